Source: an optimization exercise on an open RTL-to-GDS flow (aim: small area). Production flows keep margins and buffers that such runs may drop. The RTL was checked by simulation tests, not by an equivalence proof against the original design. The runs stand in the order in which they began. Some may have run side by side, so a run need not build on the results above it, and the first need not be the original design. The series may have gaps, and a smaller design here may also do less where the tests do not look. The clock port is modelled as an ideal driver; clocking choices that lean on that would not hold on a real chip.

==> design.v <==
module conv_buffer_5x5 (
    input clk,
    input reset,
    input [7:0] pixel_in,
    input valid_in,
    output reg [199:0] window, 
    output reg window_valid
);
reg [7:0] LB0 [31:0]; 
reg [7:0] LB1 [31:0]; 
reg [7:0] LB2 [31:0]; 
reg [7:0] LB3 [31:0]; 
reg [7:0] curr_row [31:0]; 
reg [5:0] col_count;
reg [5:0] row_count;
reg [7:0] sr0_0, sr0_1, sr0_2, sr0_3, sr0_4; 
reg [7:0] sr1_0, sr1_1, sr1_2, sr1_3, sr1_4; 
reg [7:0] sr2_0, sr2_1, sr2_2, sr2_3, sr2_4; 
reg [7:0] sr3_0, sr3_1, sr3_2, sr3_3, sr3_4; 
reg [7:0] sr4_0, sr4_1, sr4_2, sr4_3, sr4_4; 
integer i;
always @(posedge clk) begin
    if (reset) begin
        col_count <= 0;
        row_count <= 0;
        window_valid <= 0;
        for(i=0; i<32; i=i+1) begin
            LB0[i] <= 0;
            LB1[i] <= 0;
            LB2[i] <= 0; 
            LB3[i] <= 0;
            curr_row[i] <= 0;
        end
        {sr0_0,sr0_1,sr0_2,sr0_3,sr0_4} <= 0;
        {sr1_0,sr1_1,sr1_2,sr1_3,sr1_4} <= 0;
        {sr2_0,sr2_1,sr2_2,sr2_3,sr2_4} <= 0;
        {sr3_0,sr3_1,sr3_2,sr3_3,sr3_4} <= 0;
        {sr4_0,sr4_1,sr4_2,sr4_3,sr4_4} <= 0;
    end
    else if (valid_in) begin
        curr_row[col_count] <= pixel_in;
        if(row_count >= 4) begin
            sr0_0 <= sr0_1;
             sr0_1 <= sr0_2;
            sr0_2 <= sr0_3;
             sr0_3 <= sr0_4;
            sr0_4 <= LB0[col_count];
        end
        if(row_count >= 3) begin
            sr1_0 <= sr1_1; 
            sr1_1 <= sr1_2;
            sr1_2 <= sr1_3; 
            sr1_3 <= sr1_4;
            sr1_4 <= LB1[col_count];
        end
        if(row_count >= 2) begin
            sr2_0 <= sr2_1;
             sr2_1 <= sr2_2;
            sr2_2 <= sr2_3; 
            sr2_3 <= sr2_4;
            sr2_4 <= LB2[col_count];
        end
        if(row_count >= 1) begin
            sr3_0 <= sr3_1; 
            sr3_1 <= sr3_2;
            sr3_2 <= sr3_3; 
            sr3_3 <= sr3_4;
            sr3_4 <= LB3[col_count];
        end
        if(col_count == 0) begin
            {sr4_0, sr4_1, sr4_2, sr4_3, sr4_4} <= {32'b0, pixel_in};
        end else begin
            sr4_0 <= sr4_1;
            sr4_1 <= sr4_2;
            sr4_2 <= sr4_3;
            sr4_3 <= sr4_4;
            sr4_4 <= pixel_in;
        end
        if(col_count == 31) begin
            col_count <= 0;
            row_count <= (row_count == 31) ? 0 : row_count + 1;
            for(i=0; i<32; i=i+1) begin
                LB0[i] <= LB1[i];
                LB1[i] <= LB2[i];
                LB2[i] <= LB3[i];
                LB3[i] <= curr_row[i];
            end
            LB3[31] <= pixel_in;
        end
        else begin
            col_count <= col_count + 1;
        end
        window_valid <= (row_count >= 4) && (col_count >= 4);
    end
end
always @(*) begin
    window = {sr0_0,sr0_1,sr0_2,sr0_3,sr0_4,
             sr1_0,sr1_1,sr1_2,sr1_3,sr1_4,
             sr2_0,sr2_1,sr2_2,sr2_3,sr2_4,
             sr3_0,sr3_1,sr3_2,sr3_3,sr3_4,
             sr4_0,sr4_1,sr4_2,sr4_3,sr4_4};
end
endmodule
==> run.sh <==
#!/bin/bash
# synth_recipe.tcl (not shown) runs the flow's synth.tcl, then flattens the netlist and writes it again
# the make line also repeats each setting of config.mk as NAME=value (left out here)
make -C /OpenROAD-flow-scripts/flow DESIGN_CONFIG=/design/flow/config.mk WORK_HOME=/design/flow/orfs CLKGATE_MAP_FILE= SYNTH_SCRIPT=/design/flow/synth_recipe.tcl finish
==> config.mk <==
export PLATFORM = sky130hd
export DESIGN_NAME = conv_buffer_5x5
export DESIGN_NICKNAME = conv_buffer_5x5
export VERILOG_FILES = /design/flow/design.v
export SDC_FILE = /design/flow/constraint.sdc
export NUM_CORES = 4
export LEC_CHECK = 0
export CAP_MARGIN = 20
export CORE_MARGIN = 2
export CORE_UTILIZATION = 40
export SLEW_MARGIN = 20
==> constraint.sdc <==
create_clock -name core_clock -period 6.0 [get_ports {clk}]
set_input_delay 1.2000 -clock core_clock [delete_from_list [all_inputs] [get_ports {clk}]]
set_output_delay 1.2000 -clock core_clock [all_outputs]
set_load 0.01 [all_outputs]
==> results.json, run 1 <==
{
  "core_sq_mm": 0.148,
  "area_delta_synth_final_pct": 15.3,
  "grt_antenna_before_repair": 12,
  "cts.clk_slew.worst_paths_ps": 60,
  "num_vias": 54500,
  "dpl_worst_slack_ps": 1550,
  "hold_path.class": "reg2reg",
  "use_met1_pct": 46.2,
  "synth-simple-area-share_pct": 20.5,
  "yosysSeqAreaShare_pct": 54.0,
  "cts_tree": "yes",
  "setup_tns_ps": 0,
  "fin_crit_ps": 4610,
  "arrival_ps": 5290,
  "yosysUniqueCellTypes": 88,
  "initial_utilization_pct": 40.3,
  "viasPerCell": 6.02,
  "synth_area_sq_mm": 0.0597,
  "ioPinCount": 212,
  "synthMuxAreaShare_pct": 3.02,
  "synth_top_family_by_area": "simple AND/OR/NAND/NOR gates",
  "final_util_pct": 46.5,
  "synth-async-reset-ratio_pct": 0,
  "worst-path-max-fanout": 88,
  "path_buf_inv": 2,
  "critPathLaunchType": "flip-flop",
  "syn_inst": 7056,
  "wire_per_inst_um": 29.5,
  "cp_top_family": "simple AND/OR/NAND/NOR gates",
  "worstSetupPathType": "reg2reg",
  "clock_sinks": 1485,
  "worstSetupEndpointType": "flip-flop",
  "die_width_um": 390,
  "totalWireLength_um": 267000,
  "drcViolationCount": 0,
  "synth_ff_type": "dfxtp_1",
  "grt_pass1_wl_um": 371000,
  "tightestPinTransition_ps": 1280,
  "post-route-period-util_pct": 76.8,
  "synth_adder_area_share_pct": 0.210,
  "overflow": 0,
  "cts-buffers-inserted": 164,
  "place_inst": 8751,
  "core.rowCount": 141,
  "portBuffers": 211,
  "hold_path_depth": 2,
  "synth_nets": 7077,
  "die-area_sq_mm": 0.152,
  "max_stage_delay_ps": 880,
  "synthTopCellsByCount": "nand2_1 (2416), dfxtp_1 (1237), a21oi_1 (1188), clkbuf_1 (446), edfxtp_1 (248)",
  "cts_max_level": 4,
  "final_hold_viol_count": 0,
  "rsz0062_at_grt": "no",
  "rr_worst_depth": 8,
  "drive_gt1_share_pct": 7.39,
  "final.setup.worst_slack_ps": 1390,
  "synth-edff-count": 248,
  "finClkSkew_ps": 41.1,
  "synth_top_area_share_pct": 41.5,
  "dr.pass1.iters": 11,
  "synth_top_area_cell": "dfxtp_1",
  "clockBufferDepth": 3,
  "grtUsageMet3_pct": 10.8,
  "dr.first_iter.drc_count": 8637,
  "critPathSlowestCell": "dfxtp_4",
  "syn_avg_cell_area_sq_um": 8.46,
  "synth_area_leaders": "dfxtp_1 (41%), nand2_1 (15%), edfxtp_1 (12%), a21oi_1 (10%), clkbuf_1 (2.8%)",
  "globalplace.congestion": 1.01,
  "r2r_end": "sr0_4[2]$_SDFFE_PP0P_",
  "fin_nets": 7009,
  "grt.total_usage_pct": 33.9,
  "busiest_layer": "met2",
  "reg2reg_slack_ps": 1390,
  "slew_headroom_pct": 14.4,
  "route.antenna.remaining_nets": 0,
  "maxClockFrequency_ghz": 0.217,
  "synth_xor_area_share_pct": 0.0880,
  "cp_data_required_time_ps": 6690,
  "ctsHoldBuffers": 0,
  "synth_seq_cells": 1485,
  "grt_start_max_net_pins": 252,
  "fp.dieH_um": 390,
  "use_met2_pct": 47.8,
  "setup_violations": 0,
  "crit_chain": "buf_12 > nand2b_1 > a21oi_1 > or3_1 > nor2_4 > buf_4 > a21oi_1 > a32oi_1",
  "holdPathEnd": "LB2[17][6]$_SDFFE_PP0P_",
  "cts-root-buf": "clkbuf_16",
  "path_common_cell": "a21oi_1",
  "grt_pass1_vias": 49300,
  "finalMaxSlewViolations": 0,
  "outcome": "finished clean",
  "layout.cells.non_filler": 9055,
  "r2r-start": "col_count[2]$_SDFFE_PP0P_",
  "yosysMostFrequentCell": "nand2_1",
  "hold_path_startpoint": "LB3[17][6]$_SDFFE_PP0P_",
  "synth_compound_area_share_pct": 17.8,
  "clk_latency_ps": 840,
  "post-dp-hpwl_um": 178000,
  "drv_cap": 0,
  "yosys_warnings": 5,
  "post_cts_resized": 0,
  "post_cts_buffers": 0
}
## registers in the layout (all words and copies together) (netlist names), 248 cells and up
| name | flops |
|---|---|
| LB1 | 256 |
| LB3 | 256 |
| LB0 | 256 |
| curr_row | 248 |
| LB2 | 256 |
## per-layer routing
layer,up-vias,share of wire [%]
met2,3502,41
met4,12,5.8
li1,24000,-
met5,-,0.030
met1,26300,40
met3,702,13
## cell usage in the layout, fill, tap and decap left out, types with 15 or more instances in the layout
cell type        synthesis  layout
buf_4                   21     134
clkinv_2                 0      33
nand2_1               2416    2415
dfxtp_1               1237    1234
a31oi_1                 16      16
and2_1                 151     152
o22ai_1                 49      49
nor2_1                 122     113
nand4_1                 18      18
and3_1                 114     114
edfxtp_1               248     248
clkbuf_16                0     168
nand3_1                 30      29
a221oi_1                37      37
nor3_1                  31      31
o21ai_0                 91      90
a32oi_1                 15      15
mux2_2                  22      22
a22o_1                  34      34
clkdlybuf4s50_1          0     205
a21oi_1               1188    1187
buf_12                   0      20
clkbuf_1               446      35
mux2i_1                142     142
clkbuf_8                 0      27
a22oi_1                205     205
a222oi_1                20      20
## cell type report
cell class                 instances  area, sq um
antenna                            4         10.0
fill                           14600        79200
timing repair buffer             367         3530
clock inverter                    69          773
clock buffer                     230         4710
tap                             1930         2410
inverter                          14         52.6
sequential                      1485        32200
multi-input combinational       4956        25100
## worst reg2reg max path, delay by kind of cell (launching register included)
family	cells	cell delay (ps)
compound gates	3	650
buf+inv	2	1210
flops	1	880
simple gates	3	1730
## how the worst max path moves through the flow
stage | cells after the start | to | start
after CTS | 8 | sr0_4[2]$_SDFFE_PP0P_ | col_count[2]$_SDFFE_PP0P_
after global placement | 9 | sr2_4[3]$_SDFFE_PP0P_ | col_count[0]$_SDFFE_PP0P_
after floorplan | 6 | curr_row[11][0]$_SDFFCE_PN0P_ | valid_in
after global routing | 8 | sr0_4[2]$_SDFFE_PP0P_ | col_count[2]$_SDFFE_PP0P_
final | 8 | sr0_4[2]$_SDFFE_PP0P_ | col_count[2]$_SDFFE_PP0P_
after detailed placement | 8 | sr0_4[2]$_SDFFE_PP0P_ | col_count[2]$_SDFFE_PP0P_
## stage by stage
step                hold WS, ps  area (sq um)
finish                      447         68800
global route                466         68800
CTS                         451         68800
detailed placement          444         63300
global placement            438         63300
floorplan                   432         59700
## cells by family (layout without fill, tap and decap cells)
logic type,Yosys count,in the layout
other cells,0,4
buf+inv,615,680
compound gates,1805,1805
fa+ha+maj,10,10
simple gates,2965,2965
mux,170,170
xor+xnor,6,6
flops,1485,1485
Power of run 1 is not shown: the default activity estimate is doubtful for this run.
==> inputs of run 2 (changes only) <==
==> design.v (replaced) <==
module conv_buffer_5x5 (
    input clk,
    input reset,
    input [7:0] pixel_in,
    input valid_in,
    output [199:0] window,
    output reg window_valid
);
localparam N = 4 * 32 + 5;
reg [8*N-1:0] sr;       
reg [9:0] pos;          
always @(posedge clk) begin
    if (valid_in)
        sr <= {sr[8*N-9:0], pixel_in};
end
always @(posedge clk) begin
    if (reset) begin
        pos <= 10'd0;
        window_valid <= 1'b0;
    end else if (valid_in) begin
        pos <= pos + 10'd1;
        window_valid <= (pos[9:7] != 3'd0) && (pos[4:2] != 3'd0);
    end
end
genvar k, j;
generate
    for (k = 0; k < 5; k = k + 1) begin : g_row
        for (j = 0; j < 5; j = j + 1) begin : g_col
            assign window[199 - 8*(5*k + j) -: 8] = sr[8*(32*(4-k) + (4-j)) +: 8];
        end
    end
endgenerate
endmodule
==> run 2 against run 1 <==
  * Die area fell by 43%
  * Synthesized cell count fell by 81%
  * Cell area fell by 42%
  * Largest cell class unchanged
==> results.json, run 2 <==
{
  "core.rowCount": 106,
  "post_cts_buffers": 0,
  "holdPathEnd": "sr[636]$_DFFE_PP_",
  "drcViolationCount": 0,
  "critPathLaunchType": "flip-flop",
  "grt_pass1_vias": 11700,
  "post-route-period-util_pct": 49.1,
  "syn_inst": 1317,
  "grt.total_usage_pct": 9.47,
  "cts_tree": "yes",
  "r2r_end": "pos[9]$_SDFFE_PP0P_",
  "grt_antenna_before_repair": 1,
  "cp_data_required_time_ps": 4800,
  "syn_avg_cell_area_sq_um": 25.8,
  "setup_tns_ps": 0,
  "synth_area_leaders": "edfxtp_1 (94%), buf_4 (4.4%), dfxtp_1 (0.65%), a21oi_1 (0.088%), o31ai_1 (0.088%)",
  "dr.pass1.iters": 4,
  "largest_registers": "sr (1064), pos (10), window_valid (1)",
  "fp.dieH_um": 295,
  "synth-async-reset-ratio_pct": 0,
  "rr_worst_depth": 3,
  "area_delta_synth_final_pct": 16.8,
  "final_cell_mix": "edfxtp_1 (1064), clkdlybuf4s50_1 (210), clkbuf_16 (108), clkinv_1 (32), clkbuf_1 (23)",
  "synth_area_sq_mm": 0.0339,
  "synth_nets": 1329,
  "ctsHoldBuffers": 0,
  "synth-edff-count": 1064,
  "tightestPinTransition_ps": 770,
  "diodes": 0,
  "portBuffers": 211,
  "hold_path_startpoint": "sr[628]$_DFFE_PP_",
  "synth_ff_type": "edfxtp_1",
  "worst-path-stages": 1,
  "fin_crit_ps": 2940,
  "grt_pass1_wl_um": 65600,
  "wire_per_inst_um": 15.8,
  "yosysSeqAreaShare_pct": 94.8,
  "max_stage_delay_ps": 590,
  "synth_top_area_cell": "edfxtp_1",
  "path_buf_inv": 1,
  "clock_sinks": 1075,
  "worstSetupEndpointType": "output pin",
  "synthTopCellsByCount": "edfxtp_1 (1064), buf_4 (200), dfxtp_1 (11), a21oi_1 (6), nor2_1 (5)",
  "dr.first_iter.drc_count": 1104,
  "r2r-start": "pos[2]$_SDFFE_PP0P_",
  "viasPerCell": 4.35,
  "overflow": 0,
  "yosysUniqueCellTypes": 22,
  "arrival_ps": 1740,
  "grt_start_max_net_pins": 149,
  "cp_top_family": "buffers and inverters",
  "drv_cap": 0,
  "largest_register_ff_count": 1064,
  "cts-root-buf": "clkbuf_16",
  "setup_violations": 0,
  "die-area_sq_mm": 0.0872,
  "clockBufferDepth": 3,
  "critPathSlowestCell": "clkdlybuf4s50_1",
  "top_register": "sr",
  "outcome": "finished clean",
  "core_sq_mm": 0.0838,
  "worst-path-max-fanout": 2,
  "fin_nets": 1461,
  "post-dp-hpwl_um": 19200,
  "reg2reg_slack_ps": 4560,
  "die_width_um": 295,
  "ioPinCount": 212,
  "crit_chain": "clkdlybuf4s50_1",
  "hold_path.class": "reg2reg",
  "hold_path_depth": 0,
  "worstSetupPathType": "reg2out",
  "synth_top_area_share_pct": 94.1,
  "drive_gt1_share_pct": 10.6,
  "finalMaxSlewViolations": 0,
  "totalWireLength_um": 42100,
  "rsz0062_at_grt": "no",
  "synth_seq_cells": 1075,
  "globalplace.congestion": 0.684,
  "yosysMostFrequentCell": "edfxtp_1",
  "final_hold_viol_count": 0,
  "yosys_warnings": 1,
  "initial_utilization_pct": 40.5,
  "route.antenna.remaining_nets": 0,
  "cts_max_level": 3,
  "slew_headroom_pct": 48.7,
  "post_cts_resized": 0,
  "cts.clk_slew.worst_paths_ps": 60,
  "cts-buffers-inserted": 108,
  "clk_latency_ps": 670,
  "maxClockFrequency_ghz": 0.340,
  "finClkSkew_ps": 22.2,
  "final_common_cell": "edfxtp_1",
  "num_vias": 11600
}
run 2: logic make-up (layout without fill, tap and decap cells):
logic type,count (synthesis),after routing,share of synthesized area (%)
AOI/OAI and AO/OA,12,12,0.217
xor gates and xnor gates,4,4,0.103
adders and majority gates,1,1,0.0369
buffers and inverters,204,427,4.47
DFF,1075,1075,94.8
muxes,1,1,0.0295
and+or+nand+nor,20,20,0.372
run 2: cell type report:
| type | instances | area, sq um |
|---|---|---|
| Fill cell | 6814 | 44200 |
| Sequential cell | 1075 | 32200 |
| Clock buffer | 131 | 2790 |
| Timing Repair Buffer | 224 | 2310 |
| Tap cell | 1134 | 1420 |
| Clock inverter | 70 | 712 |
| Multi-Input combinational cell | 38 | 258 |
| Inverter | 2 | 7.51 |
run 2: how the worst max path moves through the flow:
stage | from | to | slack [ps]
finish | sr[540]$_DFFE_PP_ | window[108] | 3060
global placement | valid_in | sr[26]$_DFFE_PP_ | 2930
floorplan | valid_in | pos[7]$_SDFFE_PP0P_ | 3800
detailed placement | valid_in | sr[796]$_DFFE_PP_ | 2840
global route | sr[540]$_DFFE_PP_ | window[108] | 2960
CTS | sr[540]$_DFFE_PP_ | window[108] | 2970
run 2: routing by layer:
| metal | part of all wire [%] | wire [um] | GRT usage (%) | up-vias |
|---|---|---|---|---|
| li1 | - | - | - | 5252 |
| met1 | 51 | 21500 | 14.4 | 5949 |
| met2 | 40 | 16800 | 12.3 | 318 |
| met3 | 5.8 | 2440 | 2.92 | 103 |
| met4 | 3.3 | 1380 | 4.49 | 0 |
| met5 | 0 | 0 | 0 | - |
run 2: stage by stage:
| stage | instances | setup slack, ps | hold WS, ps | util [%] | instance area, sq um |
|---|---|---|---|---|---|
| 2_1_floorplan | 1317 | 3800 | 400 | - | 33900 |
| 3_3_place_gp | 2472 | 2930 | 401 | 43.1 | 36100 |
| 3_5_place_dp | 2472 | 2840 | 405 | 43.1 | 36100 |
| 4_1_cts | 2673 | 2970 | 402 | 47.3 | 39600 |
| 5_1_grt | 2674 | 2960 | 404 | 47.3 | 39700 |
| 6_report | 2674 | 3060 | 406 | 47.3 | 39700 |
Power of run 2 is not shown: the default activity estimate is doubtful for this run.
==> inputs of run 3 (changes only) <==
==> design.v (replaced) <==
module cb5_nsel (
    input en,
    input en_n,
    input a,
    input q,
    output y
);
    assign y = ~((q | en) & (a | en_n));
endmodule
module cb5_nsel8 (
    input en,
    input en_n,
    input [7:0] a,
    input [7:0] q,
    output [7:0] y
);
    genvar b;
    generate
        for (b = 0; b < 8; b = b + 1) begin : g_bit
            cb5_nsel u (.en(en), .en_n(en_n), .a(a[b]), .q(q[b]), .y(y[b]));
        end
    endgenerate
endmodule
module cb5_sel (
    input en,
    input en_n,
    input a,
    input q,
    output y
);
    assign y = (a & en) | (q & en_n);
endmodule
module cb5_sel8 (
    input en,
    input en_n,
    input [7:0] a,
    input [7:0] q,
    output [7:0] y
);
    genvar b;
    generate
        for (b = 0; b < 8; b = b + 1) begin : g_bit
            cb5_sel u (.en(en), .en_n(en_n), .a(a[b]), .q(q[b]), .y(y[b]));
        end
    endgenerate
endmodule
module conv_buffer_5x5 (
    input clk,
    input reset,
    input [7:0] pixel_in,
    input valid_in,
    output [199:0] window,
    output reg window_valid
);
localparam N = 4 * 32 + 5;
reg [8*N-1:0] s;        
wire [8*N-1:0] s_nx;
reg flip;
reg [9:0] pos;          
wire en = valid_in;
wire en_n = ~valid_in;
always @(posedge clk) begin
    if (reset)
        flip <= 1'b0;
    else
        flip <= flip ^ en_n;
end
always @(posedge clk)
    s <= s_nx;
genvar g;
generate
    for (g = 0; g < N; g = g + 1) begin : g_st
        if (g == 0) begin : g_in
            cb5_sel8 u (.en(en), .en_n(en_n), .a(pixel_in), .q(s[7:0]), .y(s_nx[7:0]));
        end else if ((g % 32) < 5 && (g % 32) != 0) begin : g_tap
            cb5_sel8 u (.en(en), .en_n(en_n), .a(s[8*g-8 +: 8]), .q(s[8*g +: 8]),
                       .y(s_nx[8*g +: 8]));
        end else if ((g % 32) == 0) begin : g_exit
            cb5_sel8 u (.en(en), .en_n(en_n), .a(s[8*g-8 +: 8] ^ {8{~flip}}),
                       .q(s[8*g +: 8]), .y(s_nx[8*g +: 8]));
        end else if ((g % 32) == 5) begin : g_enter
            cb5_nsel8 u (.en(en), .en_n(en_n), .a(s[8*g-8 +: 8] ^ {8{flip}}),
                        .q(s[8*g +: 8]), .y(s_nx[8*g +: 8]));
        end else begin : g_seg
            cb5_nsel8 u (.en(en), .en_n(en_n), .a(s[8*g-8 +: 8]), .q(s[8*g +: 8]),
                        .y(s_nx[8*g +: 8]));
        end
    end
endgenerate
always @(posedge clk) begin
    if (reset) begin
        pos <= 10'd0;
        window_valid <= 1'b0;
    end else if (valid_in) begin
        pos <= pos + 10'd1;
        window_valid <= (pos[9:7] != 3'd0) && (pos[4:2] != 3'd0);
    end
end
genvar k, j;
generate
    for (k = 0; k < 5; k = k + 1) begin : g_row
        for (j = 0; j < 5; j = j + 1) begin : g_col
            assign window[199 - 8*(5*k + j) -: 8] = s[8*(32*(4-k) + (4-j)) +: 8];
        end
    end
endgenerate
endmodule
--- a/config.mk
+++ b/config.mk
@@ -8,4 +8,7 @@
 export CAP_MARGIN = 20
 export CORE_MARGIN = 2
 export CORE_UTILIZATION = 40
+export CTS_BUF_LIST = sky130_fd_sc_hd__clkbuf_4
 export SLEW_MARGIN = 20
+export SYNTH_HIERARCHICAL = 1
+export SYNTH_MINIMUM_KEEP_SIZE = 0
==> run 3 against run 2 <==
  * Critical path depth is the same
  * Non-clock buffer count grew 8
  * Via count grew 76%
  * Cell count grew 49%
  * Synthesized cell count grew 87%
  * Hold slack lost 27 ps
  * Global-route usage grew 3.8 points
  * Flip-flop and latch count grew 1
==> results.json, run 3 <==
{
  "top_layer": "met5",
  "critPathSlowestCell": "clkdlybuf4s50_1",
  "grt_start_max_net_pins": 234,
  "top_register": "s",
  "finClkSkew_ps": 74.8,
  "yosysSeqAreaShare_pct": 69.3,
  "wl_met1_um": 25600,
  "route.antenna.remaining_nets": 0,
  "dr.first_iter.drc_count": 902,
  "fin_crit_ps": 3330,
  "ioPinCount": 212,
  "place_inst": 3519,
  "finalMaxSlewViolations": 0,
  "post-route-period-util_pct": 55.5,
  "post_cts_buffers": 0,
  "wl_met2_um": 24000,
  "rsz0062_at_grt": "no",
  "totalWireLength_um": 53900,
  "arrival_ps": 2130,
  "path_buf_inv": 1,
  "synthTopCellsByCount": "dfxtp_1 (1076), o22ai_1 (864), buf_4 (201), a22o_1 (200), xor2_1 (36)",
  "cts-root-buf": "clkbuf_4",
  "clock_sinks": 1076,
  "fp.dieH_um": 283,
  "outcome": "finished clean",
  "synth_ff_type": "dfxtp_1",
  "cp_top_family": "buffers and inverters",
  "synth-async-reset-ratio_pct": 0,
  "portBuffers": 211,
  "clockBufferDepth": 4,
  "viasPerCell": 5.14,
  "post-dp-hpwl_um": 28400,
  "crit_chain": "clkdlybuf4s50_1",
  "synth_area_leaders": "dfxtp_1 (69%), o22ai_1 (17%), a22o_1 (5.6%), buf_4 (4.9%), xor2_1 (1.0%)",
  "worst-path-max-fanout": 3,
  "final_cell_mix": "dfxtp_1 (1075), o22ai_1 (864), clkbuf_4 (400), clkdlybuf4s50_1 (210), a22o_1 (200)",
  "clk_latency_ps": 1030,
  "fin_area_sq_mm": 0.0365,
  "cp_data_required_time_ps": 4800,
  "wl_met3_um": 3160,
  "core.rowCount": 102,
  "overflow": 0,
  "synth_area_sq_mm": 0.0311,
  "area_delta_synth_final_pct": 17.5,
  "critPathLaunchType": "flip-flop",
  "worstSetupEndpointType": "output pin",
  "yosysUniqueCellTypes": 23,
  "max_stage_delay_ps": 680,
  "grt_antenna_before_repair": 2,
  "worstSetupPathType": "reg2out",
  "cts_tree": "yes",
  "yosys_warnings": 7,
  "dr.pass1.iters": 4,
  "die-area_sq_mm": 0.0800,
  "final_common_cell": "dfxtp_1",
  "drv_cap": 0,
  "ctsHoldBuffers": 0,
  "final_hold_viol_count": 0,
  "setup_tns_ps": 0,
  "grt_pass1_vias": 20200,
  "place_area_sq_mm": 0.0332,
  "drive_gt1_share_pct": 15.0,
  "yosysMostFrequentCell": "dfxtp_1",
  "synth_nets": 2469,
  "largest_registers": "s (1064), pos (10)",
  "num_vias": 20500,
  "core_sq_mm": 0.0772,
  "die_width_um": 283,
  "post_cts_resized": 0,
  "fin_nets": 2784,
  "setup_violations": 0,
  "synth_top_area_cell": "dfxtp_1",
  "globalplace.congestion": 0.693,
  "layout.cells.non_filler": 3984,
  "tightestPinTransition_ps": 995,
  "largest_register_ff_count": 1064,
  "synth_top_area_share_pct": 69.3,
  "cts.clk_slew.worst_paths_ps": 60,
  "cts_max_level": 5,
  "wire_per_inst_um": 13.5,
  "synth-edff-count": 0,
  "maxClockFrequency_ghz": 0.301,
  "drcViolationCount": 0,
  "grt_pass1_wl_um": 90700,
  "initial_utilization_pct": 40.3,
  "hold_path.class": "reg2reg",
  "synth_seq_cells": 1076,
  "grt.total_usage_pct": 13.3,
  "syn_inst": 2457,
  "syn_avg_cell_area_sq_um": 12.7,
  "cts-buffers-inserted": 291,
  "slew_headroom_pct": 33.7
}
==> run 3: area by class of cell <==
cell class | instances | area, sq um
inverter | 1 | 7.51
fill | 7028 | 40700
tap | 1040 | 1300
sequential | 1076 | 21500
timing repair buffer | 232 | 2360
clock buffer | 400 | 3000
antenna | 1 | 2.50
clock inverter | 64 | 325
multi-input combinational | 1170 | 7990
==> run 3: per-layer routing <==
layer | vias to the layer above | GRT usage [%]
met1 | 9656 | 16.2
met2 | 387 | 20.5
met5 | - | 0
met4 | 2 | 6.82
li1 | 10400 | -
met3 | 91 | 4.99
==> run 3: per-module statistics from Yosys (local to each module, per instance), excerpt <==
module,cell area (sq um),flops+latches,copies in the design,cells
conv_buffer_5x5,23900,1076,1,1393
cb5_nsel,6.26,0,864,1
cb5_sel,8.76,0,200,1
==> run 3: path summary, 6_finish.rpt <==
check / startpoint / end / slack [ps] / depth (start not counted)
worst max-delay path: s[545]$_DFF_P_ / window[113] / 2670 / 1
worst min-delay path: s[58]$_DFF_P_ / s[66]$_DFF_P_ / 380 / 1
worst max register to register: flip$_SDFF_PP0_ / s[262]$_DFF_P_ / 3930 / 3
worst min register to register: s[58]$_DFF_P_ / s[66]$_DFF_P_ / 380 / 1
==> run 3: metrics by stage <==
stage,setup slack (ps),hold WS [ps],utilization [%]
2_1_floorplan,-6180,412,-
3_3_place_gp,2260,417,43.0
3_5_place_dp,2190,424,43.0
4_1_cts,2460,371,47.3
5_1_grt,2500,368,47.3
6_report,2670,380,47.3
==> run 3: kinds of logic (layout without fill, tap and decap cells) <==
logic type	count (synthesis)	count (layout)	share of synthesized area, %
compound gates	1076	1076	23.2
xor+xnor	69	69	1.94
fa+ha+maj	1	1	0.0402
buf+inv	211	697	5.00
flops	1076	1076	69.3
mux	1	1	0.0322
other cells	0	1	0
simple gates	23	23	0.443
Power of run 3 is not shown: the default activity estimate is doubtful for this run.
==> inputs of run 4 (changes only) <==
--- a/config.mk
+++ b/config.mk
@@ -8,7 +8,7 @@
 export CAP_MARGIN = 20
 export CORE_MARGIN = 2
 export CORE_UTILIZATION = 40
-export CTS_BUF_LIST = sky130_fd_sc_hd__clkbuf_4
+export CTS_BUF_LIST = sky130_fd_sc_hd__clkbuf_2 sky130_fd_sc_hd__clkbuf_4 sky130_fd_sc_hd__clkbuf_8
 export SLEW_MARGIN = 20
 export SYNTH_HIERARCHICAL = 1
 export SYNTH_MINIMUM_KEEP_SIZE = 0
==> run 4 against run 3 <==
  * Still clean on timing, DRC and antenna
  * Setup slack improved by 170 ps
  * Hold slack improved by 37 ps
  * Critical path depth did not move
  * Flip-flop and latch count unchanged
  * Global-route usage decreased by 0.29 points
  * Wire length fell by 2.2%
  * Via count is 3.4% lower
  * Critical endpoint unchanged
  * Largest cell class unchanged
==> results.json, run 4 <==
{
  "grt_antenna_before_repair": 0,
  "fp.dieH_um": 283,
  "syn_avg_cell_area_sq_um": 12.7,
  "synth_top_area_cell": "dfxtp_1",
  "synthTopCellsByCount": "dfxtp_1 (1076), o22ai_1 (864), buf_4 (201), a22o_1 (200), xor2_1 (36)",
  "dpl_worst_slack_ps": 2190,
  "post-dp-hpwl_um": 28400,
  "drv_cap": 0,
  "synth_seq_cells": 1076,
  "rsz0062_at_grt": "no",
  "rr_worst_depth": 3,
  "fillers": 6871,
  "max_stage_delay_ps": 720,
  "wl_met2_um": 23400,
  "overflow": 0,
  "fin_crit_ps": 3160,
  "finClkSkew_ps": 32.1,
  "critPathLaunchType": "flip-flop",
  "die_width_um": 283,
  "seq_area_sq_mm": 0.0215,
  "synth_top_area_share_pct": 69.3,
  "largest_registers": "s (1064), pos (10)",
  "yosysUniqueCellTypes": 23,
  "totalWireLength_um": 52700,
  "worstSetupPathType": "reg2out",
  "drive_gt1_share_pct": 11.1,
  "cp_top_family": "buffers and inverters",
  "tightestPinTransition_ps": 993,
  "synth-edff-count": 0,
  "final_cell_mix": "dfxtp_1 (1075), o22ai_1 (864), clkdlybuf4s50_1 (210), a22o_1 (200), clkbuf_8 (193)",
  "yosysSeqAreaShare_pct": 69.3,
  "place_area_sq_mm": 0.0332,
  "finalMaxSlewViolations": 0,
  "ioPinCount": 212,
  "core_sq_mm": 0.0772,
  "drcViolationCount": 0,
  "synth_nets": 2469,
  "die-area_sq_mm": 0.0800,
  "final.setup.worst_slack_ps": 2840,
  "cts.clk_slew.worst_paths_ps": 60,
  "holdPathEnd": "s[653]$_DFF_P_",
  "place_inst": 3519,
  "portBuffers": 211,
  "grt.total_usage_pct": 13.0,
  "viasPerCell": 5.21,
  "dr.pass1.iters": 6,
  "final_common_cell": "dfxtp_1",
  "post_cts_resized": 0,
  "dr.first_iter.drc_count": 943,
  "cts-root-buf": "clkbuf_8",
  "fin_area_sq_mm": 0.0366,
  "grt_pass1_wl_um": 88800,
  "num_vias": 19800,
  "hold_path_startpoint": "s[645]$_DFF_P_",
  "core.rowCount": 102,
  "outcome": "finished clean",
  "cts_tree": "yes",
  "path_buf_inv": 1,
  "wl_met1_um": 25500,
  "slew_headroom_pct": 33.8,
  "hold_path_depth": 1,
  "grt_pass1_vias": 19200,
  "cts-buffers-inserted": 168,
  "clk_latency_ps": 790,
  "maxClockFrequency_ghz": 0.316,
  "syn_inst": 2457,
  "hold_path.class": "reg2reg",
  "wire_per_inst_um": 13.9,
  "arrival_ps": 1960,
  "post-route-period-util_pct": 52.7,
  "initial_utilization_pct": 40.3,
  "yosys_warnings": 7,
  "area_delta_synth_final_pct": 17.8,
  "synth_area_sq_mm": 0.0311,
  "cp_data_required_time_ps": 4800,
  "synth_area_leaders": "dfxtp_1 (69%), o22ai_1 (17%), a22o_1 (5.6%), buf_4 (4.9%), xor2_1 (1.0%)",
  "yosysMostFrequentCell": "dfxtp_1",
  "wl_met3_um": 2640,
  "fin_nets": 2661,
  "route.antenna.remaining_nets": 0,
  "final_hold_viol_count": 0,
  "clock_sinks": 1076,
  "globalplace.congestion": 0.693,
  "post_cts_buffers": 0,
  "grt_start_max_net_pins": 234,
  "critPathSlowestCell": "clkdlybuf4s50_1",
  "setup_violations": 0,
  "reg2reg_slack_ps": 3940,
  "multi_input_area_sq_mm": 0.00799,
  "synth_ff_type": "dfxtp_1",
  "top_register": "s",
  "r2r_end": "s[262]$_DFF_P_",
  "worstSetupEndpointType": "output pin",
  "ctsHoldBuffers": 0,
  "crit_chain": "clkdlybuf4s50_1",
  "r2r-start": "flip$_SDFF_PP0_",
  "layout.cells.non_filler": 3798,
  "cts_max_level": 4,
  "top_layer": "met4",
  "clockBufferDepth": 3,
  "largest_register_ff_count": 1064,
  "worst-path-max-fanout": 3,
  "synth-async-reset-ratio_pct": 0
}
-- run 4: kinds of logic (layout without fill, tap and decap cells) --
family	after synthesis	after routing	synth area share, %
AOI/OAI and AO/OA	1076	1076	23.2
xor gates and xnor gates	69	69	1.94
adders and majority gates	1	1	0.0402
buffers and inverters	211	511	5.00
DFF	1076	1076	69.3
muxes	1	1	0.0322
other	0	1	0
and+or+nand+nor	23	23	0.443
-- run 4: layout make-up --
class	count	area share, %
Antenna cell	1	0.00683
Clock buffer	255	8.52
Clock inverter	23	0.816
Inverter	1	0.0205
Multi-Input combinational cell	1170	21.8
Sequential cell	1076	58.8
Tap cell	1040	3.55
Timing Repair Buffer	232	6.45
-- run 4: through the flow --
step	util (%)	hold slack, ps	TNS [ps]
after floorplan	-	412	-6310540
after global placement	43.0	417	0
after detailed placement	43.0	424	0
after CTS	47.4	413	0
after global routing	47.4	427	0
final	47.4	417	0
-- run 4: Yosys stat by module, one instance, submodules excluded, a selection --
module	cells	times used	flip-flops and latches	area, sq um
cb5_sel	1	200	0	8.76
conv_buffer_5x5	1393	1	1076	23900
cb5_nsel	1	864	0	6.26
-- run 4: per-layer routing --
metal  vias to the layer above  track usage, %
li1                       9970               -
met1                      9371            16.3
met2                       351            20.6
met3                       107            4.03
met4                         0            5.86
met5                         -               0
-- run 4: worst max path at each step --
stage / startpoint / end / slack [ps] / cells past startpoint
finish: s[545]$_DFF_P_ / window[113] / 2840 / 1
global route: s[545]$_DFF_P_ / window[113] / 2770 / 1
CTS: s[545]$_DFF_P_ / window[113] / 2740 / 1
detailed placement: valid_in / s[522]$_DFF_P_ / 2190 / 5
global placement: valid_in / s[522]$_DFF_P_ / 2260 / 5
floorplan: valid_in / s[0]$_DFF_P_ / -6180 / 3
Power of run 4 is not shown: the default activity estimate is doubtful for this run.
==> inputs of run 5 (changes only) <==
==> flow/run.sh (new file) <==
#!/bin/bash
# Standard layout, with buf_1 port buffers and a clock tree of small buffers
# without dummy loads. make's full output goes to flow.log.
set -euo pipefail
export BUFFER_PORTS_ARGS="-buffer_cell sky130_fd_sc_hd__buf_1"
export CTS_ARGS="-sink_clustering_enable -repair_clock_nets -dont_use_dummy_load -buf_list {sky130_fd_sc_hd__clkbuf_8} -sink_clustering_size 20 -sink_clustering_max_diameter 40"
bash standard.sh > flow.log 2>&1
==> standard.sh (new file) <==
#!/bin/bash
# synth_recipe.tcl (not shown) runs the flow's synth.tcl, then flattens the netlist and writes it again
# the make line also repeats each setting of config.mk as NAME=value (left out here)
make -C /OpenROAD-flow-scripts/flow DESIGN_CONFIG=/design/flow/config.mk WORK_HOME=/design/flow/orfs CLKGATE_MAP_FILE= SYNTH_SCRIPT=/design/flow/synth_recipe.tcl "${@:-finish}"
--- a/config.mk
+++ b/config.mk
@@ -8,7 +8,6 @@
 export CAP_MARGIN = 20
 export CORE_MARGIN = 2
 export CORE_UTILIZATION = 40
-export CTS_BUF_LIST = sky130_fd_sc_hd__clkbuf_2 sky130_fd_sc_hd__clkbuf_4 sky130_fd_sc_hd__clkbuf_8
 export SLEW_MARGIN = 20
 export SYNTH_HIERARCHICAL = 1
 export SYNTH_MINIMUM_KEEP_SIZE = 0
removed: run.sh
==> run 5 against run 4 <==
  * Clock skew rose by 75 ps
  * Cell area down 8.4%
  * Global-route usage fell by 0.48 points
  * Sequential share of layout area grew 5.4 points
  * Utilization fell by 4.0 points
  * Flip-flop and latch count is the same
  * Die area unchanged
  * Maximum frequency is 1.9% lower
  * Non-clock buffer count rose by 3
  * Critical path type is now in2reg
==> results.json, run 5 <==
{
  "yosys_warnings": 7,
  "overflow": 0,
  "slew_headroom_pct": 23.6,
  "worstSetupPathType": "in2reg",
  "fin_crit_ps": 3220,
  "num_vias": 19400,
  "die_width_um": 283,
  "tightestPinTransition_ps": 1150,
  "largest_register_ff_count": 1064,
  "portBuffers": 211,
  "yosysUniqueCellTypes": 23,
  "synth_ff_type": "dfxtp_1",
  "synthTopCellsByCount": "dfxtp_1 (1076), o22ai_1 (864), buf_4 (201), a22o_1 (200), xor2_1 (36)",
  "arrival_ps": 3800,
  "synth_area_sq_mm": 0.0311,
  "grt_pass1_wl_um": 86600,
  "critPathLaunchType": "input pin",
  "die-area_sq_mm": 0.0800,
  "wire_per_inst_um": 14.2,
  "grt_start_max_net_pins": 239,
  "dr.pass1.iters": 4,
  "fin_nets": 2613,
  "cts_tree": "yes",
  "top_register": "s",
  "route.antenna.remaining_nets": 0,
  "maxClockFrequency_ghz": 0.310,
  "fillers": 7147,
  "cts-root-buf": "clkbuf_8",
  "dr.first_iter.drc_count": 1006,
  "drive_gt1_share_pct": 5.69,
  "core_sq_mm": 0.0772,
  "post-dp-hpwl_um": 28500,
  "seq_area_sq_mm": 0.0215,
  "setup_tns_ps": 0,
  "yosysMostFrequentCell": "dfxtp_1",
  "cp_data_required_time_ps": 6580,
  "finalMaxSlewViolations": 0,
  "syn_avg_cell_area_sq_um": 12.7,
  "clockBufferDepth": 3,
  "worstSetupEndpointType": "flip-flop",
  "cts.clk_slew.worst_paths_ps": 90,
  "ctsHoldBuffers": 0,
  "core.rowCount": 102,
  "globalplace.congestion": 0.686,
  "drcViolationCount": 0,
  "synth_top_area_cell": "dfxtp_1",
  "clk_latency_ps": 720,
  "fp.dieH_um": 283,
  "final_common_cell": "dfxtp_1",
  "multi_input_area_sq_mm": 0.00799,
  "post_cts_buffers": 0,
  "area_delta_synth_final_pct": 7.91,
  "syn_inst": 2457,
  "final_cell_mix": "dfxtp_1 (1075), o22ai_1 (864), buf_1 (210), a22o_1 (200), clkbuf_8 (117)",
  "synth-edff-count": 0,
  "initial_utilization_pct": 40.3,
  "largest_registers": "s (1064), pos (10)",
  "ioPinCount": 212,
  "totalWireLength_um": 51700,
  "setup_violations": 0,
  "post_cts_resized": 0,
  "synth_top_area_share_pct": 69.3,
  "final_hold_viol_count": 0,
  "viasPerCell": 5.34,
  "cts-buffers-inserted": 117,
  "worst-path-max-fanout": 58,
  "outcome": "finished clean",
  "finClkSkew_ps": 107,
  "synth-async-reset-ratio_pct": 0,
  "rsz0062_at_grt": "no",
  "cts_max_level": 3,
  "post-route-period-util_pct": 53.7,
  "drv_cap": 0,
  "grt_antenna_before_repair": 0,
  "synth_area_leaders": "dfxtp_1 (69%), o22ai_1 (17%), a22o_1 (5.6%), buf_4 (4.9%), xor2_1 (1.0%)",
  "synth_nets": 2469,
  "clock_sinks": 1076,
  "grt.total_usage_pct": 12.5,
  "synth_seq_cells": 1076,
  "yosysSeqAreaShare_pct": 69.3,
  "grt_pass1_vias": 18600,
  "hold_path.class": "reg2reg"
}
## run 5: cell types whose count changed in the layout (fill, tap and decap cells not counted), moves of 3 or more
cell | before | now
clkdlybuf4s50_1 | 210 | 0
clkbuf_8 | 193 | 117
buf_1 | 0 | 210
inv_12 | 4 | 0
clkinv_8 | 3 | 0
clkbuf_4 | 62 | 1
clkinv_2 | 6 | 0
## run 5: logic make-up after synthesis
group / Yosys count / synth area share [%]
AO/OA/AOI/OAI: 1076 / 23.2
flip-flops: 1076 / 69.3
buffers and inverters: 211 / 5.00
XOR/XNOR: 69 / 1.94
AND/OR/NAND/NOR: 23 / 0.443
multiplexers: 1 / 0.0322
adder cells (fa/ha/maj): 1 / 0.0402
## run 5: final timing paths
check,from,to,slack (ps),cells after the start
min,s[451]$_DFF_P_,s[459]$_DFF_P_,350,1
max,valid_in,s[394]$_DFF_P_,2780,5
min reg2reg,s[451]$_DFF_P_,s[459]$_DFF_P_,350,1
max reg2reg,flip$_SDFF_PP0_,s[262]$_DFF_P_,3890,3
## run 5: per-stage QoR
| stage | hold WS [ps] | area, sq um | utilization, % | setup slack (ps) | cells |
|---|---|---|---|---|---|
| after floorplan | 412 | 31100 | - | -6180 | 2457 |
| after global placement | 417 | 31900 | 41.4 | 2260 | 3522 |
| after detailed placement | 425 | 31900 | 41.4 | 2140 | 3522 |
| after CTS | 336 | 33500 | 43.4 | 2900 | 3639 |
| after global routing | 346 | 33500 | 43.4 | 2630 | 3639 |
| final | 355 | 33500 | 43.4 | 2780 | 3640 |
## run 5: routing by layer
layer | vias to the layer above | global-route usage [%] | part of all wire, %
li1 | 9778 | - | -
met1 | 9259 | 16.2 | 49
met2 | 309 | 20.4 | 44
met3 | 85 | 2.94 | 4.9
met4 | 0 | 4.61 | 2.2
met5 | - | 0 | 0
## run 5: Yosys stat by module (local to each module, per instance), excerpt
module,cells inside,area (sq um)
cb5_sel,1,8.76
cb5_nsel,1,6.26
conv_buffer_5x5,1393,23900
## run 5: layout make-up
type                            instances  area share [%]
Sequential cell                      1076            64.2
Multi-Input combinational cell       1170            23.8
Clock buffer                          117            4.80
Tap cell                             1040            3.88
Timing Repair Buffer                  235            3.25
Inverter                                1          0.0224
Antenna cell                            1         0.00746
## run 5: worst max-delay path, stage by stage
cell and delay (ps):
clkbuf_4 530, clkinvlp_4 990, buf_4 600, buf_4 240
o22ai_1 140
Power of run 5 is not shown: the default activity estimate is doubtful for this run.
==> inputs of run 6 (changes only) <==
==> flow/run.sh (replaced) <==
#!/bin/bash
# Standard layout, with buf_1 port buffers and a clock tree of small buffers
# without dummy loads. make's full output goes to flow.log.
set -euo pipefail
export BUFFER_PORTS_ARGS="-buffer_cell sky130_fd_sc_hd__buf_1"
export CTS_ARGS="-sink_clustering_enable -repair_clock_nets -dont_use_dummy_load -buf_list {sky130_fd_sc_hd__clkbuf_4} -sink_clustering_size 10 -sink_clustering_max_diameter 30"
bash standard.sh > flow.log 2>&1
==> run 6 against run 5 <==
  * First-iteration DRC count is 13% lower
  * Area after synthesis stayed put
  * Setup slack better by 240 ps
  * Utilization is 0.34 points lower
  * Critical path depth stayed put
  * Critical path type unchanged
  * Wire length is 0.81% higher
  * Highest routed layer unchanged
  * Count of clock-buffer cells in the layout is 62 higher
==> results.json, run 6 <==
{
  "outcome": "finished clean",
  "yosys_warnings": 7,
  "maxClockFrequency_ghz": 0.335,
  "arrival_ps": 3780,
  "slew_headroom_pct": 23.3,
  "dr.first_iter.drc_count": 878,
  "setup_violations": 0,
  "post_cts_buffers": 0,
  "post_cts_resized": 0,
  "critPathLaunchType": "input pin",
  "synth_top_area_share_pct": 69.3,
  "totalWireLength_um": 52100,
  "drive_gt1_share_pct": 7.89,
  "synth-async-reset-ratio_pct": 0,
  "initial_utilization_pct": 40.3,
  "syn_avg_cell_area_sq_um": 12.7,
  "synth_area_sq_mm": 0.0311,
  "hold_path.class": "reg2reg",
  "path_common_cell": "buf_4",
  "post-dp-hpwl_um": 28500,
  "yosysUniqueCellTypes": 23,
  "clockBufferDepth": 3,
  "top_register": "s",
  "globalplace.congestion": 0.686,
  "ioPinCount": 212,
  "num_vias": 19800,
  "final.setup.worst_slack_ps": 3010,
  "cp_data_required_time_ps": 6800,
  "portBuffers": 211,
  "synth_nets": 2469,
  "yosysMostFrequentCell": "dfxtp_1",
  "clock_sinks": 1076,
  "tightestPinTransition_ps": 1150,
  "setup_tns_ps": 0,
  "fin_crit_ps": 2990,
  "worstSetupPathType": "in2reg",
  "synth-edff-count": 0,
  "cts.clk_slew.worst_paths_ps": 80,
  "overflow": 0,
  "clk_latency_ps": 990,
  "yosysSeqAreaShare_pct": 69.3,
  "cts_tree": "yes",
  "synthTopCellsByCount": "dfxtp_1 (1076), o22ai_1 (864), buf_4 (201), a22o_1 (200), xor2_1 (36)",
  "ctsHoldBuffers": 0,
  "worstSetupEndpointType": "flip-flop",
  "path_buf_inv": 4,
  "dpl_worst_slack_ps": 2140,
  "drv_cap": 0,
  "core.rowCount": 102,
  "dr.pass1.iters": 4,
  "crit_chain": "clkbuf_4 > clkinvlp_4 > buf_4 > buf_4 > o22ai_1",
  "finClkSkew_ps": 119,
  "grt_pass1_wl_um": 87500,
  "grt_antenna_before_repair": 1,
  "wire_per_inst_um": 14.1,
  "syn_inst": 2457,
  "fin_nets": 2675,
  "grt.total_usage_pct": 12.8,
  "core_sq_mm": 0.0772,
  "die-area_sq_mm": 0.0800,
  "area_delta_synth_final_pct": 7.08,
  "critPathSlowestCell": "clkinvlp_4",
  "cts_max_level": 4,
  "finalMaxSlewViolations": 0,
  "cts-root-buf": "clkbuf_4",
  "synth_top_area_cell": "dfxtp_1",
  "route.antenna.remaining_nets": 0,
  "synth_seq_cells": 1076,
  "synth_area_leaders": "dfxtp_1 (69%), o22ai_1 (17%), a22o_1 (5.6%), buf_4 (4.9%), xor2_1 (1.0%)",
  "largest_register_ff_count": 1064,
  "synth_ff_type": "dfxtp_1",
  "cp_top_family": "buffers and inverters",
  "grt_start_max_net_pins": 239,
  "cts-buffers-inserted": 179,
  "largest_registers": "s (1064), pos (10)",
  "grt_pass1_vias": 19100,
  "final_hold_viol_count": 0,
  "max_stage_delay_ps": 990,
  "rsz0062_at_grt": "no",
  "final_cell_mix": "dfxtp_1 (1075), o22ai_1 (864), buf_1 (210), a22o_1 (200), clkbuf_4 (180)",
  "die_width_um": 283,
  "drcViolationCount": 0,
  "post-route-period-util_pct": 49.8,
  "final_common_cell": "dfxtp_1",
  "viasPerCell": 5.33,
  "fp.dieH_um": 283,
  "worst-path-max-fanout": 58
}
## run 6: cell counts after synthesis
No cell type changed its count.
## run 6: stage by stage
step                utilization, %  cell area (sq um)  instances  hold slack (ps)
floorplan                        -              31100       2457              412
global placement              41.4              31900       3522              417
detailed placement            41.4              31900       3522              425
CTS                           43.1              33300       3701              222
global route                  43.1              33300       3704              285
finish                        43.1              33300       3705              332
## run 6: path summary, 6_finish.rpt
check,to,depth (start not counted),slack [ps],from
hold reg to reg,s[396]$_DFF_P_,1,330,s[388]$_DFF_P_
setup reg to reg,s[260]$_DFF_P_,3,3890,flip$_SDFF_PP0_
hold / removal,s[396]$_DFF_P_,1,330,s[388]$_DFF_P_
setup / recovery,s[433]$_DFF_P_,5,3010,valid_in
## run 6: worst reg2reg max path, cell delays in order, from the launching register on
cell and delay (ps):
dfxtp_4 540, buf_4 870, xnor2_1 230, a22o_1 260
## run 6: final cells by class
type	count	area (sq um)
multi-input combinational	1170	7990
antenna	4	10.0
tap	1040	1300
fill	7201	43900
clock buffer	179	1340
inverter	1	7.51
timing repair buffer	235	1090
sequential	1076	21500
## run 6: cells by family after synthesis
| kind of cell | after synthesis | share of synthesized area (%) |
|---|---|---|
| AO/OA/AOI/OAI | 1076 | 23.2 |
| flip-flops | 1076 | 69.3 |
| buffers and inverters | 211 | 5.00 |
| XOR/XNOR | 69 | 1.94 |
| AND/OR/NAND/NOR | 23 | 0.443 |
| multiplexers | 1 | 0.0322 |
| adder cells (fa/ha/maj) | 1 | 0.0402 |
## run 6: Yosys stat by module, one instance, submodules excluded, excerpt
| module | flops+latches | cells inside | cell area [sq um] | times used |
|---|---|---|---|---|
| cb5_nsel | 0 | 1 | 6.26 | 864 |
| cb5_sel | 0 | 1 | 8.76 | 200 |
| conv_buffer_5x5 | 1076 | 1393 | 23900 | 1 |
## run 6: per-layer routing
metal  share of wire (%)  wire length (um)  global-route usage [%]
met5                   0                 0                       0
met4                 2.7              1420                    5.83
met1                  48             24900                    16.0
met3                 5.2              2690                    3.75
met2                  44             23100                    20.3
Power of run 6 is not shown: the default activity estimate is doubtful for this run.
==> inputs of run 7 (changes only) <==
==> flow/run.sh (replaced) <==
#!/bin/bash
# Standard layout, with buf_1 port buffers and a clock tree of small buffers
# without dummy loads. make's full output goes to flow.log.
set -euo pipefail
export BUFFER_PORTS_ARGS="-buffer_cell sky130_fd_sc_hd__buf_1"
export CTS_ARGS="-sink_clustering_enable -repair_clock_nets -dont_use_dummy_load -buf_list {sky130_fd_sc_hd__clkbuf_8} -sink_clustering_size 24 -sink_clustering_max_diameter 30"
bash standard.sh > flow.log 2>&1
--- a/config.mk
+++ b/config.mk
@@ -7,7 +7,8 @@
 export LEC_CHECK = 0
 export CAP_MARGIN = 20
 export CORE_MARGIN = 2
-export CORE_UTILIZATION = 40
+export CORE_UTILIZATION = 65
+export PLACE_DENSITY = 0.75
 export SLEW_MARGIN = 20
 export SYNTH_HIERARCHICAL = 1
 export SYNTH_MINIMUM_KEEP_SIZE = 0
==> run 7 against run 6 <==
  * Global-route usage increased by 7.2 points
  * Clock skew fell by 77 ps
  * Synthesized cell count is the same
  * Cell count is 13% lower
  * Die area shrank 38%
  * Critical path depth fell by 1
  * Utilization rose by 27 points
  * Cell area increased by 0.17%
  * First-iteration DRC count increased by 29%
  * Register-to-register slack better by 100 ps
  * Area after synthesis stayed put
  * Critical endpoint is now s[429]$_DFF_P_
==> results.json, run 7 <==
{
  "synth-async-reset-ratio_pct": 0,
  "globalplace.congestion": 0.718,
  "synthTopCellsByCount": "dfxtp_1 (1076), o22ai_1 (864), buf_4 (201), a22o_1 (200), xor2_1 (36)",
  "final_common_cell": "dfxtp_1",
  "synth-edff-count": 0,
  "setup_violations": 0,
  "syn_avg_cell_area_sq_um": 12.7,
  "grt_pass1_vias": 18900,
  "yosysMostFrequentCell": "dfxtp_1",
  "grt_start_max_net_pins": 274,
  "wl_met2_um": 23400,
  "die_width_um": 223,
  "cp_data_required_time_ps": 6570,
  "clockBufferDepth": 3,
  "overflow": 0,
  "hold_path.class": "reg2reg",
  "arrival_ps": 3530,
  "synth_ff_type": "dfxtp_1",
  "ioPinCount": 212,
  "core.rowCount": 80,
  "maxClockFrequency_ghz": 0.338,
  "slew_headroom_pct": 21.5,
  "finalMaxSlewViolations": 0,
  "final_cell_mix": "dfxtp_1 (1075), o22ai_1 (864), buf_1 (210), a22o_1 (200), clkbuf_8 (147)",
  "yosysUniqueCellTypes": 23,
  "worstSetupPathType": "in2reg",
  "largest_register_ff_count": 1064,
  "cts.clk_slew.worst_paths_ps": 80,
  "num_vias": 19500,
  "synth_top_area_share_pct": 69.3,
  "top_register": "s",
  "grt.total_usage_pct": 19.9,
  "synth_area_leaders": "dfxtp_1 (69%), o22ai_1 (17%), a22o_1 (5.6%), buf_4 (4.9%), xor2_1 (1.0%)",
  "drcViolationCount": 0,
  "outcome": "finished clean",
  "die-area_sq_mm": 0.0496,
  "drive_gt1_share_pct": 6.45,
  "clk_latency_ps": 770,
  "crit_chain": "clkbuf_4 > buf_12 > buf_4 > o22ai_1",
  "diodes": 0,
  "dr.first_iter.drc_count": 1132,
  "syn_inst": 2457,
  "cts-root-buf": "clkbuf_8",
  "top_layer": "met4",
  "largest_registers": "s (1064), pos (10)",
  "dr.pass1.iters": 5,
  "post-dp-hpwl_um": 27000,
  "portBuffers": 211,
  "post_cts_buffers": 0,
  "place_area_sq_mm": 0.0313,
  "cp_top_family": "buffers and inverters",
  "fin_nets": 2634,
  "synth_area_sq_mm": 0.0311,
  "wl_met3_um": 2070,
  "tightestPinTransition_ps": 1180,
  "grt_antenna_before_repair": 0,
  "synth_nets": 2469,
  "cts_tree": "yes",
  "viasPerCell": 6.01,
  "initial_utilization_pct": 65.5,
  "finClkSkew_ps": 41.4,
  "totalWireLength_um": 49700,
  "critPathLaunchType": "input pin",
  "fin_area_sq_mm": 0.0333,
  "clock_sinks": 1076,
  "post_cts_resized": 0,
  "cts-buffers-inserted": 147,
  "critPathSlowestCell": "buf_4",
  "yosys_warnings": 7,
  "wire_per_inst_um": 15.4,
  "rsz0062_at_grt": "no",
  "max_stage_delay_ps": 770,
  "wl_met1_um": 23300,
  "post-route-period-util_pct": 49.4,
  "synth_top_area_cell": "dfxtp_1",
  "fin_crit_ps": 2960,
  "cts_max_level": 4,
  "worstSetupEndpointType": "flip-flop",
  "grt_pass1_wl_um": 84400,
  "final_hold_viol_count": 0,
  "yosysSeqAreaShare_pct": 69.3,
  "core_sq_mm": 0.0474,
  "ctsHoldBuffers": 0,
  "worst-path-max-fanout": 258,
  "synth_seq_cells": 1076,
  "path_buf_inv": 3,
  "route.antenna.remaining_nets": 0,
  "fp.dieH_um": 223,
  "area_delta_synth_final_pct": 7.26,
  "drv_cap": 0
}
==> run 7: cell counts after synthesis <==
No cell type changed its count.
==> run 7: logic make-up (layout without fill, tap and decap cells) <==
family                     after synthesis  after routing  share of synthesized area (%)
AOI/OAI and AO/OA                     1076           1076                           23.2
DFF                                   1076           1076                           69.3
buffers and inverters                  211            374                           5.00
xor gates and xnor gates                69             69                           1.94
and+or+nand+nor                         23             23                          0.443
adders and majority gates                1              1                         0.0402
muxes                                    1              1                         0.0322
==> run 7: area by class of cell <==
cell class | instances | area (sq um)
fillers | 3441 | 14100
multi-input cells | 1170 | 7990
inverters | 1 | 7.51
flip-flops and latches | 1076 | 21500
repair buffers | 226 | 1010
well taps | 615 | 769
clock buffers | 147 | 2020
==> run 7: through the flow <==
stage          instances  hold slack [ps]  setup TNS, ps  worst slack, ps  util [%]
3_3_place_gp        3088              419              0             2480      66.0
6_report            3235              401              0             3040      70.3
3_5_place_dp        3088              425              0             2360      66.0
4_1_cts             3235              399              0             3190      70.3
5_1_grt             3235              406              0             2920      70.3
2_1_floorplan       2457              412       -6310540            -6180         -
==> run 7: routing by layer <==
| metal | GRT usage (%) | vias to the layer above |
|---|---|---|
| met5 | 0 | - |
| li1 | - | 9814 |
| met2 | 33.4 | 290 |
| met1 | 24.4 | 9281 |
| met3 | 5.53 | 71 |
| met4 | 7.95 | 0 |
==> run 7: path summary, 6_finish.rpt <==
path                            cells past startpoint       startpoint              to  slack (ps)
worst min-delay path                                1   s[623]$_DFF_P_  s[631]$_DFF_P_         400
worst min register to register                      1   s[623]$_DFF_P_  s[631]$_DFF_P_         400
worst max register to register                      3  flip$_SDFF_PP0_  s[772]$_DFF_P_        3990
worst max-delay path                                4         valid_in  s[429]$_DFF_P_        3040
==> run 7: per-module statistics from Yosys, one instance, submodules excluded, excerpt <==
module | flip-flops and latches | area (sq um) | cells | times used
cb5_nsel | 0 | 6.26 | 1 | 864
cb5_sel | 0 | 8.76 | 1 | 200
conv_buffer_5x5 | 1076 | 23900 | 1393 | 1
Power of run 7 is not shown: the default activity estimate is doubtful for this run.
==> inputs of run 8 (changes only) <==
==> flow/run.sh (replaced) <==
#!/bin/bash
# Standard layout, with buf_1 port buffers and a clock tree of small buffers
# without dummy loads. make's full output goes to flow.log.
set -euo pipefail
export BUFFER_PORTS_ARGS="-buffer_cell sky130_fd_sc_hd__buf_1"
export CTS_ARGS="-sink_clustering_enable -repair_clock_nets -dont_use_dummy_load -buf_list {sky130_fd_sc_hd__clkbuf_16} -sink_clustering_size 48 -sink_clustering_max_diameter 40"
bash standard.sh > flow.log 2>&1
==> run 8 against run 7 <==
  * Die area stayed put
  * Utilization is 1.1 points higher
  * Area after synthesis stayed put
  * Largest cell class unchanged
  * Cell count is 1.4% lower
==> results.json, run 8 <==
{
  "grt_pass1_vias": 18700,
  "core_sq_mm": 0.0474,
  "fin_crit_ps": 3070,
  "seq_area_sq_mm": 0.0215,
  "fp.dieH_um": 223,
  "finalMaxSlewViolations": 0,
  "worstSetupEndpointType": "flip-flop",
  "path_buf_inv": 3,
  "dr.first_iter.drc_count": 1157,
  "yosysMostFrequentCell": "dfxtp_1",
  "wire_per_inst_um": 15.5,
  "dr.pass1.iters": 4,
  "rr_worst_depth": 3,
  "tightestPinTransition_ps": 1160,
  "synth_top_area_share_pct": 69.3,
  "yosysUniqueCellTypes": 23,
  "totalWireLength_um": 49400,
  "overflow": 0,
  "outcome": "finished clean",
  "maxClockFrequency_ghz": 0.325,
  "final_hold_viol_count": 0,
  "area_delta_synth_final_pct": 8.96,
  "synthTopCellsByCount": "dfxtp_1 (1076), o22ai_1 (864), buf_4 (201), a22o_1 (200), xor2_1 (36)",
  "largest_register_ff_count": 1064,
  "layout.cells.non_filler": 3190,
  "yosys_warnings": 7,
  "slew_headroom_pct": 22.8,
  "grt.total_usage_pct": 19.6,
  "rsz0062_at_grt": "no",
  "cts-root-buf": "clkbuf_16",
  "diodes": 0,
  "final_util_pct": 71.4,
  "grt_pass1_wl_um": 84400,
  "grt_start_max_net_pins": 274,
  "synth-edff-count": 0,
  "finClkSkew_ps": 39.4,
  "cts.clk_slew.worst_paths_ps": 70,
  "synth_nets": 2469,
  "synth-async-reset-ratio_pct": 0,
  "clockBufferDepth": 3,
  "setup_violations": 0,
  "place_inst": 3088,
  "route.antenna.remaining_nets": 0,
  "synth_area_leaders": "dfxtp_1 (69%), o22ai_1 (17%), a22o_1 (5.6%), buf_4 (4.9%), xor2_1 (1.0%)",
  "worst-path-stages": 4,
  "post_cts_buffers": 0,
  "syn_inst": 2457,
  "cp_data_required_time_ps": 6420,
  "critPathLaunchType": "input pin",
  "initial_utilization_pct": 65.5,
  "portBuffers": 211,
  "clock_sinks": 1076,
  "ctsHoldBuffers": 0,
  "final_cell_mix": "dfxtp_1 (1075), o22ai_1 (864), buf_1 (210), a22o_1 (200), clkbuf_16 (102)",
  "post-route-period-util_pct": 51.2,
  "die_width_um": 223,
  "num_vias": 19300,
  "cts-buffers-inserted": 102,
  "cts_tree": "yes",
  "synth_top_area_cell": "dfxtp_1",
  "max_stage_delay_ps": 770,
  "post-dp-hpwl_um": 27000,
  "grt_antenna_before_repair": 0,
  "synth_area_sq_mm": 0.0311,
  "drv_cap": 0,
  "globalplace.congestion": 0.718,
  "drive_gt1_share_pct": 4.82,
  "drcViolationCount": 0,
  "top_register": "s",
  "worstSetupPathType": "in2reg",
  "post_cts_resized": 0,
  "syn_avg_cell_area_sq_um": 12.7,
  "critPathSlowestCell": "buf_4",
  "largest_registers": "s (1064), pos (10)",
  "crit_chain": "clkbuf_4 > buf_12 > buf_4 > o22ai_1",
  "die-area_sq_mm": 0.0496,
  "viasPerCell": 6.06,
  "clk_latency_ps": 630,
  "arrival_ps": 3500,
  "multi_input_area_sq_mm": 0.00799,
  "synth_seq_cells": 1076,
  "yosysSeqAreaShare_pct": 69.3,
  "final_common_cell": "dfxtp_1",
  "cp_top_family": "buffers and inverters",
  "hold_path.class": "reg2reg",
  "core.rowCount": 80,
  "hold_path_depth": 1,
  "cts_max_level": 3,
  "synth_ff_type": "dfxtp_1",
  "fin_nets": 2589,
  "worst-path-max-fanout": 258,
  "fillers": 3327,
  "ioPinCount": 212
}
run 8: cells by family after synthesis:
logic type / after synthesis / synth area share, %
and+or+nand+nor: 23 / 0.443
buffers and inverters: 211 / 5.00
muxes: 1 / 0.0322
xor gates and xnor gates: 69 / 1.94
AOI/OAI and AO/OA: 1076 / 23.2
DFF: 1076 / 69.3
adders and majority gates: 1 / 0.0402
run 8: area by class of cell:
cell class | instances | share of cell area (%)
inverters | 1 | 0.0222
flip-flops and latches | 1076 | 63.6
clock buffers | 102 | 7.54
well taps | 615 | 2.27
repair buffers | 226 | 2.98
multi-input cells | 1170 | 23.6
run 8: path summary, 6_finish.rpt:
check	start	endpoint	slack [ps]
setup reg to reg	flip$_SDFF_PP0_	s[1025]$_DFF_P_	3960
setup / recovery	valid_in	s[760]$_DFF_P_	2930
hold / removal	s[944]$_DFF_P_	s[952]$_DFF_P_	410
hold reg to reg	s[944]$_DFF_P_	s[952]$_DFF_P_	410
run 8: per-module statistics from Yosys (local to each module, per instance), a selection:
module | times used | cell area (sq um) | flops+latches
cb5_nsel | 864 | 6.26 | 0
cb5_sel | 200 | 8.76 | 0
conv_buffer_5x5 | 1 | 23900 | 1076
run 8: stage by stage:
stage	hold WS, ps	TNS, ps	worst slack [ps]	cell area (sq um)
finish	413	0	2930	33900
CTS	418	0	3020	33900
floorplan	412	-6310540	-6180	31100
detailed placement	425	0	2360	31300
global placement	419	0	2480	31300
global route	426	0	2750	33900
run 8: per-layer routing:
layer  up-vias  track usage [%]  routed length [um]
met1      9222             24.6               23100
li1       9743                -                   -
met5         -                0                   0
met2       274             34.1               23600
met4         0             5.59                 984
met3        80             4.24                1700
Power of run 8 is not shown: the default activity estimate is doubtful for this run.
==> inputs of run 9 (changes only) <==
==> flow/run.sh (replaced) <==
#!/bin/bash
# Standard layout, with buf_1 port buffers and a clock tree of small buffers
# without dummy loads. make's full output goes to flow.log.
set -euo pipefail
export BUFFER_PORTS_ARGS="-buffer_cell sky130_fd_sc_hd__buf_1"
export CTS_ARGS="-sink_clustering_enable -repair_clock_nets -dont_use_dummy_load -buf_list {sky130_fd_sc_hd__clkbuf_4 sky130_fd_sc_hd__clkbuf_8 sky130_fd_sc_hd__clkbuf_16} -sink_clustering_size 16 -sink_clustering_max_diameter 40"
bash standard.sh > flow.log 2>&1
--- a/config.mk
+++ b/config.mk
@@ -7,8 +7,7 @@
 export LEC_CHECK = 0
 export CAP_MARGIN = 20
 export CORE_MARGIN = 2
-export CORE_UTILIZATION = 65
-export PLACE_DENSITY = 0.75
+export CORE_UTILIZATION = 40
 export SLEW_MARGIN = 20
 export SYNTH_HIERARCHICAL = 1
 export SYNTH_MINIMUM_KEEP_SIZE = 0
==> run 9 against run 8 <==
  * Still clean on timing, DRC and antenna
  * Die area is 61% higher
  * Critical endpoint is now s[394]$_DFF_P_
  * Flip-flop and latch count did not move
  * Cell area grew 2.9%
  * Non-clock buffer count is 9 higher
  * Critical path type unchanged
==> results.json, run 9 <==
{
  "outcome": "finished clean",
  "cts_max_level": 3,
  "die_width_um": 283,
  "final_cell_mix": "dfxtp_1 (1075), o22ai_1 (864), buf_1 (210), a22o_1 (200), clkbuf_16 (117)",
  "crit_path_start": "valid_in",
  "route.antenna.remaining_nets": 0,
  "fin_crit_ps": 3290,
  "core.rowCount": 102,
  "wire_per_inst_um": 14.3,
  "post_cts_buffers": 0,
  "r2r_end": "s[261]$_DFF_P_",
  "setup_violations": 0,
  "rsz0062_at_grt": "no",
  "synth_ff_type": "dfxtp_1",
  "syn_inst": 2457,
  "yosysSeqAreaShare_pct": 69.3,
  "dr.pass1.iters": 4,
  "cts-root-buf": "clkbuf_16",
  "worstSetupEndpoint": "s[394]$_DFF_P_",
  "fp.dieH_um": 283,
  "arrival_ps": 3800,
  "ctsHoldBuffers": 0,
  "finClkSkew_ps": 90.0,
  "place_inst": 3522,
  "rr_worst_depth": 3,
  "initial_utilization_pct": 40.3,
  "post_cts_resized": 0,
  "synth_seq_cells": 1076,
  "largest_registers": "s (1064), pos (10)",
  "tightestPinTransition_ps": 1250,
  "cts.clk_slew.worst_paths_ps": 60,
  "portBuffers": 211,
  "synth_area_leaders": "dfxtp_1 (69%), o22ai_1 (17%), a22o_1 (5.6%), buf_4 (4.9%), xor2_1 (1.0%)",
  "post-dp-hpwl_um": 28500,
  "drive_gt1_share_pct": 5.69,
  "num_vias": 19500,
  "drv_cap": 0,
  "synth_top_area_share_pct": 69.3,
  "clk_latency_ps": 660,
  "yosys_warnings": 7,
  "top_register": "s",
  "syn_avg_cell_area_sq_um": 12.7,
  "final.setup.worst_slack_ps": 2710,
  "worstSetupEndpointType": "flip-flop",
  "grt_pass1_vias": 18700,
  "synth-edff-count": 0,
  "critPathLaunchType": "input pin",
  "grt_pass1_wl_um": 87500,
  "yosysMostFrequentCell": "dfxtp_1",
  "drcViolationCount": 0,
  "worst-path-max-fanout": 58,
  "layout.cells.non_filler": 3639,
  "fin_nets": 2613,
  "reg2reg_slack_ps": 3920,
  "ioPinCount": 212,
  "clock_sinks": 1076,
  "dpl_worst_slack_ps": 2140,
  "slew_headroom_pct": 16.9,
  "yosysUniqueCellTypes": 23,
  "globalplace.congestion": 0.686,
  "final_common_cell": "dfxtp_1",
  "diodes": 0,
  "overflow": 0,
  "synthTopCellsByCount": "dfxtp_1 (1076), o22ai_1 (864), buf_4 (201), a22o_1 (200), xor2_1 (36)",
  "grt_start_max_net_pins": 239,
  "area_delta_synth_final_pct": 12.1,
  "hold_path.class": "reg2reg",
  "viasPerCell": 5.35,
  "synth_top_area_cell": "dfxtp_1",
  "synth_area_sq_mm": 0.0311,
  "core_sq_mm": 0.0772,
  "cts-buffers-inserted": 117,
  "synth-async-reset-ratio_pct": 0,
  "final_hold_viol_count": 0,
  "post-route-period-util_pct": 54.8,
  "final_util_pct": 45.1,
  "largest_register_ff_count": 1064,
  "totalWireLength_um": 52000,
  "dr.first_iter.drc_count": 975,
  "cts_tree": "yes",
  "grt_antenna_before_repair": 0,
  "r2r-start": "flip$_SDFF_PP0_",
  "maxClockFrequency_ghz": 0.304,
  "cp_data_required_time_ps": 6520,
  "clockBufferDepth": 3,
  "synth_nets": 2469,
  "worstSetupPathType": "in2reg",
  "die-area_sq_mm": 0.0800,
  "finalMaxSlewViolations": 0,
  "grt.total_usage_pct": 12.7
}
run 9: layer usage:
metal  up-vias  share of wire [%]  global-route usage, %  wire length, um
li1       9790                  -                      -                -
met1      9283                 48                   16.3            25000
met2       307                 45                   20.7            23400
met3        86                4.7                   2.91             2460
met4         0                2.1                   4.68             1110
met5         -                  0                      0                0
run 9: worst min-delay path by stage:
stage | start | endpoint | slack (ps) | cells after the start
2_1_floorplan | s[992]$_DFF_P_ | s[1000]$_DFF_P_ | 410 | 1
3_3_place_gp | s[938]$_DFF_P_ | s[946]$_DFF_P_ | 420 | 1
3_5_place_dp | s[90]$_DFF_P_ | s[98]$_DFF_P_ | 430 | 1
4_1_cts | s[451]$_DFF_P_ | s[459]$_DFF_P_ | 360 | 1
5_1_grt | s[451]$_DFF_P_ | s[459]$_DFF_P_ | 370 | 1
6_report | s[451]$_DFF_P_ | s[459]$_DFF_P_ | 370 | 1
run 9: cells by family after synthesis:
family                     count (synthesis)  synth area share [%]
AOI/OAI and AO/OA                       1076                  23.2
DFF                                     1076                  69.3
buffers and inverters                    211                  5.00
xor gates and xnor gates                  69                  1.94
and+or+nand+nor                           23                 0.443
muxes                                      1                0.0322
adders and majority gates                  1                0.0402
run 9: final cells by class:
type                       count  area [sq um]
clock buffer                 117          2930
fill                        6997         42400
inverter                       1          7.51
multi-input combinational   1170          7990
sequential                  1076         21500
tap                         1040          1300
timing repair buffer         235          1090
run 9: per-stage QoR:
stage	hold WS [ps]	cell area, sq um	TNS (ps)
after global routing	368	34900	0
after global placement	417	31900	0
after CTS	356	34900	0
final	369	34900	0
after detailed placement	425	31900	0
after floorplan	412	31100	-6310540
run 9: worst max-delay path, stage by stage:
cell	delay [ps]
clkbuf_4	530
clkinvlp_4	990
buf_4	600
buf_4	240
o22ai_1	140
run 9: Yosys stat by module (local to each module, per instance), excerpt:
module	times used	cells inside
cb5_nsel	864	1
conv_buffer_5x5	1	1393
cb5_sel	200	1
Power of run 9 is not shown: the default activity estimate is doubtful for this run.
==> inputs of run 10 (changes only) <==
==> flow/run.sh (replaced) <==
#!/bin/bash
# Standard layout, with buf_1 port buffers and a clock tree of small buffers
# without dummy loads. make's full output goes to flow.log.
set -euo pipefail
export BUFFER_PORTS_ARGS="-buffer_cell sky130_fd_sc_hd__buf_1"
export CTS_ARGS="-sink_clustering_enable -repair_clock_nets -dont_use_dummy_load -buf_list {sky130_fd_sc_hd__clkbuf_4} -sink_clustering_size 12 -sink_clustering_max_diameter 40"
bash standard.sh > flow.log 2>&1
==> run 10 against run 9 <==
  * Still clean
  * Cell area shrank 5.6%
  * Die area is the same
  * Clock skew grew 37 ps
  * Cell count grew 0.41%
  * First-iteration DRC count grew 0.92%
==> results.json, run 10 <==
{
  "outcome": "finished clean",
  "syn_inst": 2457,
  "yosysMostFrequentCell": "dfxtp_1",
  "setup_violations": 0,
  "fin_crit_ps": 2950,
  "die-area_sq_mm": 0.0800,
  "fp.dieH_um": 283,
  "worst-path-max-fanout": 4,
  "wl_met3_um": 2600,
  "clockBufferDepth": 3,
  "finClkSkew_ps": 127,
  "drcViolationCount": 0,
  "synth_ff_type": "dfxtp_1",
  "worstSetupPathType": "reg2out",
  "yosys_warnings": 7,
  "final_cell_mix": "dfxtp_1 (1075), o22ai_1 (864), buf_1 (210), a22o_1 (200), clkbuf_4 (131)",
  "dpl_worst_slack_ps": 2140,
  "die_width_um": 283,
  "grt_pass1_vias": 18700,
  "largest_register_ff_count": 1064,
  "globalplace.congestion": 0.686,
  "synth-edff-count": 0,
  "cts-buffers-inserted": 130,
  "cp_data_required_time_ps": 4800,
  "drv_cap": 0,
  "cts_tree": "yes",
  "synth-async-reset-ratio_pct": 0,
  "synth_area_sq_mm": 0.0311,
  "critPathLaunchType": "flip-flop",
  "core.rowCount": 102,
  "tightestPinTransition_ps": 1210,
  "synth_top_area_cell": "dfxtp_1",
  "r2r-start": "flip$_SDFF_PP0_",
  "wl_met1_um": 25100,
  "cts-root-buf": "clkbuf_4",
  "drive_gt1_share_pct": 6.16,
  "num_vias": 19500,
  "synth_nets": 2469,
  "synth_area_leaders": "dfxtp_1 (69%), o22ai_1 (17%), a22o_1 (5.6%), buf_4 (4.9%), xor2_1 (1.0%)",
  "post-dp-hpwl_um": 28500,
  "max_stage_delay_ps": 570,
  "cts_max_level": 4,
  "syn_avg_cell_area_sq_um": 12.7,
  "yosysUniqueCellTypes": 23,
  "final.setup.worst_slack_ps": 3050,
  "setup_tns_ps": 0,
  "crit_chain": "buf_1",
  "portBuffers": 211,
  "wl_met2_um": 23000,
  "grt_antenna_before_repair": 1,
  "maxClockFrequency_ghz": 0.339,
  "top_layer": "met4",
  "dr.pass1.iters": 4,
  "grt.total_usage_pct": 12.7,
  "clock_sinks": 1076,
  "whs_ps": 346,
  "final_hold_viol_count": 0,
  "post_cts_resized": 0,
  "largest_registers": "s (1064), pos (10)",
  "arrival_ps": 1750,
  "post-route-period-util_pct": 49.1,
  "area_delta_synth_final_pct": 5.88,
  "grt_start_max_net_pins": 239,
  "yosysSeqAreaShare_pct": 69.3,
  "synthTopCellsByCount": "dfxtp_1 (1076), o22ai_1 (864), buf_4 (201), a22o_1 (200), xor2_1 (36)",
  "final_common_cell": "dfxtp_1",
  "viasPerCell": 5.33,
  "grt_pass1_wl_um": 86800,
  "initial_utilization_pct": 40.3,
  "hold_path_startpoint": "s[427]$_DFF_P_",
  "hold_path.class": "reg2reg",
  "post_cts_buffers": 0,
  "core_sq_mm": 0.0772,
  "ctsHoldBuffers": 0,
  "synth_top_area_share_pct": 69.3,
  "cts.clk_slew.worst_paths_ps": 110,
  "path_buf_inv": 1,
  "cp_top_family": "flip-flops",
  "route.antenna.remaining_nets": 0,
  "totalWireLength_um": 51900,
  "worstSetupEndpointType": "output pin",
  "clk_latency_ps": 960,
  "rsz0062_at_grt": "no",
  "top_register": "s",
  "critPathSlowestCell": "dfxtp_1",
  "fin_nets": 2626,
  "overflow": 0,
  "dr.first_iter.drc_count": 984,
  "crit_path_start": "s[514]$_DFF_P_",
  "finalMaxSlewViolations": 0,
  "slew_headroom_pct": 19.7,
  "ioPinCount": 212,
  "synth_seq_cells": 1076,
  "wire_per_inst_um": 14.2
}
run 10: cell counts after synthesis:
No cell type changed its count.
run 10: cells by family after synthesis:
family | share of synthesized area [%]
flops | 69.3
xor+xnor | 1.94
compound gates | 23.2
fa+ha+maj | 0.0402
buf+inv | 5.00
simple gates | 0.443
mux | 0.0322
run 10: worst paths after layout:
check              endpoint  slack (ps)  depth (start not counted)
max              window[82]        3050                          1
min          s[435]$_DFF_P_         350                          1
max reg2reg  s[262]$_DFF_P_        3880                          3
min reg2reg  s[435]$_DFF_P_         350                          1
run 10: metrics by stage:
stage,instance area [sq um],util [%],instances
final,32900,42.6,3654
after global routing,32900,42.6,3653
after CTS,32900,42.6,3652
after detailed placement,31900,41.4,3522
after global placement,31900,41.4,3522
after floorplan,31100,-,2457
run 10: routing by layer:
| metal | vias to the layer above | GRT usage [%] |
|---|---|---|
| met4 | 0 | 4.75 |
| met2 | 321 | 20.3 |
| met3 | 95 | 3.84 |
| li1 | 9850 | - |
| met1 | 9207 | 16.2 |
| met5 | - | 0 |
run 10: layout make-up:
class | instances | area, sq um
timing repair buffer | 235 | 1090
multi-input combinational | 1170 | 7990
inverter | 1 | 7.51
sequential | 1076 | 21500
antenna | 2 | 5.00
fill | 7242 | 44300
tap | 1040 | 1300
clock buffer | 130 | 976
run 10: per-module statistics from Yosys, one instance, submodules excluded, excerpt:
module / copies in the design / area [sq um]
conv_buffer_5x5: 1 / 23900
cb5_sel: 200 / 8.76
cb5_nsel: 864 / 6.26
Power of run 10 is not shown: the default activity estimate is doubtful for this run.
==> inputs of run 11 (changes only) <==
--- a/config.mk
+++ b/config.mk
@@ -5,9 +5,9 @@
 export SDC_FILE = /design/flow/constraint.sdc
 export NUM_CORES = 4
 export LEC_CHECK = 0
-export CAP_MARGIN = 20
+export CAP_MARGIN = 0
 export CORE_MARGIN = 2
 export CORE_UTILIZATION = 40
-export SLEW_MARGIN = 20
+export SLEW_MARGIN = 0
 export SYNTH_HIERARCHICAL = 1
 export SYNTH_MINIMUM_KEEP_SIZE = 0
==> run 11 against run 10 <==
  * Setup slack unchanged
  * Critical path depth unchanged
  * Cell area unchanged
==> results.json, run 11 <==
{
  "outcome": "finished clean",
  "core_sq_mm": 0.0772,
  "ioPinCount": 212,
  "area_delta_synth_final_pct": 5.88,
  "clock_sinks": 1076,
  "ctsHoldBuffers": 0,
  "post_cts_buffers": 0,
  "use_met1_pct": 16.2,
  "final_cell_mix": "dfxtp_1 (1075), o22ai_1 (864), buf_1 (210), a22o_1 (200), clkbuf_4 (131)",
  "syn_avg_cell_area_sq_um": 12.7,
  "max_stage_delay_ps": 570,
  "yosys_warnings": 7,
  "finClkSkew_ps": 127,
  "route.antenna.remaining_nets": 0,
  "drive_gt1_share_pct": 6.16,
  "num_vias": 19500,
  "yosysMostFrequentCell": "dfxtp_1",
  "cts.clk_slew.worst_paths_ps": 110,
  "worst-path-max-fanout": 4,
  "die-area_sq_mm": 0.0800,
  "busiest_layer": "met2",
  "cts_tree": "yes",
  "yosysUniqueCellTypes": 23,
  "portBuffers": 211,
  "post_cts_resized": 0,
  "arrival_ps": 1750,
  "setup_tns_ps": 0,
  "viasPerCell": 5.33,
  "synth-async-reset-ratio_pct": 0,
  "grt.total_usage_pct": 12.7,
  "grt_pass1_wl_um": 86800,
  "largest_register_ff_count": 1064,
  "dr.first_iter.drc_count": 984,
  "final_common_cell": "dfxtp_1",
  "drv_cap": 0,
  "seq_area_sq_mm": 0.0215,
  "crit_path_start": "s[514]$_DFF_P_",
  "grt_antenna_before_repair": 1,
  "fin_nets": 2626,
  "drcViolationCount": 0,
  "multi_input_area_sq_mm": 0.00799,
  "synth-edff-count": 0,
  "fin_crit_ps": 2950,
  "use_met2_pct": 20.3,
  "dr.pass1.iters": 4,
  "core.rowCount": 102,
  "fp.dieH_um": 283,
  "grt_pass1_vias": 18700,
  "final_hold_viol_count": 0,
  "worstSetupPathType": "reg2out",
  "synth_ff_type": "dfxtp_1",
  "synth_area_leaders": "dfxtp_1 (69%), o22ai_1 (17%), a22o_1 (5.6%), buf_4 (4.9%), xor2_1 (1.0%)",
  "cp_data_required_time_ps": 4800,
  "setup_violations": 0,
  "synth_top_area_share_pct": 69.3,
  "worstSetupEndpointType": "output pin",
  "clockBufferDepth": 3,
  "maxClockFrequency_ghz": 0.339,
  "initial_utilization_pct": 40.3,
  "cts_max_level": 4,
  "grtUsageMet3_pct": 3.84,
  "grt_start_max_net_pins": 239,
  "fillers": 7242,
  "yosysSeqAreaShare_pct": 69.3,
  "hold_path.class": "reg2reg",
  "cp_top_family": "flip-flops",
  "wire_per_inst_um": 14.2,
  "globalplace.congestion": 0.686,
  "crit_chain": "buf_1",
  "synth_seq_cells": 1076,
  "critPathSlowestCell": "dfxtp_1",
  "cts-root-buf": "clkbuf_4",
  "post-route-period-util_pct": 49.1,
  "top_register": "s",
  "die_width_um": 283,
  "synth_top_area_cell": "dfxtp_1",
  "cts-buffers-inserted": 130,
  "slew_headroom_pct": 19.7,
  "hold_path_startpoint": "s[427]$_DFF_P_",
  "path_buf_inv": 1,
  "post-dp-hpwl_um": 28500,
  "rsz0062_at_grt": "no",
  "r2r-start": "flip$_SDFF_PP0_",
  "totalWireLength_um": 51900,
  "tightestPinTransition_ps": 1210,
  "clk_latency_ps": 960,
  "whs_ps": 346,
  "syn_inst": 2457,
  "largest_registers": "s (1064), pos (10)",
  "synth_area_sq_mm": 0.0311,
  "synth_nets": 2469,
  "finalMaxSlewViolations": 0,
  "critPathLaunchType": "flip-flop",
  "overflow": 0,
  "synthTopCellsByCount": "dfxtp_1 (1076), o22ai_1 (864), buf_4 (201), a22o_1 (200), xor2_1 (36)"
}
## run 11: cell counts in the layout (fill, tap and decap cells not counted)
Identical to the previous run, type by type.
## run 11: final cells by class
| type | instances | share of cell area (%) |
|---|---|---|
| tap | 1040 | 3.95 |
| antenna | 2 | 0.0152 |
| clock buffer | 130 | 2.97 |
| timing repair buffer | 235 | 3.31 |
| multi-input combinational | 1170 | 24.3 |
| inverter | 1 | 0.0228 |
| sequential | 1076 | 65.5 |
## run 11: kinds of logic (layout without fill, tap and decap cells)
logic type,Yosys count,after routing,share of synthesized area [%]
AOI/OAI and AO/OA,1076,1076,23.2
DFF,1076,1076,69.3
buffers and inverters,211,366,5.00
xor gates and xnor gates,69,69,1.94
and+or+nand+nor,23,23,0.443
adders and majority gates,1,1,0.0402
muxes,1,1,0.0322
other,0,2,0
## run 11: path summary, 6_finish.rpt
kind,slack (ps),cells after the start,end
worst max register to register,3880,3,s[262]$_DFF_P_
worst min-delay path,350,1,s[435]$_DFF_P_
worst min register to register,350,1,s[435]$_DFF_P_
worst max-delay path,3050,1,window[82]
## run 11: metal layers
layer | wire [um] | part of all wire (%)
met3 | 2600 | 5.0
met4 | 1160 | 2.2
met2 | 23000 | 44
met5 | 0 | 0
met1 | 25100 | 48
## run 11: per-stage QoR
stage                     worst slack, ps  instance area, sq um  std cells  utilization [%]
after floorplan                     -6180                 31100       2457                -
after global placement               2260                 31900       3522             41.4
after detailed placement             2140                 31900       3522             41.4
after CTS                            2890                 32900       3652             42.6
after global routing                 2890                 32900       3653             42.6
final                                3050                 32900       3654             42.6
## run 11: per-module statistics from Yosys, one instance, submodules excluded, excerpt
module / cells inside / copies in the design / flops+latches
conv_buffer_5x5: 1393 / 1 / 1076
cb5_nsel: 1 / 864 / 0
cb5_sel: 1 / 200 / 0
## run 11: worst register-to-register path: stages, from the launching register on
cell     delay (ps)
dfxtp_4         550
buf_4           890
xnor2_1         210
a22o_1          270
Power of run 11 is not shown: the default activity estimate is doubtful for this run.
==> inputs of run 12 (changes only) <==
==> flow/run.sh (replaced) <==
#!/bin/bash
# Standard layout, with buf_1 port buffers and a clock tree of small buffers
# without dummy loads. make's full output goes to flow.log.
set -euo pipefail
export BUFFER_PORTS_ARGS="-buffer_cell sky130_fd_sc_hd__buf_1"
export CTS_ARGS="-sink_clustering_enable -repair_clock_nets -dont_use_dummy_load -buf_list {sky130_fd_sc_hd__clkbuf_4} -sink_clustering_size 12 -sink_clustering_max_diameter 50"
export POST_CTS_TCL="$PWD/flow/post_cts.tcl"
bash standard.sh > flow.log 2>&1
==> flow/post_cts.tcl (new file) <==
estimate_parasitics -placement
set n_up 0
foreach inst [get_cells clkbuf_leaf_*] {
  set worst 0
  set onet [get_nets -of_objects [get_pins [get_full_name $inst]/X]]
  foreach p [get_pins -of_objects $onet -filter "direction==input"] {
    set s [get_property $p slew_max]
    if {$s > $worst} { set worst $s }
  }
  if {$worst > 0.115} {
    replace_cell $inst sky130_fd_sc_hd__clkbuf_8
    incr n_up
  }
}
puts "post_cts.tcl: upsized $n_up leaf clock buffers"
detailed_placement
check_placement -verbose
estimate_parasitics -placement
--- a/config.mk
+++ b/config.mk
@@ -5,9 +5,9 @@
 export SDC_FILE = /design/flow/constraint.sdc
 export NUM_CORES = 4
 export LEC_CHECK = 0
-export CAP_MARGIN = 0
+export CAP_MARGIN = 20
 export CORE_MARGIN = 2
 export CORE_UTILIZATION = 40
-export SLEW_MARGIN = 0
+export SLEW_MARGIN = 20
 export SYNTH_HIERARCHICAL = 1
 export SYNTH_MINIMUM_KEEP_SIZE = 0
==> run 12 against run 11 <==
  * Setup slack lost 90 ps
  * Critical path depth grew 3
  * Wire length shrank 0.56%
  * Critical endpoint is now s[2]$_DFF_P_
==> results.json, run 12 <==
{
  "rsz0062_at_grt": "no",
  "portBuffers": 211,
  "final_cell_mix": "dfxtp_1 (1075), o22ai_1 (864), buf_1 (210), a22o_1 (200), clkbuf_4 (65)",
  "grt_pass1_wl_um": 86900,
  "viasPerCell": 5.34,
  "drv_cap": 0,
  "grt.total_usage_pct": 12.6,
  "yosysMostFrequentCell": "dfxtp_1",
  "post-route-period-util_pct": 50.6,
  "finClkSkew_ps": 86.4,
  "yosysSeqAreaShare_pct": 69.3,
  "syn_inst": 2457,
  "hold_path_depth": 1,
  "fin_nets": 2606,
  "synth_area_leaders": "dfxtp_1 (69%), o22ai_1 (17%), a22o_1 (5.6%), buf_4 (4.9%), xor2_1 (1.0%)",
  "reg2reg_slack_ps": 3910,
  "final_common_cell": "dfxtp_1",
  "hold_path.class": "reg2reg",
  "core_sq_mm": 0.0772,
  "worst-path-max-fanout": 132,
  "largest_register_ff_count": 1064,
  "yosys_warnings": 7,
  "hold_path_startpoint": "s[361]$_DFF_P_",
  "critPathLaunchType": "input pin",
  "die-area_sq_mm": 0.0800,
  "cts.clk_slew.worst_paths_ps": 110,
  "grt_antenna_before_repair": 1,
  "top_register": "s",
  "worstSetupPathType": "in2reg",
  "synthTopCellsByCount": "dfxtp_1 (1076), o22ai_1 (864), buf_4 (201), a22o_1 (200), xor2_1 (36)",
  "grt_pass1_vias": 18700,
  "largest_registers": "s (1064), pos (10)",
  "yosysUniqueCellTypes": 23,
  "max_stage_delay_ps": 990,
  "synth_top_area_share_pct": 69.3,
  "die_width_um": 283,
  "worstSetupEndpointType": "flip-flop",
  "route.antenna.remaining_nets": 0,
  "synth_area_sq_mm": 0.0311,
  "synth_ff_type": "dfxtp_1",
  "tightestPinTransition_ps": 1150,
  "overflow": 0,
  "fp.dieH_um": 283,
  "drive_gt1_share_pct": 5.44,
  "maxClockFrequency_ghz": 0.329,
  "syn_avg_cell_area_sq_um": 12.7,
  "clock_sinks": 1076,
  "drcViolationCount": 0,
  "grt_start_max_net_pins": 239,
  "r2r-start": "flip$_SDFF_PP0_",
  "slew_headroom_pct": 23.3,
  "synth-edff-count": 0,
  "outcome": "finished clean",
  "rr_worst_depth": 3,
  "synth_seq_cells": 1076,
  "dr.first_iter.drc_count": 950,
  "cp_data_required_time_ps": 6680,
  "critPathSlowestCell": "clkinvlp_4",
  "final_hold_viol_count": 0,
  "finalMaxSlewViolations": 0,
  "area_delta_synth_final_pct": 6.32,
  "post-dp-hpwl_um": 28500,
  "holdPathEnd": "s[369]$_DFF_P_",
  "setup_violations": 0,
  "initial_utilization_pct": 40.3,
  "clk_latency_ps": 880,
  "wire_per_inst_um": 14.2,
  "r2r_end": "s[263]$_DFF_P_",
  "fin_crit_ps": 3040,
  "synth_nets": 2469,
  "setup_tns_ps": 0,
  "dr.pass1.iters": 4,
  "totalWireLength_um": 51600,
  "ioPinCount": 212,
  "crit_chain": "clkbuf_4 > clkinvlp_4 > buf_12 > a22o_1",
  "cts_tree": "yes",
  "num_vias": 19400,
  "core.rowCount": 102,
  "globalplace.congestion": 0.686,
  "synth-async-reset-ratio_pct": 0,
  "whs_ps": 360,
  "synth_top_area_cell": "dfxtp_1",
  "arrival_ps": 3710
}
-- run 12: changes by cell type in the layout (fill, tap and decap cells not counted), sizes merged --
cell    previous run  this run
clkbuf           131       111
-- run 12: per-layer routing --
| metal | share of wire [%] | up-vias | global-route usage, % |
|---|---|---|---|
| li1 | - | 9792 | - |
| met1 | 49 | 9208 | 16.1 |
| met2 | 45 | 295 | 20.8 |
| met3 | 4.2 | 98 | 2.73 |
| met4 | 2.5 | 0 | 4.64 |
| met5 | 0 | - | 0 |
-- run 12: metrics by stage --
step | instance area (sq um) | util [%] | setup slack, ps | instances
2_1_floorplan | 31100 | - | -6180 | 2457
3_3_place_gp | 31900 | 41.4 | 2260 | 3522
3_5_place_dp | 31900 | 41.4 | 2140 | 3522
5_1_grt | 33000 | 42.8 | 2890 | 3633
6_report | 33100 | 42.8 | 2960 | 3634
-- run 12: how the worst max path moves through the flow --
stage                     end  cells past startpoint      from  slack [ps]
3_3_place_gp   s[354]$_DFF_P_                      5  valid_in        2260
2_1_floorplan    s[0]$_DFF_P_                      3  valid_in       -6180
6_report         s[2]$_DFF_P_                      4  valid_in        2960
3_5_place_dp   s[370]$_DFF_P_                      5  valid_in        2140
5_1_grt        s[370]$_DFF_P_                      5  valid_in        2890
-- run 12: kinds of logic after synthesis --
logic type	Yosys count	share of synthesized area, %
DFF	1076	69.3
buffers and inverters	211	5.00
and+or+nand+nor	23	0.443
xor gates and xnor gates	69	1.94
muxes	1	0.0322
AOI/OAI and AO/OA	1076	23.2
adders and majority gates	1	0.0402
-- run 12: worst max-delay path, delay by kind of cell --
| family | cells | cell delay [ps] |
|---|---|---|
| AOI/OAI and AO/OA | 1 | 270 |
| buffers and inverters | 3 | 2050 |
-- run 12: area by class of cell --
class | instances | area [sq um]
multi-input combinational | 1170 | 7990
sequential | 1076 | 21500
tap | 1040 | 1300
clock buffer | 110 | 1110
fill | 7219 | 44200
inverter | 1 | 7.51
timing repair buffer | 235 | 1090
antenna | 2 | 5.00
-- run 12: per-module statistics from Yosys, one instance, submodules excluded, a selection --
module | area [sq um] | flops+latches
cb5_nsel | 6.26 | 0
cb5_sel | 8.76 | 0
conv_buffer_5x5 | 23900 | 1076
Power of run 12 is not shown: the default activity estimate is doubtful for this run.
==> inputs of run 13 (changes only) <==
==> flow/run.sh (replaced) <==
#!/bin/bash
# Standard layout, with buf_1 port buffers and a clock tree of small buffers
# without dummy loads. make's full output goes to flow.log.
set -euo pipefail
export BUFFER_PORTS_ARGS="-buffer_cell sky130_fd_sc_hd__buf_1"
export CTS_ARGS="-sink_clustering_enable -repair_clock_nets -dont_use_dummy_load -buf_list {sky130_fd_sc_hd__clkbuf_4} -sink_clustering_size 16 -sink_clustering_max_diameter 60"
export POST_CTS_TCL="$PWD/flow/post_cts.tcl"
bash standard.sh > flow.log 2>&1
==> run 13 against run 12 <==
  * Hold slack got worse by 33 ps
  * First-iteration DRC count up 2.6%
  * Cell count down 0.72%
  * Critical endpoint is now s[370]$_DFF_P_
==> results.json, run 13 <==
{
  "synth_compound_area_share_pct": 23.2,
  "post-dp-hpwl_um": 28500,
  "seq_area_sq_mm": 0.0215,
  "drcViolationCount": 0,
  "clk_latency_ps": 860,
  "grt_start_max_net_pins": 239,
  "top_register": "s",
  "yosysMostFrequentCell": "dfxtp_1",
  "cp_top_family": "buffers and inverters",
  "synth_area_leaders": "dfxtp_1 (69%), o22ai_1 (17%), a22o_1 (5.6%), buf_4 (4.9%), xor2_1 (1.0%)",
  "post-route-period-util_pct": 51.2,
  "drv_cap": 0,
  "synth_seq_cells": 1076,
  "ioPinCount": 212,
  "fin_crit_ps": 3070,
  "fillers": 7194,
  "reg2reg_slack_ps": 3860,
  "dpl_worst_slack_ps": 2140,
  "cp_data_required_time_ps": 6710,
  "yosys_warnings": 7,
  "finClkSkew_ps": 118,
  "largest_registers": "s (1064), pos (10)",
  "outcome": "finished clean",
  "area_delta_synth_final_pct": 6.08,
  "holdPathEnd": "s[459]$_DFF_P_",
  "arrival_ps": 3790,
  "worstSetupPathType": "in2reg",
  "path_buf_inv": 4,
  "synth_top_area_cell": "dfxtp_1",
  "grt_pass1_vias": 18400,
  "synth_xor_area_share_pct": 1.94,
  "syn_inst": 2457,
  "clock_sinks": 1076,
  "synth-simple-area-share_pct": 0.443,
  "grt.total_usage_pct": 12.4,
  "fin_area_sq_mm": 0.0330,
  "worst-path-max-fanout": 58,
  "synth_nets": 2469,
  "synth-edff-count": 0,
  "synth_adder_area_share_pct": 0.0402,
  "globalplace.congestion": 0.686,
  "slew_headroom_pct": 23.2,
  "cts.clk_slew.worst_paths_ps": 100,
  "final_cell_mix": "dfxtp_1 (1075), o22ai_1 (864), buf_1 (210), a22o_1 (200), clkbuf_8 (66)",
  "die-area_sq_mm": 0.0800,
  "r2r_end": "s[261]$_DFF_P_",
  "hold_path.class": "reg2reg",
  "portBuffers": 211,
  "synth_top_family_by_area": "compound AO/OA/AOI/OAI gates",
  "setup_violations": 0,
  "worstSetupEndpointType": "flip-flop",
  "grtUsageMet3_pct": 2.68,
  "r2r-start": "flip$_SDFF_PP0_",
  "dr.pass1.iters": 5,
  "core.rowCount": 102,
  "final.setup.worst_slack_ps": 2930,
  "critPathSlowestCell": "clkinvlp_4",
  "cts_tree": "yes",
  "drive_gt1_share_pct": 4.44,
  "max_stage_delay_ps": 980,
  "tightestPinTransition_ps": 1150,
  "place_area_sq_mm": 0.0319,
  "rr_worst_depth": 3,
  "synth-async-reset-ratio_pct": 0,
  "yosysSeqAreaShare_pct": 69.3,
  "core_sq_mm": 0.0772,
  "crit_chain": "clkbuf_4 > clkinvlp_4 > buf_4 > buf_4 > o22ai_1",
  "finalMaxSlewViolations": 0,
  "grt_pass1_wl_um": 85800,
  "use_met1_pct": 16.1,
  "path_common_cell": "buf_4",
  "final_common_cell": "dfxtp_1",
  "final_hold_viol_count": 0,
  "busiest_layer": "met2",
  "dr.first_iter.drc_count": 975,
  "initial_utilization_pct": 40.3,
  "synthTopCellsByCount": "dfxtp_1 (1076), o22ai_1 (864), buf_4 (201), a22o_1 (200), xor2_1 (36)",
  "hold_path_startpoint": "s[451]$_DFF_P_",
  "largest_register_ff_count": 1064,
  "yosysUniqueCellTypes": 23,
  "critPathLaunchType": "input pin",
  "wire_per_inst_um": 14.2,
  "multi_input_area_sq_mm": 0.00799,
  "route.antenna.remaining_nets": 0,
  "use_met2_pct": 20.6,
  "viasPerCell": 5.32,
  "synthMuxAreaShare_pct": 0.0322,
  "synth_area_sq_mm": 0.0311,
  "overflow": 0,
  "syn_avg_cell_area_sq_um": 12.7,
  "hold_path_depth": 1,
  "grt_antenna_before_repair": 1,
  "die_width_um": 283,
  "totalWireLength_um": 51100,
  "fin_nets": 2579,
  "maxClockFrequency_ghz": 0.325,
  "num_vias": 19200,
  "synth_top_area_share_pct": 69.3,
  "synth_ff_type": "dfxtp_1",
  "rsz0062_at_grt": "no",
  "fp.dieH_um": 283
}
-- run 13: cell counts after synthesis --
Identical to the previous run, type by type.
-- run 13: how the worst max path moves through the flow --
| stage | startpoint | endpoint | slack, ps | cells after the start |
|---|---|---|---|---|
| after floorplan | valid_in | s[0]$_DFF_P_ | -6180 | 3 |
| after global placement | valid_in | s[354]$_DFF_P_ | 2260 | 5 |
| after detailed placement | valid_in | s[370]$_DFF_P_ | 2140 | 5 |
| after global routing | valid_in | s[370]$_DFF_P_ | 2810 | 5 |
| final | valid_in | s[370]$_DFF_P_ | 2930 | 5 |
-- run 13: cell families (layout without fill, tap and decap cells) --
group,Yosys count,after routing
AND/OR/NAND/NOR,23,23
adder cells (fa/ha/maj),1,1
AO/OA/AOI/OAI,1076,1076
multiplexers,1,1
buffers and inverters,211,319
other,0,3
XOR/XNOR,69,69
flip-flops,1076,1076
-- run 13: Yosys stat by module, one instance, submodules excluded, a selection --
module,copies in the design,flops+latches,area [sq um],cells inside
cb5_sel,200,0,8.76,1
conv_buffer_5x5,1,1076,23900,1393
cb5_nsel,864,0,6.26,1
-- run 13: layout make-up --
| type | instances | area share, % |
|---|---|---|
| Timing Repair Buffer | 235 | 3.30 |
| Antenna cell | 3 | 0.0228 |
| Multi-Input combinational cell | 1170 | 24.2 |
| Clock buffer | 83 | 3.14 |
| Sequential cell | 1076 | 65.3 |
| Inverter | 1 | 0.0228 |
| Tap cell | 1040 | 3.95 |
-- run 13: worst register-to-register path, stage by stage, from the launching register on --
cell and delay (ps):
dfxtp_4 530, buf_4 880, xnor2_1 260, a22o_1 270
-- run 13: layer usage --
layer  routed length (um)  vias to the layer above  share of wire, %
met5                    0                        -                 0
met4                  953                        0               1.9
met3                 2270                       70               4.4
met2                23000                      291                45
met1                24900                     9118                49
li1                     -                     9730                 -
-- run 13: metrics by stage --
step	setup TNS, ps	hold slack, ps	util [%]	instances
floorplan	-6310540	412	-	2457
global placement	0	417	41.4	3522
detailed placement	0	425	41.4	3522
global route	0	324	42.7	3607
finish	0	327	42.7	3608
Power of run 13 is not shown: the default activity estimate is doubtful for this run.
==> inputs of run 14 (changes only) <==
==> flow/run.sh (replaced) <==
#!/bin/bash
# Standard layout, with buf_1 port buffers and a clock tree of small buffers
# without dummy loads. make's full output goes to flow.log.
set -euo pipefail
export BUFFER_PORTS_ARGS="-buffer_cell sky130_fd_sc_hd__buf_1"
export CTS_ARGS="-sink_clustering_enable -repair_clock_nets -dont_use_dummy_load -buf_list {sky130_fd_sc_hd__clkbuf_4} -sink_clustering_size 12 -sink_clustering_max_diameter 50"
export POST_CTS_TCL="$PWD/flow/post_cts.tcl"
bash standard.sh > flow.log 2>&1
--- a/flow/post_cts.tcl
+++ b/flow/post_cts.tcl
@@ -7,7 +7,7 @@
     set s [get_property $p slew_max]
     if {$s > $worst} { set worst $s }
   }
-  if {$worst > 0.115} {
+  if {$worst > 0.124} {
     replace_cell $inst sky130_fd_sc_hd__clkbuf_8
     incr n_up
   }
==> run 14 against run 13 <==
  * Setup slack improved by 6.2 ps
  * Die area unchanged
  * Cell count increased by 0.72%
  * Flip-flop and latch count unchanged
  * First-iteration DRC count decreased by 4.6%
  * Clock skew decreased by 17 ps
  * Cell area decreased by 0.51%
  * Area after synthesis unchanged
==> results.json, run 14 <==
{
  "synthMuxAreaShare_pct": 0.0322,
  "synth_ff_type": "dfxtp_1",
  "arrival_ps": 3720,
  "drive_gt1_share_pct": 5.44,
  "synth-simple-area-share_pct": 0.443,
  "hold_path_startpoint": "s[304]$_DFF_P_",
  "fin_nets": 2606,
  "core.rowCount": 102,
  "die-area_sq_mm": 0.0800,
  "clock_sinks": 1076,
  "final_cell_mix": "dfxtp_1 (1075), o22ai_1 (864), buf_1 (210), a22o_1 (200), clkbuf_4 (104)",
  "clk_latency_ps": 880,
  "outcome": "finished clean",
  "fin_crit_ps": 3070,
  "rr_worst_depth": 3,
  "synth_area_leaders": "dfxtp_1 (69%), o22ai_1 (17%), a22o_1 (5.6%), buf_4 (4.9%), xor2_1 (1.0%)",
  "worstSetupEndpointType": "flip-flop",
  "synth_top_area_cell": "dfxtp_1",
  "syn_avg_cell_area_sq_um": 12.7,
  "slew_headroom_pct": 22.0,
  "dr.pass1.iters": 4,
  "grt.total_usage_pct": 12.5,
  "critPathLaunchType": "input pin",
  "final_hold_viol_count": 0,
  "r2r_end": "s[263]$_DFF_P_",
  "yosysUniqueCellTypes": 23,
  "cp_data_required_time_ps": 6650,
  "wire_per_inst_um": 14.2,
  "viasPerCell": 5.35,
  "post-route-period-util_pct": 51.1,
  "post-dp-hpwl_um": 28500,
  "synth_top_family_by_area": "compound AO/OA/AOI/OAI gates",
  "worst-path-max-fanout": 132,
  "overflow": 0,
  "dr.first_iter.drc_count": 930,
  "synth_nets": 2469,
  "fp.dieH_um": 283,
  "maxClockFrequency_ghz": 0.326,
  "route.antenna.remaining_nets": 0,
  "grt_pass1_wl_um": 86700,
  "core_sq_mm": 0.0772,
  "finalMaxSlewViolations": 0,
  "synth_top_area_share_pct": 69.3,
  "grt_pass1_vias": 18700,
  "final.setup.worst_slack_ps": 2930,
  "synth_xor_area_share_pct": 1.94,
  "rsz0062_at_grt": "no",
  "largest_register_ff_count": 1064,
  "initial_utilization_pct": 40.3,
  "synth-async-reset-ratio_pct": 0,
  "yosys_warnings": 7,
  "synthTopCellsByCount": "dfxtp_1 (1076), o22ai_1 (864), buf_4 (201), a22o_1 (200), xor2_1 (36)",
  "drcViolationCount": 0,
  "portBuffers": 211,
  "dpl_worst_slack_ps": 2140,
  "synth_area_sq_mm": 0.0311,
  "grt_antenna_before_repair": 1,
  "totalWireLength_um": 51500,
  "cts.clk_slew.worst_paths_ps": 100,
  "die_width_um": 283,
  "grt_start_max_net_pins": 239,
  "syn_inst": 2457,
  "yosysSeqAreaShare_pct": 69.3,
  "drv_cap": 0,
  "globalplace.congestion": 0.686,
  "setup_violations": 0,
  "yosysMostFrequentCell": "dfxtp_1",
  "hold_path_depth": 1,
  "area_delta_synth_final_pct": 5.53,
  "final_common_cell": "dfxtp_1",
  "hold_path.class": "reg2reg",
  "reg2reg_slack_ps": 3920,
  "largest_registers": "s (1064), pos (10)",
  "worstSetupPathType": "in2reg",
  "num_vias": 19400,
  "fin_area_sq_mm": 0.0328,
  "synth_compound_area_share_pct": 23.2,
  "tightestPinTransition_ps": 1170,
  "holdPathEnd": "s[312]$_DFF_P_",
  "synth_seq_cells": 1076,
  "final_util_pct": 42.5,
  "place_area_sq_mm": 0.0319,
  "ioPinCount": 212,
  "r2r-start": "flip$_SDFF_PP0_",
  "synth_adder_area_share_pct": 0.0402,
  "synth-edff-count": 0,
  "top_register": "s",
  "finClkSkew_ps": 102,
  "cts_tree": "yes"
}
[run 14: changes by cell type in the layout (fill, tap and decap cells not counted), sizes merged]
| cell | change |
|---|---|
| clkbuf | +27 |
| diode | -1 |
[run 14: kinds of logic (layout without fill, tap and decap cells)]
group | Yosys count | in the layout
flops | 1076 | 1076
buf+inv | 211 | 346
xor+xnor | 69 | 69
simple gates | 23 | 23
fa+ha+maj | 1 | 1
compound gates | 1076 | 1076
mux | 1 | 1
other cells | 0 | 2
[run 14: worst max-delay path by stage]
stage | from | endpoint | slack (ps) | cells after the start
after floorplan | valid_in | s[0]$_DFF_P_ | -6180 | 3
after global placement | valid_in | s[354]$_DFF_P_ | 2260 | 5
after detailed placement | valid_in | s[370]$_DFF_P_ | 2140 | 5
after global routing | valid_in | s[362]$_DFF_P_ | 2900 | 5
final | valid_in | s[2]$_DFF_P_ | 2930 | 4
[run 14: Yosys stat by module, one instance, submodules excluded, a selection]
| module | cells inside | area [sq um] | flops+latches |
|---|---|---|---|
| cb5_nsel | 1 | 6.26 | 0 |
| cb5_sel | 1 | 8.76 | 0 |
| conv_buffer_5x5 | 1393 | 23900 | 1076 |
[run 14: metal layers]
layer  up-vias  global-route usage, %  routed length, um
met5         -                      0                  0
met4         0                   4.68               1280
met3       102                   2.74               2140
met2       291                   20.7              22900
met1      9238                   16.1              25200
li1       9801                      -                  -
[run 14: final cells by class]
cell class	count	area (sq um)
Timing Repair Buffer	235	1090
Sequential cell	1076	21500
Inverter	1	7.51
Tap cell	1040	1300
Antenna cell	2	5.00
Clock buffer	110	870
Fill cell	7238	44400
Multi-Input combinational cell	1170	7990
[run 14: worst max-delay path: stages]
cell	delay (ps)
clkbuf_4	520
clkinvlp_4	990
buf_12	540
a22o_1	270
[run 14: metrics by stage]
| step | TNS, ps | std cells | hold slack (ps) |
|---|---|---|---|
| after detailed placement | 0 | 3522 | 425 |
| after global placement | 0 | 3522 | 417 |
| after floorplan | -6310540 | 2457 | 412 |
| final | 0 | 3634 | 360 |
| after global routing | 0 | 3633 | 346 |
Power of run 14 is not shown: the default activity estimate is doubtful for this run.
==> inputs of run 15 (changes only) <==
==> flow/run.sh (replaced) <==
#!/bin/bash
# Standard layout, with buf_1 port buffers and a clock tree of small buffers
# without dummy loads. make's full output goes to flow.log.
set -euo pipefail
export BUFFER_PORTS_ARGS="-buffer_cell sky130_fd_sc_hd__buf_1"
export CTS_ARGS="-sink_clustering_enable -repair_clock_nets -dont_use_dummy_load -buf_list {sky130_fd_sc_hd__clkbuf_4} -sink_clustering_size 11 -sink_clustering_max_diameter 60"
bash standard.sh > flow.log 2>&1
removed: flow/post_cts.tcl
==> run 15 against run 14 <==
  * Still clean on timing, DRC and antenna
  * Utilization about the same
  * Die area unchanged
  * Cell count about the same
  * Sequential share of layout area increased by 0.073 points
  * Clock skew decreased by 15 ps
  * Count of clock-buffer cells in the layout increased by 1
  * Critical endpoint unchanged
  * Highest routed layer is now met5
==> results.json, run 15 <==
{
  "maxClockFrequency_ghz": 0.329,
  "worst-path-max-fanout": 132,
  "clock_sinks": 1076,
  "cts-root-buf": "clkbuf_4",
  "critPathSlowestCell": "clkinvlp_4",
  "whs_ps": 350,
  "outcome": "finished clean",
  "setup_violations": 0,
  "core.rowCount": 102,
  "area_delta_synth_final_pct": 5.42,
  "portBuffers": 211,
  "grt.total_usage_pct": 12.5,
  "totalWireLength_um": 51400,
  "yosys_warnings": 7,
  "ctsHoldBuffers": 0,
  "post-route-period-util_pct": 50.7,
  "arrival_ps": 3740,
  "post-dp-hpwl_um": 28500,
  "cts_max_level": 3,
  "worstSetupPathType": "in2reg",
  "synth_area_sq_mm": 0.0311,
  "synth_ff_type": "dfxtp_1",
  "crit_chain": "clkbuf_4 > clkinvlp_4 > buf_12 > a22o_1",
  "final_common_cell": "dfxtp_1",
  "synth_area_leaders": "dfxtp_1 (69%), o22ai_1 (17%), a22o_1 (5.6%), buf_4 (4.9%), xor2_1 (1.0%)",
  "finalMaxSlewViolations": 0,
  "cts_tree": "yes",
  "synth_top_area_share_pct": 69.3,
  "synth-edff-count": 0,
  "grt_antenna_before_repair": 2,
  "synth_nets": 2469,
  "dr.pass1.iters": 5,
  "clk_latency_ps": 870,
  "finClkSkew_ps": 86.4,
  "num_vias": 19400,
  "die-area_sq_mm": 0.0800,
  "ioPinCount": 212,
  "syn_inst": 2457,
  "dr.first_iter.drc_count": 932,
  "clockBufferDepth": 3,
  "cts-buffers-inserted": 111,
  "initial_utilization_pct": 40.3,
  "overflow": 0,
  "final_hold_viol_count": 0,
  "critPathLaunchType": "input pin",
  "fillers": 7230,
  "die_width_um": 283,
  "synth-async-reset-ratio_pct": 0,
  "synth_top_area_cell": "dfxtp_1",
  "drive_gt1_share_pct": 5.48,
  "grt_pass1_wl_um": 86500,
  "route.antenna.remaining_nets": 0,
  "drv_cap": 0,
  "cts.clk_slew.worst_paths_ps": 100,
  "final_cell_mix": "dfxtp_1 (1075), o22ai_1 (864), buf_1 (210), a22o_1 (200), clkbuf_4 (112)",
  "post_cts_buffers": 0,
  "core_sq_mm": 0.0772,
  "globalplace.congestion": 0.686,
  "syn_avg_cell_area_sq_um": 12.7,
  "top_register": "s",
  "yosysUniqueCellTypes": 23,
  "worstSetupEndpointType": "flip-flop",
  "yosysMostFrequentCell": "dfxtp_1",
  "grt_start_max_net_pins": 239,
  "post_cts_resized": 0,
  "largest_register_ff_count": 1064,
  "cp_data_required_time_ps": 6690,
  "viasPerCell": 5.34,
  "grt_pass1_vias": 18600,
  "hold_path.class": "reg2reg",
  "max_stage_delay_ps": 990,
  "largest_registers": "s (1064), pos (10)",
  "synth_seq_cells": 1076,
  "fp.dieH_um": 283,
  "rsz0062_at_grt": "no",
  "synthTopCellsByCount": "dfxtp_1 (1076), o22ai_1 (864), buf_4 (201), a22o_1 (200), xor2_1 (36)",
  "fin_crit_ps": 3040,
  "drcViolationCount": 0,
  "tightestPinTransition_ps": 1230,
  "yosysSeqAreaShare_pct": 69.3,
  "wire_per_inst_um": 14.1,
  "fin_nets": 2607,
  "slew_headroom_pct": 17.8
}
-- run 15: cell counts after synthesis --
Identical to the previous run, type by type.
-- run 15: worst paths after layout --
kind                    from             end  slack (ps)  cells after the start
max                 valid_in    s[2]$_DFF_P_        2960                      4
min            s[91]$_DFF_P_   s[99]$_DFF_P_         350                      1
max reg2reg  flip$_SDFF_PP0_  s[261]$_DFF_P_        3940                      3
min reg2reg    s[91]$_DFF_P_   s[99]$_DFF_P_         350                      1
-- run 15: layout make-up --
class | instances | area (sq um) | share of cell area, %
Timing Repair Buffer | 235 | 1090 | 3.32
Antenna cell | 2 | 5.00 | 0.0153
Sequential cell | 1076 | 21500 | 65.7
Tap cell | 1040 | 1300 | 3.97
Clock buffer | 111 | 833 | 2.54
Inverter | 1 | 7.51 | 0.0229
Multi-Input combinational cell | 1170 | 7990 | 24.4
-- run 15: through the flow --
stage	worst slack (ps)	instances	utilization (%)	TNS, ps	instance area [sq um]
2_1_floorplan	-6180	2457	-	-6310540	31100
3_3_place_gp	2260	3522	41.4	0	31900
3_5_place_dp	2140	3522	41.4	0	31900
4_1_cts	2960	3633	42.4	0	32800
5_1_grt	2890	3634	42.4	0	32800
6_report	2960	3635	42.4	0	32800
-- run 15: logic make-up after synthesis --
logic type               Yosys count  share of synthesized area, %
AND/OR/NAND/NOR                   23                         0.443
XOR/XNOR                          69                          1.94
AO/OA/AOI/OAI                   1076                          23.2
adder cells (fa/ha/maj)            1                        0.0402
multiplexers                       1                        0.0322
buffers and inverters            211                          5.00
flip-flops                      1076                          69.3
-- run 15: Yosys stat by module, one instance, submodules excluded, excerpt --
module | flops+latches | cells inside | copies in the design | area (sq um)
conv_buffer_5x5 | 1076 | 1393 | 1 | 23900
cb5_sel | 0 | 1 | 200 | 8.76
cb5_nsel | 0 | 1 | 864 | 6.26
-- run 15: critical path, delay by kind of cell --
family          cells  cell delay [ps]
compound gates      1              280
buf+inv             3             2030
-- run 15: layer usage --
layer	GRT usage (%)	share of wire (%)	wire, um	vias to the layer above
met4	4.72	2.3	1170	2
met3	2.90	4.6	2350	91
li1	-	-	-	9814
met2	20.4	45	22900	308
met5	0	0.025	13	-
met1	16.2	48	24900	9184
Power of run 15 is not shown: the default activity estimate is doubtful for this run.
==> inputs of run 16 (changes only) <==
==> flow/run.sh (replaced) <==
#!/bin/bash
# Standard layout, with buf_1 port buffers and a clock tree of small buffers
# without dummy loads. make's full output goes to flow.log.
set -euo pipefail
export BUFFER_PORTS_ARGS="-buffer_cell sky130_fd_sc_hd__buf_1"
export CTS_ARGS="-sink_clustering_enable -repair_clock_nets -dont_use_dummy_load -buf_list {sky130_fd_sc_hd__clkbuf_4} -sink_clustering_size 11 -sink_clustering_max_diameter 90"
bash standard.sh > flow.log 2>&1
==> run 16 against run 15 <==
  * Cell area about the same
  * Global-route usage barely moved
  * Register-to-register slack worse by 20 ps
  * Synthesized cell count stayed put
  * First-iteration DRC count shrank 0.97%
  * Flip-flop and latch count is the same
  * Utilization is essentially flat
  * Clock skew shrank 1.8 ps
  * Wire length grew 0.38%
  * Critical path type unchanged
  * Largest cell class unchanged
==> results.json, run 16 <==
{
  "synth_seq_cells": 1076,
  "syn_avg_cell_area_sq_um": 12.7,
  "globalplace.congestion": 0.686,
  "fp.dieH_um": 283,
  "synthTopCellsByCount": "dfxtp_1 (1076), o22ai_1 (864), buf_4 (201), a22o_1 (200), xor2_1 (36)",
  "num_vias": 19400,
  "portBuffers": 211,
  "cts_tree": "yes",
  "grt_start_max_net_pins": 239,
  "grt_pass1_wl_um": 86600,
  "wire_per_inst_um": 14.2,
  "area_delta_synth_final_pct": 5.36,
  "core_sq_mm": 0.0772,
  "drv_cap": 0,
  "outcome": "finished clean",
  "final_common_cell": "dfxtp_1",
  "finalMaxSlewViolations": 0,
  "grt_pass1_vias": 18500,
  "cp_data_required_time_ps": 6670,
  "final_hold_viol_count": 0,
  "synth_top_area_cell": "dfxtp_1",
  "die_width_um": 283,
  "fin_crit_ps": 3040,
  "post-dp-hpwl_um": 28500,
  "dr.first_iter.drc_count": 923,
  "die-area_sq_mm": 0.0800,
  "synth-edff-count": 0,
  "place_area_sq_mm": 0.0319,
  "arrival_ps": 3700,
  "fillers": 7209,
  "cts-root-buf": "clkbuf_4",
  "seq_area_sq_mm": 0.0215,
  "overflow": 0,
  "yosysMostFrequentCell": "dfxtp_1",
  "drcViolationCount": 0,
  "worstSetupPathType": "in2reg",
  "ctsHoldBuffers": 0,
  "cts_max_level": 3,
  "synth_ff_type": "dfxtp_1",
  "yosysSeqAreaShare_pct": 69.3,
  "viasPerCell": 5.33,
  "initial_utilization_pct": 40.3,
  "final_cell_mix": "dfxtp_1 (1075), o22ai_1 (864), buf_1 (210), a22o_1 (200), clkbuf_4 (109)",
  "worst-path-max-fanout": 132,
  "cts-buffers-inserted": 108,
  "cts.clk_slew.worst_paths_ps": 110,
  "multi_input_area_sq_mm": 0.00799,
  "slew_headroom_pct": 19.9,
  "post_cts_resized": 0,
  "post_cts_buffers": 0,
  "largest_registers": "s (1064), pos (10)",
  "core.rowCount": 102,
  "ioPinCount": 212,
  "drive_gt1_share_pct": 5.37,
  "clockBufferDepth": 3,
  "grt_antenna_before_repair": 2,
  "clock_sinks": 1076,
  "fin_nets": 2604,
  "largest_register_ff_count": 1064,
  "synth_area_leaders": "dfxtp_1 (69%), o22ai_1 (17%), a22o_1 (5.6%), buf_4 (4.9%), xor2_1 (1.0%)",
  "setup_violations": 0,
  "yosysUniqueCellTypes": 23,
  "top_register": "s",
  "synth-async-reset-ratio_pct": 0,
  "finClkSkew_ps": 84.6,
  "hold_path.class": "reg2reg",
  "route.antenna.remaining_nets": 0,
  "rsz0062_at_grt": "no",
  "clk_latency_ps": 900,
  "synth_top_area_share_pct": 69.3,
  "totalWireLength_um": 51600,
  "worstSetupEndpointType": "flip-flop",
  "critPathLaunchType": "input pin",
  "dr.pass1.iters": 4,
  "post-route-period-util_pct": 50.6,
  "syn_inst": 2457,
  "synth_area_sq_mm": 0.0311,
  "fin_area_sq_mm": 0.0328,
  "tightestPinTransition_ps": 1200,
  "yosys_warnings": 7,
  "maxClockFrequency_ghz": 0.329,
  "synth_nets": 2469,
  "grt.total_usage_pct": 12.6
}
## run 16: cell counts after synthesis
No cell type changed its count.
## run 16: critical path: stages
cell and delay, ps:
clkbuf_4 520, clkinvlp_4 980, buf_12 530, a22o_1 270
## run 16: path summary, 6_finish.rpt
check,from,endpoint,slack [ps],depth (start not counted)
setup / recovery,valid_in,s[2]$_DFF_P_,2960,4
hold / removal,s[89]$_DFF_P_,s[97]$_DFF_P_,380,1
setup reg to reg,flip$_SDFF_PP0_,s[263]$_DFF_P_,3920,3
hold reg to reg,s[89]$_DFF_P_,s[97]$_DFF_P_,380,1
## run 16: cells by family (layout without fill, tap and decap cells)
logic type / after synthesis / in the layout / share of synthesized area [%]
AOI/OAI and AO/OA: 1076 / 1076 / 23.2
DFF: 1076 / 1076 / 69.3
buffers and inverters: 211 / 344 / 5.00
xor gates and xnor gates: 69 / 69 / 1.94
and+or+nand+nor: 23 / 23 / 0.443
adders and majority gates: 1 / 1 / 0.0402
muxes: 1 / 1 / 0.0322
other: 0 / 4 / 0
## run 16: cell type report
type	instances	share of cell area, %
flip-flops and latches	1076	65.8
multi-input cells	1170	24.4
well taps	1040	3.97
repair buffers	235	3.32
clock buffers	108	2.48
diodes	4	0.0306
inverters	1	0.0229
## run 16: per-module statistics from Yosys (local to each module, per instance), excerpt
| module | flip-flops and latches | times used |
|---|---|---|
| conv_buffer_5x5 | 1076 | 1 |
| cb5_sel | 0 | 200 |
| cb5_nsel | 0 | 864 |
## run 16: metrics by stage
step                TNS (ps)  util [%]  setup slack, ps  cells  hold slack [ps]
floorplan           -6310540         -            -6180   2457              412
global placement           0      41.4             2260   3522              417
detailed placement         0      41.4             2140   3522              425
CTS                        0      42.4             2930   3630              377
global route               0      42.4             2930   3633              386
finish                     0      42.4             2960   3634              383
## run 16: per-layer routing
| metal | vias to the layer above | wire length (um) | track usage (%) | share of wire [%] |
|---|---|---|---|---|
| met5 | - | 0 | 0 | 0 |
| met1 | 9171 | 25200 | 16.4 | 49 |
| met3 | 101 | 2220 | 3.01 | 4.3 |
| met2 | 292 | 22900 | 20.4 | 44 |
| met4 | 0 | 1260 | 4.22 | 2.4 |
| li1 | 9811 | - | - | - |
Power of run 16 is not shown: the default activity estimate is doubtful for this run.

[afterwards: timing with drivers on the ports]
In the flow no input, the clock included, has a driving cell. The finished layouts below were timed again as built, in two steps.
Step 1: set_driving_cell puts a clkbuf_16 on clk and a buf_2 on each other input, an assumption about the parent block.
Step 2 moves the port delays by t, midway between the first and last clock arrival at a register: inputs arrive t later, outputs are due t later. That takes back most of the time a late clock gives input paths.
Slacks: ideal ports / drivers / drivers and shift; pairs: ideal ports / drivers.
| run | t, ns | setup slack, ns | hold WS [ns] |
|---|---|---|---|
| run 1 | 0.889 | 1.391 / 1.391 / 1.344 | 0.447 / 0.447 / 0.447 |
| run 2 | 0.716 | 3.055 / 2.997 / 2.853 | 0.406 / 0.406 / 0.406 |
| run 3 | 1.048 | 2.673 / 2.617 / 2.082 | 0.380 / 0.380 / 0.380 |
| run 4 | 0.837 | 2.838 / 2.783 / 2.127 | 0.417 / 0.417 / 0.417 |
| run 5 | 0.726 | 2.775 / 2.795 / 2.069 | 0.355 / 0.355 / 0.355 |
| run 6 | 0.978 | 3.014 / 3.020 / 2.057 | 0.332 / 0.332 / 0.332 |
| run 7 | 0.802 | 3.038 / 3.071 / 2.269 | 0.401 / 0.401 / 0.401 |
| run 8 | 0.664 | 2.925 / 2.960 / 2.295 | 0.413 / 0.413 / 0.413 |
| run 9 | 0.678 | 2.714 / 2.736 / 2.058 | 0.369 / 0.369 / 0.369 |
| run 10 | 0.946 | 3.053 / 3.002 / 2.126 | 0.346 / 0.346 / 0.346 |
| run 11 | 0.946 | 3.053 / 3.002 / 2.126 | 0.346 / 0.346 / 0.346 |
| run 12 | 0.911 | 2.964 / 2.979 / 2.068 | 0.360 / 0.360 / 0.360 |
| run 13 | 0.867 | 2.925 / 2.942 / 2.076 | 0.327 / 0.327 / 0.327 |
| run 14 | 0.884 | 2.931 / 2.947 / 2.063 | 0.360 / 0.360 / 0.360 |
| run 15 | 0.900 | 2.958 / 2.976 / 2.076 | 0.350 / 0.350 / 0.350 |
| run 16 | 0.900 | 2.965 / 2.981 / 2.081 | 0.383 / 0.383 / 0.383 |
After both steps every run listed still meets setup and hold. For run 6, which loses most, drivers alone change the setup slack by +0.006 ns; drivers and shift together by -0.957 ns.
